This is an optimization exercise on Yosys and OpenROAD, whose aim is small area, not a production implementation.
The RTL was checked by simulation tests, not by an equivalence proof against the original design.
Order is by start time. A run may have started before the one above it ended, and the first run may already hold edits.
The series may have gaps, and a smaller design here may also do less where the tests do not look.
No activity file was given, so power comes from the tool's default toggle rates.

==> design/flow/design.v <==
`timescale 1 ps/1 ps
module spi_slave_usb
  ( input             spiclk,    
    input             CS,
    input             SI,    
    output            SO,    
    input             rst,   
    output reg [7:0]  status3_pullup,  
    input [7:0]       status_reg3,
    input [7:0]       status3_clr_tog,
    output reg [7:0] vendor_cmd_buf0,  
    output reg [7:0] vendor_cmd_buf1,  
    output reg [7:0] vendor_cmd_buf2,  
    output reg [7:0] vendor_cmd_buf3,  
    output reg [7:0] vendor_cmd_buf4,  
    output reg [7:0] vendor_cmd_buf5,  
    output reg [7:0] vendor_cmd_buf6,  
    output reg [7:0] vendor_cmd_buf7,  
    output reg [7:0] vendor_cmd_buf8,  
    output reg [7:0] vendor_cmd_buf9,  
    output reg [7:0] vendor_cmd_buf10,  
    output reg [7:0] vendor_cmd_buf11,  
    output reg [7:0] vendor_cmd_buf12,  
    output [63:0] wdata, 
    output sram_wr_start,  
    output reg wr_8byte_done,
    input [63:0] rdata,  
    output sram_rd_start,
    output reg rd_8byte_done,  
    input [7:0] reg_status0,
    input [7:0] reg_status1,
    input [7:0] reg_status2
    );
parameter cnt_bit = 16;  
parameter cnt_byte = 13;  
reg [7:0] SI_shift;  
reg [7:0] SI_buf;
reg SO_o1;  
reg [7:0] SO_buf;
reg [cnt_bit :0] Bit; 
reg [cnt_bit :0] SI_bit_cnt; 
reg [cnt_byte:0] SI_byte_cnt; 
reg [2:0]state; 
reg [2:0]state_next; 
localparam IDLE                 =3'b000;    
localparam READ_CMD             =3'b001; 
localparam STATUS_READ          =3'b010; 
localparam VENDOR_CMD_WRITE     =3'b011;
localparam DATA_WRITE           =3'b100;
localparam DATA_READ            =3'b101;
reg byte_done;  
reg [7:0] cmd_bus; 
reg tran_end;
reg err_cmd;
wire status_rd_mode;
reg [63:0] data;  
wire vendor_wr_mode;
reg [15:0] data_len;  
reg [cnt_byte:0]total_data_bytelen; 
reg [2:0]sram_data_8bit_cnt; 
reg [2:0]sram_data_8byte_cnt; 
reg sram_8byte_done;
reg rd_byte_done;
reg [63:0]data_temp;
reg rd_cmd_end;
assign SO =( (CS==0) && (status_rd_mode==1 || sram_rd_start==1) )? SO_o1 : 1'b0;
always @(posedge spiclk or negedge rst)begin
    if (~rst)begin
        SI_shift <= 8'b0;
    end else begin
            if(CS)
                    SI_shift <= 8'b0;
            else 
                    SI_shift <= {SI_shift[6:0],SI};
        end
end
always @(posedge spiclk or negedge rst)begin
    if (~rst)begin
         SI_bit_cnt  <= 0;
         SI_byte_cnt <= 0;
         SI_buf <=0;
    end else if (CS ==0 )begin
        if (SI_bit_cnt==7)begin
            SI_bit_cnt <= 0;
            if (tran_end==1 || err_cmd==1)begin
                SI_byte_cnt <= 0;
            end else begin
                SI_byte_cnt <= SI_byte_cnt+1;
                SI_buf <=  {SI_shift[6:0],SI};  
            end
        end else begin
            SI_bit_cnt <= SI_bit_cnt+1;
        end
    end
end
always @(posedge spiclk or negedge rst)begin
    if (~rst)
        Bit <= 0;
    else if (tran_end==1 || err_cmd==1) 
        Bit <= 0;
    else if (CS==0)
        Bit <= Bit +1;
end
always @(posedge spiclk or negedge rst)begin
    if (~rst)begin
        cmd_bus <= 8'hff; 
    end else if (Bit == 0)begin  
            cmd_bus <= 8'hff;  
    end else if (Bit == 7 )begin  
            cmd_bus <= {SI_shift[6:0],SI};
    end
end
always @(posedge spiclk or negedge rst)begin
    if (~rst)begin
        state <= IDLE;
    end else begin
        state <= state_next;
    end
end
always @(*)begin  
tran_end =0;
err_cmd =0;
    case(state)
        IDLE:begin
                        if (CS==0)begin
                state_next = READ_CMD;
            end
            else begin
                state_next = IDLE;
            end
        end
                READ_CMD:begin
                        if(Bit==7 && ~SI_shift[3:1]==3'b0)begin
                            err_cmd = 1;
                        end
                        if(Bit==8)begin
                            case(cmd_bus)  
                                8'h00:begin 
                                            state_next = STATUS_READ; 
                                            end
                                8'h10:begin 
                                            state_next = VENDOR_CMD_WRITE; 
                                            end
                                8'h20:begin 
                                            state_next = DATA_WRITE; 
                                            end
                                8'h30:begin 
                                            state_next = DATA_READ; 
                                            end
                                default:begin
                                        state_next = IDLE;
                                        end
                            endcase
                        end
                        else begin
                            state_next = READ_CMD;
                        end
        end      
                STATUS_READ:begin
                        if(Bit==15'h27)begin 
                state_next = IDLE;
                tran_end = 1;
            end else begin               
                state_next = STATUS_READ;
            end
        end
                VENDOR_CMD_WRITE:begin
                        if(Bit==15'h6f)begin  
                state_next = IDLE;
                tran_end = 1;
                        end else begin
                state_next = VENDOR_CMD_WRITE;
            end
        end
                DATA_WRITE:begin  
                        if(SI_byte_cnt == total_data_bytelen && SI_bit_cnt ==7)begin 
                state_next = IDLE;
                tran_end = 1;
            end else begin
                state_next = DATA_WRITE;
            end
        end
        DATA_READ:begin  
                        if(SI_byte_cnt == total_data_bytelen && SI_bit_cnt ==7)begin 
                state_next = IDLE;
                tran_end = 1;
            end else begin 
                state_next = DATA_READ;
            end
        end
        default:begin
                state_next = IDLE;
              end
    endcase
end
assign status_rd_mode = (CS==0 && cmd_bus == 8'h00 )? 1'b1 : 1'b0;
assign vendor_wr_mode = (CS==0 && cmd_bus == 8'h10 )? 1'b1 : 1'b0;
assign sram_wr_start = (CS==0 && cmd_bus == 8'h20 )? 1'b1 : 1'b0;
assign sram_rd_start = (CS==0 && cmd_bus == 8'h30 )? 1'b1 : 1'b0;  
always @(negedge spiclk or negedge rst)begin  
   if (~rst)begin
        SO_o1 <= 0;
   end else begin
        if (status_rd_mode==1 || (sram_rd_start==1 && SI_byte_cnt>2) )  
           SO_o1 <= SO_buf[7-SI_bit_cnt]; 
        else
           SO_o1 <= 0;
   end
end
always @(posedge spiclk or negedge rst)begin 
   if (~rst)begin
        status3_pullup <= 1'b0;
   end else if (vendor_wr_mode==1'b1 && SI_byte_cnt<2)begin
        status3_pullup[0] <= 1'b1;
   end else if (sram_wr_start==1'b1 && SI_byte_cnt<2)begin
        status3_pullup[2] <= 1'b1;
   end else if (sram_rd_start==1'b1 && SI_byte_cnt<2)begin
        status3_pullup[1] <= 1'b1;
   end else begin
        status3_pullup <= 1'b0;
   end
end
always @(posedge spiclk or negedge rst)begin
    if (~rst)begin
         byte_done <=0;
    end else begin
            if (SI_bit_cnt ==6)begin
                byte_done <=1;
            end else begin
                byte_done <=0;
            end
    end
end
always @(posedge spiclk or negedge rst)begin
    if (~rst)begin
        vendor_cmd_buf0 <= 8'hf3;
        vendor_cmd_buf1 <= 8'hf4;
        vendor_cmd_buf2 <= 8'hf5;
        vendor_cmd_buf3 <= 8'hf6;
        vendor_cmd_buf4 <= 8'hf7;
        vendor_cmd_buf5 <= 8'hf8;
        vendor_cmd_buf6 <= 8'hf9;
        vendor_cmd_buf7 <= 8'hfa;
        vendor_cmd_buf8 <= 8'hfb;
        vendor_cmd_buf9 <= 8'hfc;
        vendor_cmd_buf10<= 8'hfd;
        vendor_cmd_buf11<= 8'hfe;
        vendor_cmd_buf12<= 8'hff;
    end else if (vendor_wr_mode==1)begin
        case(SI_byte_cnt[3:0])
            4'b0010: begin
                        vendor_cmd_buf0 <= SI_buf; 
                     end
            4'b0011: vendor_cmd_buf1 <= SI_buf;
            4'b0100: vendor_cmd_buf2 <= SI_buf;
            4'b0101: vendor_cmd_buf3 <= SI_buf;
            4'b0110: vendor_cmd_buf4 <= SI_buf;
            4'b0111: vendor_cmd_buf5 <= SI_buf;
            4'b1000: vendor_cmd_buf6 <= SI_buf;
            4'b1001: vendor_cmd_buf7 <= SI_buf;
            4'b1010: vendor_cmd_buf8 <= SI_buf;
            4'b1011: vendor_cmd_buf9 <= SI_buf;
            4'b1100: vendor_cmd_buf10 <= SI_buf;
            4'b1101: begin vendor_cmd_buf11 <= SI_buf; 
                        if (SI_bit_cnt==7)begin
                            vendor_cmd_buf12 <= {SI_shift[6:0],SI}; 
                        end
                     end
        endcase
    end 
end
always @(posedge spiclk or negedge rst)begin
    if (~rst)begin
        data_len <= 16'h0003;  
    end else if (sram_wr_start==1 || sram_rd_start==1)begin    
        if (SI_byte_cnt==2)
            data_len[15:8] <= SI_buf;
        else if (SI_byte_cnt==3)
            data_len[7:0] <= SI_buf;
    end
end
always @(posedge spiclk or negedge rst)begin
    if (~rst)begin
        total_data_bytelen <= 0;  
    end else if (sram_wr_start==1 ||  sram_rd_start==1)begin
        if (SI_byte_cnt < 3)
            total_data_bytelen <= data_len  + 3; 
        else
            total_data_bytelen <= data_len  + 2; 
    end
end
always @(posedge spiclk or negedge rst)begin  
    if (~rst)begin
        sram_data_8bit_cnt <= 0;
        sram_data_8byte_cnt <= 0;
        sram_8byte_done <= 0;
    end 
    else if (sram_wr_start==1 || sram_rd_start==1)begin  
        if (SI_byte_cnt >=3 ) begin
            sram_data_8bit_cnt <= sram_data_8bit_cnt +1;
            sram_8byte_done <= 0;
            if (sram_data_8bit_cnt ==7)begin
                sram_data_8bit_cnt <=0;
                sram_data_8byte_cnt <= sram_data_8byte_cnt+1;
                if(sram_data_8byte_cnt==7)begin
                    sram_data_8byte_cnt <= 0;
                    sram_8byte_done <= 1;
                end
            end
        end    
    end
end
always @(posedge spiclk or negedge rst)begin
    if (~rst)begin
        wr_8byte_done <= 0;
    end 
    else if(sram_wr_start==1 && SI_byte_cnt > 4 && ((sram_data_8byte_cnt==7 && sram_data_8bit_cnt > 6) || (sram_data_8byte_cnt==0 && sram_data_8bit_cnt < 2)) )begin 
        wr_8byte_done <= 1; 
    end 
    else begin
        wr_8byte_done <= 0;
    end
end
always @(posedge spiclk or negedge rst)begin
    if (~rst)begin
        rd_byte_done <= 0;
        rd_8byte_done <= 0;
    end else if (sram_rd_start==1 && SI_byte_cnt >= 2)begin  
            if (SI_bit_cnt ==6)begin
                rd_byte_done <=1;  
            end 
            else if (sram_rd_start==1 && sram_data_8byte_cnt==6 && sram_data_8bit_cnt<2 && SI_byte_cnt < data_len)begin  
                rd_8byte_done <= 1;
            end
            else begin
                rd_byte_done <=0;
                rd_8byte_done <= 0;
            end
    end
end
always @(posedge spiclk or negedge rst)begin
    if (~rst)begin
        data <= 0;
        data_temp <= 0;
        SO_buf <=0;
    end else if (sram_wr_start==1 && SI_byte_cnt >=3 && SI_bit_cnt==7)begin  
            data <= { {SI_shift[6:0]}, SI, {data[63:8]} };
    end else if (Bit==7)begin
            SO_buf <= reg_status0;  
    end else if (status_rd_mode==1 && byte_done)begin
         case(SI_byte_cnt[2:0])  
             3'b001: SO_buf <= reg_status1;
             3'b010: SO_buf <= reg_status2;
             3'b011: SO_buf <= status_reg3;
             default: SO_buf <= 0;
         endcase
    end else if (sram_rd_start==1)begin 
        if ( (SI_byte_cnt == 2 && SI_bit_cnt ==6) || (sram_data_8byte_cnt==7 && sram_data_8bit_cnt==6 ) )begin 
            data_temp <= rdata;
        end
        else if (SI_byte_cnt >= 2 && rd_byte_done==1 )begin
            SO_buf <= data_temp[8:0];
            data_temp <= data_temp >> 8;
        end
    end
end
assign wdata = data;
endmodule
`timescale 1 ps/1 ps
module spi_slave_CPU(
    input cpu_clk,
    input rstb,
    input [7:0] status3_setup_tog,  
    input [7:0] status3_clr_tog,  
    output reg [7:0] CPU_status_reg3  
);
reg [7:0] syc_status3_setup_tog_ff1;  
reg [7:0] syc_status3_setup_tog_ff2; 
reg [7:0] status3_clr_tog_s;
wire [7:0] reg_status3_clear = (status3_clr_tog & ~status3_clr_tog_s) | (~status3_clr_tog & status3_clr_tog_s);
always @(posedge cpu_clk or negedge rstb)begin
    if(rstb==0) syc_status3_setup_tog_ff1 <=0;
    else syc_status3_setup_tog_ff1 <= status3_setup_tog;
end
always @(posedge cpu_clk or negedge rstb)begin
    if(rstb==0) syc_status3_setup_tog_ff2 <=0;
    else syc_status3_setup_tog_ff2 <= syc_status3_setup_tog_ff1;
end
always @(negedge rstb or posedge cpu_clk) begin
   if(~rstb) begin
      status3_clr_tog_s <= 1'b0;
   end
   else begin
      status3_clr_tog_s <= status3_clr_tog;
   end
end
always @(posedge cpu_clk or negedge rstb)begin
    if (rstb==0)begin
        CPU_status_reg3 <= 8'h00;
    end else if (reg_status3_clear[2] == 1'b1)begin
        CPU_status_reg3[2] <= 1'b0;
    end else if (reg_status3_clear[1] == 1'b1)begin
        CPU_status_reg3[1] <= 1'b0;
    end else if (reg_status3_clear[0] == 1'b1)begin
        CPU_status_reg3[0] <= 1'b0;
    end else if ( |syc_status3_setup_tog_ff2[2:0] ==1'b1 )begin  
        if ( syc_status3_setup_tog_ff2[2] ==1'b1 )begin
            CPU_status_reg3[2] <= 1'b1;
        end else if ( syc_status3_setup_tog_ff2[1] ==1'b1 )begin
            CPU_status_reg3[1] <= 1'b1;
        end else if ( syc_status3_setup_tog_ff2[0] ==1'b1 )begin
            CPU_status_reg3[0] <= 1'b1;
        end
    end else begin
             CPU_status_reg3 <=  CPU_status_reg3;
    end
end
endmodule
`timescale 1 ps/1 ps
module sram_ctrl_CPU(
    input CS,
    input sram_wr_start,
    input [63:0]wdata,
    input wr_8byte_done,
    input sram_rd_start,
    input rd_8byte_done,
    input cpu_clk,
    input rstb,
    output CEN,
    output [7:0] WEN,
    output [16:0]A, 
    output [63:0]D, 
    input  [63:0]Q,  
    input ready,  
    input [7:0]wr_start_addr_HS,
    input [7:0]wr_start_addr_H, 
    input [7:0]wr_start_addr_L, 
    input [7:0]rd_start_addr_HS, 
    input [7:0]rd_start_addr_H, 
    input [7:0]rd_start_addr_L,
    output reg[63:0]rdata_cpu_sram 
);
reg sync_sram_wr_start_ff1;
reg sync_sram_wr_start_ff2;
reg sync_sram_wr_start_ff3; 
reg sync_wr_8byte_done_ff1;
reg sync_wr_8byte_done_ff2;
reg sync_wr_8byte_done_ff3; 
reg sync_sram_rd_start_ff1;
reg sync_sram_rd_start_ff2;
reg sync_sram_rd_start_ff3; 
reg sync_rd_8byte_done_ff1;
reg sync_rd_8byte_done_ff2;
reg sync_rd_8byte_done_ff3; 
reg wr_pulse_A;
reg wr_pulse_B;
wire wr_pulse;
reg rd_pulse_A;
reg rd_pulse_B;
reg rd_pulse_C; 
wire rd_pulse;
reg [13:0] wen_cnt; 
reg [16:0] A_temp_wr;
reg [16:0] A_temp_rd;
wire [16:0] A_wr_start;
wire [16:0] A_rd_start;
reg A_wr_keep; 
reg A_rd_keep;
reg [4:0]era_sram_rd_start_cnt;
always @(posedge cpu_clk or negedge rstb)begin
    if(rstb==0)
         era_sram_rd_start_cnt <=0;
    else if (CS==1)
         era_sram_rd_start_cnt <=0;
    else if (CS==0)
         era_sram_rd_start_cnt <= era_sram_rd_start_cnt+1;
end
always @(posedge cpu_clk or negedge rstb)begin
    if(rstb==0)
         sync_sram_wr_start_ff1 <=0;
    else
         sync_sram_wr_start_ff1 <= sram_wr_start;
end
always @(posedge cpu_clk or negedge rstb)begin
    if(rstb==0)
         sync_sram_wr_start_ff2 <=0;
    else
         sync_sram_wr_start_ff2 <= sync_sram_wr_start_ff1;
end
always @(posedge cpu_clk or negedge rstb)begin
    if(rstb==0)
         sync_sram_wr_start_ff3 <=0;
    else
         sync_sram_wr_start_ff3 <= sync_sram_wr_start_ff2;
end
always @(posedge cpu_clk or negedge rstb)begin
    if(rstb==0)
         sync_wr_8byte_done_ff1 <=0;
    else 
         sync_wr_8byte_done_ff1 <= wr_8byte_done;
end
always @(posedge cpu_clk or negedge rstb)begin
    if(rstb==0)
         sync_wr_8byte_done_ff2 <=0;
    else
         sync_wr_8byte_done_ff2 <= sync_wr_8byte_done_ff1;
end
always @(posedge cpu_clk or negedge rstb)begin
    if(rstb==0)
         sync_wr_8byte_done_ff3 <=0;
    else
         sync_wr_8byte_done_ff3 <= sync_wr_8byte_done_ff2;
end
always @(posedge cpu_clk or negedge rstb)begin
    if(rstb==0)
         sync_sram_rd_start_ff1 <=0;
    else if (era_sram_rd_start_cnt>3) 
         sync_sram_rd_start_ff1 <= sram_rd_start;
end
always @(posedge cpu_clk or negedge rstb)begin
    if(rstb==0)
         sync_sram_rd_start_ff2 <=0;
    else
         sync_sram_rd_start_ff2 <= sync_sram_rd_start_ff1;
end
always @(posedge cpu_clk or negedge rstb)begin
    if(rstb==0)
         sync_sram_rd_start_ff3 <=0;
    else
         sync_sram_rd_start_ff3 <= sync_sram_rd_start_ff2;
end
always @(posedge cpu_clk or negedge rstb)begin
    if(rstb==0)
         sync_rd_8byte_done_ff1 <=0;
    else
         sync_rd_8byte_done_ff1 <= rd_8byte_done;
end
always @(posedge cpu_clk or negedge rstb)begin
    if(rstb==0)
         sync_rd_8byte_done_ff2 <=0;
    else
         sync_rd_8byte_done_ff2 <= sync_rd_8byte_done_ff1;
end
always @(posedge cpu_clk or negedge rstb)begin
    if(rstb==0)
         sync_rd_8byte_done_ff3 <=0;
    else
         sync_rd_8byte_done_ff3 <= sync_rd_8byte_done_ff2;
end
always @(*)begin
    if (sync_wr_8byte_done_ff2 ==1 && sync_wr_8byte_done_ff3==0)
        wr_pulse_A =1;
    else
        wr_pulse_A =0;
end
always @(posedge cpu_clk or negedge rstb)begin
    if(rstb==0)
        wr_pulse_B <= 0;
    else if (ready == 0 && wr_pulse ==1) 
        wr_pulse_B <= 1; 
    else if (ready == 1)
        wr_pulse_B <= 0; 
end
assign wr_pulse = wr_pulse_A | wr_pulse_B;
always @(*)begin
    if ((sync_sram_rd_start_ff2 ==1 && sync_sram_rd_start_ff3 ==0) || (sync_rd_8byte_done_ff2 ==0 &&sync_rd_8byte_done_ff3 ==1))
        rd_pulse_A =1;
    else
        rd_pulse_A =0;
end
always @(posedge cpu_clk or negedge rstb)begin
    if(rstb==0)
        rd_pulse_B <= 0;
    else if (ready == 0 && rd_pulse ==1) 
        rd_pulse_B <= 1; 
    else if (ready == 1)
        rd_pulse_B <= 0;
end
assign rd_pulse = rd_pulse_A | rd_pulse_B;
assign CEN = (wr_pulse | rd_pulse) ? 1'b0 : 1'b1;  
assign WEN = wr_pulse==1'b1 ?  8'h00: 
             rd_pulse==1'b1 ?  8'hff: 8'hff;
assign A_wr_start = {{wr_start_addr_HS[0]},{wr_start_addr_H},{wr_start_addr_L}};
assign A_rd_start = {{rd_start_addr_HS[0]},{rd_start_addr_H},{rd_start_addr_L}};
always @(posedge cpu_clk or negedge rstb)begin
    if(rstb==0)begin
            wen_cnt <= 0;
    end else begin
            if(CS==1)begin
                wen_cnt <= 0;
            end else if(CEN==0 && rd_pulse_B==1)begin
                wen_cnt <= wen_cnt +1;
            end
    end
end
always @(posedge cpu_clk or negedge rstb)begin
    if(rstb==0)begin
        A_wr_keep <= 0;
    end else if (sync_sram_wr_start_ff3 ==1) begin
        A_wr_keep <= 1;
    end
end
always @(posedge cpu_clk or negedge rstb)begin
    if(rstb==0)begin
            A_temp_wr <= 0;
    end else begin
        if (A_wr_start!=1'b0 && wen_cnt==14'b0 && wr_pulse==1'b0 && A_wr_keep==1'b0 )begin 
            A_temp_wr <= A_wr_start;
        end else if (wr_pulse && ready==1)begin 
            A_temp_wr <= A_temp_wr + 8;
        end
    end
end
always @(posedge cpu_clk or negedge rstb)begin
    if(rstb==0)begin
        A_rd_keep <= 0;
    end else if (sync_sram_rd_start_ff3 ==1) begin
        A_rd_keep <= 1;
    end
end
always @(posedge cpu_clk or negedge rstb)begin
    if(rstb==0)begin
            A_temp_rd <= 0;
    end else begin
        if (A_rd_start!=1'b0 && wen_cnt==14'b0 && rd_pulse==1'b0 && A_rd_keep==1'b0 )begin 
            A_temp_rd <= A_rd_start;
        end else if (rd_pulse_B==1'b1 && ready==1)begin 
            A_temp_rd <= A_temp_rd + 8;
        end
    end
end
assign A = (wr_pulse) ? A_temp_wr : 
           (rd_pulse) ? A_temp_rd   : 20'h0; 
assign D = wr_pulse ? wdata : 0;
always @(posedge cpu_clk or negedge rstb)begin
    if(rstb==0)
         rd_pulse_C <=0;
    else
         rd_pulse_C <= rd_pulse_B ;
end
always @(posedge cpu_clk or negedge rstb)begin
    if(rstb==0)begin
            rdata_cpu_sram  <= 0;
    end else begin
        if (rd_pulse_C == 1)
            rdata_cpu_sram  <= Q;
    end
end
endmodule
`timescale 1ps/1ps
module cpu2apb
(
  clk,
  resetn,
  xaddress,
  xdatao,
  xdatai,
  xdataz,
  xdatawr,
  xdatard,
  ready,
  pclk,  
  presetn,
  paddr,
  penable,
  pwrite,
  pprot,
  pstrb,
  pwdata
  ,psel1
  ,pready1
  ,prdata1
  ,pslverr1
  ,reg_slverr_clr
  ,slverr      
);
input        clk;
input        resetn;
input[23:0]  xaddress;
input[7:0]   xdatao;
input        xdataz;
input        xdatawr;
input        xdatard;
output[7:0]  xdatai;
output       ready;
input        pclk;
input        presetn;
output[31:0] paddr;
reg   [31:0] paddr;
output       penable;
reg          penable;
output       pwrite;
reg          pwrite;
output[2:0]  pprot;
output       pstrb;
output[7:0]  pwdata;
  output      psel1;
  input       pready1;
  input[7:0] prdata1;
  input       pslverr1;
  input       reg_slverr_clr;
  output      slverr;
  reg         slverr;
wire        valid_cpu_cmd;
wire        pready_muxed;
wire [7:0] prdata_muxed;
reg  [2:0]  apb_state;
wire [2:0]  apb_state_idle;
wire [2:0]  apb_state_setup;
wire [2:0]  apb_state_access;
reg  [15:0] slave_select;
wire [15:0] pready_vector;
wire [15:0] pslverr_vector;
reg  [15:0] psel_vector;
wire        pslverr_muxed;
wire [7:0] prdata0_q;
wire [7:0] prdata1_q;
wire [7:0] prdata2_q;
wire [7:0] prdata3_q;
wire [7:0] prdata4_q;
wire [7:0] prdata5_q;
wire [7:0] prdata6_q;
wire [7:0] prdata7_q;
wire [7:0] prdata8_q;
wire [7:0] prdata9_q;
wire [7:0] prdata10_q;
wire [7:0] prdata11_q;
wire [7:0] prdata12_q;
wire [7:0] prdata13_q;
wire [7:0] prdata14_q;
wire [7:0] prdata15_q;
reg        ready_mask;
assign ready = (((apb_state == apb_state_idle)&(valid_cpu_cmd == 1'b1 ))|
                (apb_state == apb_state_setup)) ? 1'b0 : 1'b1;
assign xdatai = prdata_muxed;
reg [7:0]  pwdata;
assign pprot    = 3'h2;
assign pstrb    = 1'b1;
assign valid_cpu_cmd = xdatawr | xdatard;
always @(posedge clk or negedge resetn) begin
  if (resetn == 1'b0) begin
    ready_mask <= 1'b0;
  end else if (apb_state == apb_state_access && pready_muxed == 1'b1) begin 
    ready_mask <= 1'b1;
  end else begin  
    ready_mask <= 1'b0;
  end  
end
always @(posedge clk or negedge resetn) begin
  if (resetn == 1'b0) begin
    slverr <= 1'b0;
  end else if (reg_slverr_clr) begin 
    slverr <= 1'b0;
  end else if (apb_state == apb_state_access && pready_muxed == 1'b1) begin  
    slverr <= pslverr_muxed;
  end  
end
assign apb_state_idle   = 3'b001;
assign apb_state_setup  = 3'b010;
assign apb_state_access = 3'b100;
always @(posedge pclk or negedge presetn) begin
  if (presetn == 1'b0) begin
    apb_state   <= apb_state_idle;
    psel_vector <= 16'b0;
    penable     <= 1'b0;
    paddr       <= 1'b0;
    pwrite      <= 1'b0;
    pwdata      <= 8'b0;
  end  
  else begin
    if (apb_state == apb_state_idle) begin
      if (valid_cpu_cmd == 1'b1  ) begin
        apb_state   <= apb_state_setup;
        psel_vector <= slave_select;
        paddr       <= xaddress;
        pwrite      <= xdatawr;
        pwdata      <= xdatao;
      end  
    end
    if (apb_state == apb_state_setup) begin
        if (psel1) begin
            apb_state <= apb_state_access;
            penable   <= 1'b1;
        end else begin
            apb_state <= apb_state_idle;
            penable   <= 1'b0;
        end
    end
    if (apb_state == apb_state_access) begin
      if (pready_muxed == 1'b1) begin
        apb_state   <= apb_state_idle;      
        penable     <= 1'b0;
        psel_vector <= 'b0;
      end
    end
  end
end
always @(*) begin
  slave_select = 16'b0;
  case(xaddress[17])  
    1'b1 : slave_select[1]   = 1'b1;
    default : slave_select = 16'b0;
  endcase
end
assign pready_muxed  = |(psel_vector & pready_vector);
assign pslverr_muxed = |(psel_vector & pslverr_vector);
assign prdata_muxed  = prdata0_q  | prdata1_q  | prdata2_q  | prdata3_q  |
                       prdata4_q  | prdata5_q  | prdata6_q  | prdata7_q  |
                       prdata8_q  | prdata9_q  | prdata10_q | prdata11_q |
                       prdata12_q | prdata13_q | prdata14_q | prdata15_q ;
  assign pready_vector[0] = 1'b0;
  assign pslverr_vector[0] = 1'b0;
  assign prdata0_q        = 'b0;
  assign psel1            = psel_vector[1];
  assign pready_vector[1] = pready1;
  assign pslverr_vector[1] = pslverr1;
  assign prdata1_q        = (psel1 == 1'b1) ? prdata1 : 'b0;
  assign pready_vector[2] = 1'b0;
  assign pslverr_vector[2] = 1'b0;
  assign prdata2_q        = 'b0;
  assign pready_vector[3] = 1'b0;
  assign pslverr_vector[3] = 1'b0;
  assign prdata3_q        = 'b0;
  assign pready_vector[4] = 1'b0;
  assign pslverr_vector[4] = 1'b0;
  assign prdata4_q        = 'b0;
  assign pready_vector[5] = 1'b0;
  assign pslverr_vector[5] = 1'b0;
  assign prdata5_q        = 'b0;
  assign pready_vector[6] = 1'b0;
  assign pslverr_vector[6] = 1'b0;
  assign prdata6_q        = 'b0;
  assign pready_vector[7] = 1'b0;
  assign pslverr_vector[7] = 1'b0;
  assign prdata7_q        = 'b0;
  assign pready_vector[8] = 1'b0;
  assign pslverr_vector[8] = 1'b0;
  assign prdata8_q        = 'b0;
  assign pready_vector[9] = 1'b0;
  assign pslverr_vector[9] = 1'b0;
  assign prdata9_q        = 'b0;
  assign pready_vector[10] = 1'b0;
  assign pslverr_vector[10] = 1'b0;
  assign prdata10_q        = 'b0;
  assign pready_vector[11] = 1'b0;
  assign pslverr_vector[11] = 1'b0;
  assign prdata11_q        = 'b0;
  assign pready_vector[12] = 1'b0;
  assign pslverr_vector[12] = 1'b0;
  assign prdata12_q        = 'b0;
  assign pready_vector[13] = 1'b0;
  assign pslverr_vector[13] = 1'b0;
  assign prdata13_q        = 'b0;
  assign pready_vector[14] = 1'b0;
  assign pslverr_vector[14] = 1'b0;
  assign prdata14_q        = 'b0;
  assign pready_vector[15] = 1'b0;
  assign pslverr_vector[15] = 1'b0;
  assign prdata15_q        = 'b0;
endmodule
module reg_spi_slave_reg (
output reg [ 7: 0] reg_rdata_address_H,
output reg [ 7: 0] reg_rdata_address_HS,
output reg [ 7: 0] reg_rdata_address_L,
output reg [ 7: 0] reg_status0,
output reg [ 7: 0] reg_status1,
output reg [ 7: 0] reg_status2,
output reg [ 7: 0] reg_wdata_address_H,
output reg [ 7: 0] reg_wdata_address_HS,
output reg [ 7: 0] reg_wdata_address_L,
output reg [ 7: 0] reg_status3_clr,
input [ 7: 0] reg_status3,
input [ 7: 0] reg_vnedor_cmd0,
input [ 7: 0] reg_vnedor_cmd1,
input [ 7: 0] reg_vnedor_cmd10,
input [ 7: 0] reg_vnedor_cmd11,
input [ 7: 0] reg_vnedor_cmd12,
input [ 7: 0] reg_vnedor_cmd2,
input [ 7: 0] reg_vnedor_cmd3,
input [ 7: 0] reg_vnedor_cmd4,
input [ 7: 0] reg_vnedor_cmd5,
input [ 7: 0] reg_vnedor_cmd6,
input [ 7: 0] reg_vnedor_cmd7,
input [ 7: 0] reg_vnedor_cmd8,
input [ 7: 0] reg_vnedor_cmd9,
input         cpu_clk,
input         presetn,
input  [11:0] paddr,
input         pwrite,
input         psel,
input         penable,
input  [2:0]  pprot,     
input  [0:0]  pstrb,     
input  [7:0] pwdata,    
input         pready_ack,
output reg  [7:0] prdata,
output reg         pready,
output reg         pslverr
);
parameter RD=0;
parameter REG_SPI_SLAVE_REG_SPI_CFG_0 = 12'h0;
parameter REG_SPI_SLAVE_REG_SPI_CFG_1 = 12'h1;
parameter REG_SPI_SLAVE_REG_SPI_CFG_2 = 12'h2;
parameter REG_SPI_SLAVE_REG_SPI_CFG_3 = 12'h3;
parameter REG_SPI_SLAVE_REG_SPI_CFG_4 = 12'h4;
parameter REG_SPI_SLAVE_REG_SPI_CFG_5 = 12'h5;
parameter REG_SPI_SLAVE_REG_SPI_CFG_6 = 12'h6;
parameter REG_SPI_SLAVE_REG_SPI_CFG_7 = 12'h7;
parameter REG_SPI_SLAVE_REG_SPI_CFG_8 = 12'h8;
parameter REG_SPI_SLAVE_REG_SPI_CFG_9 = 12'h9;
parameter REG_SPI_SLAVE_REG_SPI_CFG_10 = 12'ha;
parameter REG_SPI_SLAVE_REG_SPI_CFG_11 = 12'hb;
parameter REG_SPI_SLAVE_REG_SPI_CFG_12 = 12'hc;
parameter REG_SPI_SLAVE_REG_SPI_CFG_13 = 12'hd;
parameter REG_SPI_SLAVE_REG_SPI_CFG_14 = 12'he;
parameter REG_SPI_SLAVE_REG_SPI_CFG_15 = 12'hf;
parameter REG_SPI_SLAVE_REG_SPI_CFG_16 = 12'h10;
parameter REG_SPI_SLAVE_REG_SPI_CFG_17 = 12'h11;
parameter REG_SPI_SLAVE_REG_SPI_CFG_18 = 12'h12;
parameter REG_SPI_SLAVE_REG_SPI_CFG_19 = 12'h13;
parameter REG_SPI_SLAVE_REG_SPI_CFG_20 = 12'h14;
parameter REG_SPI_SLAVE_REG_SPI_CFG_21 = 12'h15;
parameter REG_SPI_SLAVE_REG_SPI_CFG_22 = 12'h16;
parameter REG_STATUS0_INIT = 8'hf0;
parameter REG_STATUS1_INIT = 8'hf1;
parameter REG_STATUS2_INIT = 8'hf2;
parameter REG_STATUS3_INIT = 8'h06;
parameter REG_VNEDOR_CMD0_INIT = 8'hf3;
parameter REG_VNEDOR_CMD1_INIT = 8'hf4;
parameter REG_VNEDOR_CMD2_INIT = 8'hf5;
parameter REG_VNEDOR_CMD3_INIT = 8'hf6;
parameter REG_VNEDOR_CMD4_INIT = 8'hf7;
parameter REG_VNEDOR_CMD5_INIT = 8'hf8;
parameter REG_VNEDOR_CMD6_INIT = 8'hf9;
parameter REG_VNEDOR_CMD7_INIT = 8'hfa;
parameter REG_VNEDOR_CMD8_INIT = 8'hfb;
parameter REG_VNEDOR_CMD9_INIT = 8'hfc;
parameter REG_VNEDOR_CMD10_INIT = 8'hfd;
parameter REG_VNEDOR_CMD11_INIT = 8'hfe;
parameter REG_VNEDOR_CMD12_INIT = 8'hff;
parameter REG_WDATA_ADDRESS_HS_INIT = 8'h1;
parameter REG_WDATA_ADDRESS_H_INIT = 8'h2;
parameter REG_WDATA_ADDRESS_L_INIT = 8'h3;
parameter REG_RDATA_ADDRESS_HS_INIT = 8'h1;
parameter REG_RDATA_ADDRESS_H_INIT = 8'h2;
parameter REG_RDATA_ADDRESS_L_INIT = 8'h3;
reg pready_pre;
wire rdata_en = psel & ~pwrite;
wire rd_en    = penable & psel & ~pwrite & pready_pre;
wire wr_en = psel & pwrite & ~penable;
wire wr_en_mask = wr_en;
wire [7:0] pwstrb_mask = {{8{pstrb[0]}}};
wire [7:0] pwstrb_mask_pwdata = pwstrb_mask[7:0] & pwdata[7:0];
wire en_addr_0000 = (paddr[11:0] == REG_SPI_SLAVE_REG_SPI_CFG_0) & wr_en;
wire en_addr_0001 = (paddr[11:0] == REG_SPI_SLAVE_REG_SPI_CFG_1) & wr_en;
wire en_addr_0002 = (paddr[11:0] == REG_SPI_SLAVE_REG_SPI_CFG_2) & wr_en;
wire en_addr_0003 = (paddr[11:0] == REG_SPI_SLAVE_REG_SPI_CFG_3) & wr_en;
wire en_addr_0004 = (paddr[11:0] == REG_SPI_SLAVE_REG_SPI_CFG_4) & wr_en;
wire en_addr_0005 = (paddr[11:0] == REG_SPI_SLAVE_REG_SPI_CFG_5) & wr_en;
wire en_addr_0006 = (paddr[11:0] == REG_SPI_SLAVE_REG_SPI_CFG_6) & wr_en;
wire en_addr_0007 = (paddr[11:0] == REG_SPI_SLAVE_REG_SPI_CFG_7) & wr_en;
wire en_addr_0008 = (paddr[11:0] == REG_SPI_SLAVE_REG_SPI_CFG_8) & wr_en;
wire en_addr_0009 = (paddr[11:0] == REG_SPI_SLAVE_REG_SPI_CFG_9) & wr_en;
wire en_addr_000a = (paddr[11:0] == REG_SPI_SLAVE_REG_SPI_CFG_10) & wr_en;
wire en_addr_000b = (paddr[11:0] == REG_SPI_SLAVE_REG_SPI_CFG_11) & wr_en;
wire en_addr_000c = (paddr[11:0] == REG_SPI_SLAVE_REG_SPI_CFG_12) & wr_en;
wire en_addr_000d = (paddr[11:0] == REG_SPI_SLAVE_REG_SPI_CFG_13) & wr_en;
wire en_addr_000e = (paddr[11:0] == REG_SPI_SLAVE_REG_SPI_CFG_14) & wr_en;
wire en_addr_000f = (paddr[11:0] == REG_SPI_SLAVE_REG_SPI_CFG_15) & wr_en;
wire en_addr_0010 = (paddr[11:0] == REG_SPI_SLAVE_REG_SPI_CFG_16) & wr_en;
wire en_addr_0011 = (paddr[11:0] == REG_SPI_SLAVE_REG_SPI_CFG_17) & wr_en;
wire en_addr_0012 = (paddr[11:0] == REG_SPI_SLAVE_REG_SPI_CFG_18) & wr_en;
wire en_addr_0013 = (paddr[11:0] == REG_SPI_SLAVE_REG_SPI_CFG_19) & wr_en;
wire en_addr_0014 = (paddr[11:0] == REG_SPI_SLAVE_REG_SPI_CFG_20) & wr_en;
wire en_addr_0015 = (paddr[11:0] == REG_SPI_SLAVE_REG_SPI_CFG_21) & wr_en;
wire en_addr_0016 = (paddr[11:0] == REG_SPI_SLAVE_REG_SPI_CFG_22) & wr_en;
reg [7:0] prdata_p;
reg        pslverr_p;
always@* begin : REG_PRDATA
    pslverr_p = 1'b0;
    case(paddr[11:0])
      REG_SPI_SLAVE_REG_SPI_CFG_0  : prdata_p =  {reg_status0[7:0]} ;
      REG_SPI_SLAVE_REG_SPI_CFG_1  : prdata_p =  {reg_status1[7:0]} ;
      REG_SPI_SLAVE_REG_SPI_CFG_2  : prdata_p =  {reg_status2[7:0]} ;
      REG_SPI_SLAVE_REG_SPI_CFG_3  : prdata_p =  {reg_status3[7:0]} ;
      REG_SPI_SLAVE_REG_SPI_CFG_4  : prdata_p =  {reg_vnedor_cmd0[7:0]} ;
      REG_SPI_SLAVE_REG_SPI_CFG_5  : prdata_p =  {reg_vnedor_cmd1[7:0]} ;
      REG_SPI_SLAVE_REG_SPI_CFG_6  : prdata_p =  {reg_vnedor_cmd2[7:0]} ;
      REG_SPI_SLAVE_REG_SPI_CFG_7  : prdata_p =  {reg_vnedor_cmd3[7:0]} ;
      REG_SPI_SLAVE_REG_SPI_CFG_8  : prdata_p =  {reg_vnedor_cmd4[7:0]} ;
      REG_SPI_SLAVE_REG_SPI_CFG_9  : prdata_p =  {reg_vnedor_cmd5[7:0]} ;
      REG_SPI_SLAVE_REG_SPI_CFG_10 : prdata_p =  {reg_vnedor_cmd6[7:0]} ;
      REG_SPI_SLAVE_REG_SPI_CFG_11 : prdata_p =  {reg_vnedor_cmd7[7:0]} ;
      REG_SPI_SLAVE_REG_SPI_CFG_12 : prdata_p =  {reg_vnedor_cmd8[7:0]} ;
      REG_SPI_SLAVE_REG_SPI_CFG_13 : prdata_p =  {reg_vnedor_cmd9[7:0]} ;
      REG_SPI_SLAVE_REG_SPI_CFG_14 : prdata_p =  {reg_vnedor_cmd10[7:0]} ;
      REG_SPI_SLAVE_REG_SPI_CFG_15 : prdata_p =  {reg_vnedor_cmd11[7:0]} ;
      REG_SPI_SLAVE_REG_SPI_CFG_16 : prdata_p =  {reg_vnedor_cmd12[7:0]} ;
      REG_SPI_SLAVE_REG_SPI_CFG_17 : prdata_p =  {reg_wdata_address_HS[7:0]} ;
      REG_SPI_SLAVE_REG_SPI_CFG_18 : prdata_p =  {reg_wdata_address_H[7:0]} ;
      REG_SPI_SLAVE_REG_SPI_CFG_19 : prdata_p =  {reg_wdata_address_L[7:0]} ;
      REG_SPI_SLAVE_REG_SPI_CFG_20 : prdata_p =  {reg_rdata_address_HS[7:0]} ;
      REG_SPI_SLAVE_REG_SPI_CFG_21 : prdata_p =  {reg_rdata_address_H[7:0]} ;
      REG_SPI_SLAVE_REG_SPI_CFG_22 : prdata_p =  {reg_rdata_address_L[7:0]} ;
      default:begin
          prdata_p = 8'h00;
          pslverr_p = 1'b0;
        end
    endcase
end
always @(posedge cpu_clk or negedge presetn)
begin:blk_prdata_pslverr
  if(~presetn) begin
    prdata <= 8'h0;
  end
  else if(rdata_en) begin
    prdata <= prdata_p;
  end
end
always @(posedge cpu_clk or negedge presetn) 
begin:blk_pready_pre
  if(~presetn)
    pready_pre <= 1'b0;
  else if(psel & !penable)
    pready_pre <= 1'b1;
  else
    pready_pre <= 1'b0;
end
always @(posedge cpu_clk or negedge presetn) 
begin:blk_pready_pslverr
  if(~presetn) begin
    pready  <= 1'b1;
    pslverr <= 1'b1;
  end
  else if(pready) begin
    pready  <= 1'b0;
    pslverr <= 1'b0;
  end
  else if(psel & pready_ack) begin
    pready  <= 1'b1;
    pslverr <= pslverr_p;
  end
end
always @(posedge cpu_clk or negedge presetn)
begin:addr_h0_blk_SPI_CFG_0
  if(~presetn) begin
    reg_status0[7:0] <= REG_STATUS0_INIT[7:0];
  end
  else if(en_addr_0000) begin
    reg_status0[7:0] <= (~pwstrb_mask[7:0] & reg_status0[7:0]) |  pwstrb_mask_pwdata[7:0]; 
  end
end
always @(posedge cpu_clk or negedge presetn)
begin:addr_h1_blk_SPI_CFG_1
  if(~presetn) begin
    reg_status1[7:0] <= REG_STATUS1_INIT[7:0];
  end
  else if(en_addr_0001) begin
    reg_status1[7:0] <= (~pwstrb_mask[7:0] & reg_status1[7:0]) |  pwstrb_mask_pwdata[7:0]; 
  end
end
always @(posedge cpu_clk or negedge presetn)
begin:addr_h2_blk_SPI_CFG_2
  if(~presetn) begin
    reg_status2[7:0] <= REG_STATUS2_INIT[7:0];
  end
  else if(en_addr_0002) begin
    reg_status2[7:0] <= (~pwstrb_mask[7:0] & reg_status2[7:0]) |  pwstrb_mask_pwdata[7:0]; 
  end
end
always @(posedge cpu_clk or negedge presetn)
begin:addr_h3_blk_SPI_CFG_3
  if(~presetn) begin
    reg_status3_clr[7:0] <= 8'h0;
  end
  else if(en_addr_0003) begin
    reg_status3_clr[7:0] <= reg_status3_clr[7:0] ^ pwstrb_mask_pwdata[7:0];
  end
end
always @(posedge cpu_clk or negedge presetn)
begin:addr_h11_blk_SPI_CFG_17
  if(~presetn) begin
    reg_wdata_address_HS[7:0] <= REG_WDATA_ADDRESS_HS_INIT[7:0];
  end
  else if(en_addr_0011) begin
    reg_wdata_address_HS[7:0] <= (~pwstrb_mask[7:0] & reg_wdata_address_HS[7:0]) |  pwstrb_mask_pwdata[7:0]; 
  end
end
always @(posedge cpu_clk or negedge presetn)
begin:addr_h12_blk_SPI_CFG_18
  if(~presetn) begin
    reg_wdata_address_H[7:0] <= REG_WDATA_ADDRESS_H_INIT[7:0];
  end
  else if(en_addr_0012) begin
    reg_wdata_address_H[7:0] <= (~pwstrb_mask[7:0] & reg_wdata_address_H[7:0]) |  pwstrb_mask_pwdata[7:0]; 
  end
end
always @(posedge cpu_clk or negedge presetn)
begin:addr_h13_blk_SPI_CFG_19
  if(~presetn) begin
    reg_wdata_address_L[7:0] <= REG_WDATA_ADDRESS_L_INIT[7:0];
  end
  else if(en_addr_0013) begin
    reg_wdata_address_L[7:0] <= (~pwstrb_mask[7:0] & reg_wdata_address_L[7:0]) |  pwstrb_mask_pwdata[7:0]; 
  end
end
always @(posedge cpu_clk or negedge presetn)
begin:addr_h14_blk_SPI_CFG_20
  if(~presetn) begin
    reg_rdata_address_HS[7:0] <= REG_RDATA_ADDRESS_HS_INIT[7:0];
  end
  else if(en_addr_0014) begin
    reg_rdata_address_HS[7:0] <= (~pwstrb_mask[7:0] & reg_rdata_address_HS[7:0]) |  pwstrb_mask_pwdata[7:0]; 
  end
end
always @(posedge cpu_clk or negedge presetn)
begin:addr_h15_blk_SPI_CFG_21
  if(~presetn) begin
    reg_rdata_address_H[7:0] <= REG_RDATA_ADDRESS_H_INIT[7:0];
  end
  else if(en_addr_0015) begin
    reg_rdata_address_H[7:0] <= (~pwstrb_mask[7:0] & reg_rdata_address_H[7:0]) |  pwstrb_mask_pwdata[7:0]; 
  end
end
always @(posedge cpu_clk or negedge presetn)
begin:addr_h16_blk_SPI_CFG_22
  if(~presetn) begin
    reg_rdata_address_L[7:0] <= REG_RDATA_ADDRESS_L_INIT[7:0];
  end
  else if(en_addr_0016) begin
    reg_rdata_address_L[7:0] <= (~pwstrb_mask[7:0] & reg_rdata_address_L[7:0]) |  pwstrb_mask_pwdata[7:0]; 
  end
end
endmodule  
`timescale 1 ps/1 ps
module spi_slave_top(
input reset_spi, 
input spiclk,
input CS,  
input SI,
output SO,
output [7:0] WEN_o,  
output [16:0]A_o,  
output [63:0]D_o,  
input  [63:0]Q,  
input ready,
output CEN_N,  
output wr,
output rd,
input cpu_clk,
input reset_cpu, 
output [7:0] xdatai_cpu2apb,
output ready_cpu2apb,
input [7:0] xdatao,
input [23:0] xaddress,
input xdatawr,
input xdatard
);
wire CEN;
wire [7:0] WEN;
assign CEN_N = ~CEN;
assign WEN_o = WEN;
assign wr = ( (&WEN[7:0])==0 && CEN ==0)? 1'b1 : 1'b0; 
assign rd = (WEN==8'hff && CEN ==0)? 1'b1 : 1'b0; 
wire [7:0] status3_pullup;
wire [7:0] CPUout_status_reg3;
wire [63:0] wdata_fsm;
wire [63:0] wdata_usb_o;
wire [63:0] rdata_cpu_o;
wire sram_wr_start;
wire wr_8byte_done_fsm;
wire sram_rd_start_fsm;
wire rd_8byte_done_o;
wire [31:0] paddr;
wire [2:0] pprot;
wire [7:0] pwdata;
wire [7:0] prdata1;
wire [7:0] vendor_cmd_buf0;                   
wire [7:0] vendor_cmd_buf1;                   
wire [7:0] vendor_cmd_buf2;                  
wire [7:0] vendor_cmd_buf3;                   
wire [7:0] vendor_cmd_buf4;                   
wire [7:0] vendor_cmd_buf5;                   
wire [7:0] vendor_cmd_buf6;                   
wire [7:0] vendor_cmd_buf7;                   
wire [7:0] vendor_cmd_buf8;                   
wire [7:0] vendor_cmd_buf9;                   
wire [7:0] vendor_cmd_buf10;                   
wire [7:0] vendor_cmd_buf11;                   
wire [7:0] vendor_cmd_buf12; 
wire [7:0] reg_status0;
wire [7:0] reg_status1;
wire [7:0] reg_status2;
wire [7:0] reg_status3_clear;
wire [7:0] status3_clr_tog;
wire [7:0] reg_wdata_address_HS;
wire [7:0] reg_wdata_address_H;
wire [7:0] reg_wdata_address_L;
wire [7:0] reg_rdata_address_HS;
wire [7:0] reg_rdata_address_H;
wire [7:0] reg_rdata_address_L;
spi_slave_usb u_spi_slave_usb(
                          .spiclk               (spiclk), 
                          .CS                   (CS),
                          .SI                   (SI), 
                          .SO                   (SO),       
                          .rst                  (reset_spi),
                          .status3_pullup       (status3_pullup), 
                          .status_reg3          (CPUout_status_reg3),  
                          .status3_clr_tog     (status3_clr_tog), 
                          .vendor_cmd_buf0      (vendor_cmd_buf0),
                          .vendor_cmd_buf1      (vendor_cmd_buf1),
                          .vendor_cmd_buf2      (vendor_cmd_buf2),
                          .vendor_cmd_buf3      (vendor_cmd_buf3),
                          .vendor_cmd_buf4      (vendor_cmd_buf4),
                          .vendor_cmd_buf5      (vendor_cmd_buf5),
                          .vendor_cmd_buf6      (vendor_cmd_buf6),
                          .vendor_cmd_buf7      (vendor_cmd_buf7),
                          .vendor_cmd_buf8      (vendor_cmd_buf8),
                          .vendor_cmd_buf9      (vendor_cmd_buf9),
                          .vendor_cmd_buf10     (vendor_cmd_buf10),
                          .vendor_cmd_buf11     (vendor_cmd_buf11),
                          .vendor_cmd_buf12     (vendor_cmd_buf12),
                          .wdata                (wdata_fsm),  
                          .sram_wr_start        (sram_wr_start), 
                          .wr_8byte_done        (wr_8byte_done_fsm), 
                          .rdata                (rdata_cpu_o),  
                          .sram_rd_start        (sram_rd_start_fsm),
                          .rd_8byte_done        (rd_8byte_done_o),
                          .reg_status0          (reg_status0),
                          .reg_status1          (reg_status1),
                          .reg_status2          (reg_status2)
                         );
spi_slave_CPU u_spi_slave_CPU(
                           .cpu_clk              (cpu_clk),
                           .rstb                 (reset_cpu),
                           .status3_setup_tog    (status3_pullup), 
                           .status3_clr_tog     (status3_clr_tog), 
                           .CPU_status_reg3      (CPUout_status_reg3) 
                          );
sram_ctrl_CPU u_sram_ctrl_CPU(      
                            .CS                  (CS), 
                            .sram_wr_start       (sram_wr_start),
                            .wdata               (wdata_fsm),  
                            .wr_8byte_done        (wr_8byte_done_fsm),  
                            .sram_rd_start       (sram_rd_start_fsm),  
                            .rd_8byte_done        (rd_8byte_done_o), 
                            .cpu_clk            (cpu_clk),  
                            .rstb               (reset_cpu),  
                            .CEN                (CEN),  
                            .WEN                (WEN),  
                            .A                  (A_o),  
                            .D                  (D_o),  
                            .Q                  (Q),  
                            .ready              (ready),  
                            .wr_start_addr_HS   (reg_wdata_address_HS), 
                            .wr_start_addr_H    (reg_wdata_address_H), 
                            .wr_start_addr_L    (reg_wdata_address_L), 
                            .rd_start_addr_HS   (reg_rdata_address_HS ), 
                            .rd_start_addr_H    (reg_rdata_address_H ), 
                            .rd_start_addr_L    (reg_rdata_address_L ),  
                            .rdata_cpu_sram     (rdata_cpu_o)
                    );
cpu2apb u_cpu2apb ( 
                   .xdatai              (xdatai_cpu2apb),         
                   .ready               (ready_cpu2apb),          
                   .paddr               (paddr[31:0]),
                   .penable             (penable),
                   .pwrite              (pwrite),
                   .pprot               (pprot[2:0]),
                   .pstrb               (pstrb),
                   .pwdata              (pwdata[7:0]),
                   .psel1               (psel1),
                   .slverr              (),                       
                   .clk                 (cpu_clk),                        
                   .resetn              (reset_cpu),              
                   .xaddress    (xaddress),
                   .xdatao              (xdatao),
                   .xdatawr             (xdatawr),
                   .xdatard             (xdatard),
                   .pclk                (cpu_clk),
                   .presetn             (reset_cpu),
                   .pready1             (pready1),
                   .prdata1             (prdata1[7:0]),
                   .pslverr1    (pslverr1),
                   .reg_slverr_clr      (1'b0)
);                        
wire [11:0] paddr_sel;
assign paddr_sel =  { {7'b0000000} , {paddr[4:0]} };
reg_spi_slave_reg u_reg_spi_slave_reg(
           .cpu_clk                     (cpu_clk),
               .presetn                 (reset_cpu),
           .paddr                       (paddr_sel[11:0]),
               .pwrite                  (pwrite),
               .psel                    (psel1),
               .penable                 (penable),
               .pprot                   (pprot[2:0]),
               .pstrb                   (pstrb),
               .pwdata                  (pwdata[7:0]),
           .pready_ack      (1'b1),
           .prdata          (prdata1),
           .pready          (pready1),
           .pslverr         (pslverr1),
            .reg_rdata_address_HS    (reg_rdata_address_HS),
            .reg_rdata_address_H     (reg_rdata_address_H),
            .reg_rdata_address_L     (reg_rdata_address_L),
            .reg_status0             (reg_status0),
            .reg_status1             (reg_status1),
            .reg_status2             (reg_status2),
            .reg_wdata_address_HS    (reg_wdata_address_HS),
            .reg_wdata_address_H     (reg_wdata_address_H),
            .reg_wdata_address_L     (reg_wdata_address_L),
            .reg_status3_clr         (status3_clr_tog),
            .reg_status3            (CPUout_status_reg3),
            .reg_vnedor_cmd0        (vendor_cmd_buf0),
            .reg_vnedor_cmd1        (vendor_cmd_buf1),       
            .reg_vnedor_cmd2        (vendor_cmd_buf2),
            .reg_vnedor_cmd3        (vendor_cmd_buf3),
            .reg_vnedor_cmd4        (vendor_cmd_buf4),
            .reg_vnedor_cmd5        (vendor_cmd_buf5),
            .reg_vnedor_cmd6        (vendor_cmd_buf6),
            .reg_vnedor_cmd7        (vendor_cmd_buf7),
            .reg_vnedor_cmd8        (vendor_cmd_buf8),
            .reg_vnedor_cmd9        (vendor_cmd_buf9),
            .reg_vnedor_cmd10       (vendor_cmd_buf10),
            .reg_vnedor_cmd11       (vendor_cmd_buf11),
            .reg_vnedor_cmd12       (vendor_cmd_buf12)
);
endmodule
module spi2usb_sync (
    input         clk,
    input         rst_n,
    input         CS,
    input         SI,
    output        SO,
    output [7:0]  WEN_o,
    output [16:0] A_o,
    output [63:0] D_o,
    input  [63:0] Q,
    input         ready,
    output        CEN_N,
    output        wr,
    output        rd,
    output [7:0]  xdatai_cpu2apb,
    output        ready_cpu2apb,
    input  [7:0]  xdatao,
    input  [23:0] xaddress,
    input         xdatawr,
    input         xdatard
);
spi_slave_top u_top (
    .reset_spi      (rst_n),
    .spiclk         (clk),
    .CS             (CS),
    .SI             (SI),
    .SO             (SO),
    .WEN_o          (WEN_o),
    .A_o            (A_o),
    .D_o            (D_o),
    .Q              (Q),
    .ready          (ready),
    .CEN_N          (CEN_N),
    .wr             (wr),
    .rd             (rd),
    .cpu_clk        (clk),
    .reset_cpu      (rst_n),
    .xdatai_cpu2apb (xdatai_cpu2apb),
    .ready_cpu2apb  (ready_cpu2apb),
    .xdatao         (xdatao),
    .xaddress       (xaddress),
    .xdatawr        (xdatawr),
    .xdatard        (xdatard)
);
endmodule
==> design/flow/run.sh <==
#!/bin/bash
# synth_recipe.tcl (not shown) runs the flow's synth.tcl, then flattens the netlist and writes it again
# the make line also repeats each setting of config.mk as NAME=value (left out here)
make -C /OpenROAD-flow-scripts/flow DESIGN_CONFIG=/design/flow/config.mk WORK_HOME=/design/flow/orfs CLKGATE_MAP_FILE= SYNTH_SCRIPT=/design/flow/synth_recipe.tcl finish
==> design/flow/config.mk <==
export PLATFORM = sky130hd
export DESIGN_NAME = spi2usb_sync
export DESIGN_NICKNAME = spi2usb_sync
export VERILOG_FILES = /design/flow/design.v
export SDC_FILE = /design/flow/constraint.sdc
export NUM_CORES = 4
export LEC_CHECK = 0
export CAP_MARGIN = 20
export CORE_MARGIN = 2
export CORE_UTILIZATION = 40
export SLEW_MARGIN = 20
==> design/flow/constraint.sdc <==
create_clock -name core_clock -period 10.0 [get_ports {clk}]
set_input_delay 2.0000 -clock core_clock [delete_from_list [all_inputs] [get_ports {clk}]]
set_output_delay 2.0000 -clock core_clock [all_outputs]
set_load 0.01 [all_outputs]
==> flow_metrics.env, run 1 <==
export IMPL_status="timing/DRC/antenna clean"
export IMPL_drcViolationCount=0
export IMPL_cp_data_required_time_ps=8000
export IMPL_crit_path_start="u_top.u_spi_slave_usb.SO_o1$_DFF_NN0_"
export IMPL_dieArea_um2=72940
export IMPL_synth_cell_types=79
export IMPL_slew_viol_final=0
export IMPL_place_gp_congestion=0.9250
export IMPL_drt_vias_per_instance=5.517
export IMPL_rrSetupSlack_ps=2680
export IMPL_nets=2791
export IMPL_pre_cts_ws_ps=1681
export IMPL_synth_edf_count=0
export IMPL_dr_pass1_iters=5
export IMPL_leakage_nw=14.87
export IMPL_num_antenna_cells=0
export IMPL_fin_area_um2=33190
export IMPL_worstSetupPathType="flip-flop to output port"
export IMPL_port_buffers=186
export IMPL_coreArea_um2=70030
export IMPL_clock_path_buffers=3
export IMPL_grt_pass1_vias=20260
export IMPL_htreeDepth=3
export IMPL_relSlewSlack_pct=22.77
export IMPL_crit_fanout=1
export IMPL_routed_wl_um=77430
export IMPL_syn_area_um2=28320
export IMPL_hpwlAfterDp_um=53620
export IMPL_cts_sinks=607
export IMPL_cts_setup_buffers=0
export IMPL_clock_root_buffer="clkbuf_16"
export IMPL_final_seq_area_um2=15340
export IMPL_start_util_pct=40.43
export IMPL_wl_per_cell_um=21.26
export IMPL_final_cell_mix="dfrtp_1 (489), mux2_2 (338), nand2_1 (274)"
export IMPL_critical_path_arrival_ps=6890
export IMPL_antenna_found_initial=3
export IMPL_drt_iter0_drc=1621
export IMPL_setup_ws_ps=1105
export IMPL_clock_skew_final_ps=22.44
export IMPL_postSynthAreaPerCell_um2=11.30
export IMPL_setup_violations=0
export IMPL_final_common_cell="dfrtp_1"
export IMPL_ys_ff_latch=607
export IMPL_ctsHoldBuffers=0
export IMPL_start_kind="flip-flop"
export IMPL_grt_usage_pct=21.13
export IMPL_async_flop_share_pct=100.0
export IMPL_cts_resized=0
export IMPL_clk_latency_ps=610
export IMPL_ir_drop_v=0.0001424
export IMPL_path_clk_slew_ps=60
export IMPL_hold_class="flip-flop to flip-flop"
export IMPL_worst_slew_pin_slew_ps=1154
export IMPL_grt_max_degree=172
export IMPL_final_hold_violation_count=0
export IMPL_setup_tns_ps=0
export IMPL_cts_buffers=69
export IMPL_synth_cells=2506
export IMPL_yosysWarnings=11
export IMPL_drive_above_1_share_pct=22.58
export IMPL_min_from="u_top.u_sram_ctrl_CPU.sync_rd_8byte_done_ff1$_DFF_PN0_"
export IMPL_die_width_um=270.1
export IMPL_rsz0062_at_grt="no"
export IMPL_syn2layout_area_growth_pct=17.21
export IMPL_dominantRegCellSynth="dfrtp_1"
export IMPL_seq_area_frac_synth_pct=54.16
export IMPL_crit_path_end_kind="output port"
export IMPL_num_rows=97
export IMPL_power_density_nw_per_um2=194.7
export IMPL_synth_nets=2649
export IMPL_fillerInstances=6362
export IMPL_grt_overflow=0
export IMPL_multi_input_area_um2=12230
export IMPL_die_y_um=270.1
export IMPL_num_vias=20090
export IMPL_r2r_start="u_top.u_spi_slave_usb.SI_byte_cnt[9]$_DFFE_PN0P_"
export IMPL_ant_nets=0
export IMPL_grt_pass1_wl_um=121000
export IMPL_maxCapViolations=0
export IMPL_io_pins=205
export IMPL_dpl_cell_area_um2=30970
export IMPL_cts_tree="built"
flip-flops by register name (all words and copies together), names as in the netlist, 14 cells and up:
signal                                    count
u_top.u_spi_slave_usb.SI_bit_cnt             17
u_top.u_spi_slave_usb.data_temp              64
u_top.u_sram_ctrl_CPU.wen_cnt                14
u_top.u_spi_slave_usb.total_data_bytelen     14
u_top.u_spi_slave_usb.data_len               16
u_top.u_sram_ctrl_CPU.A_temp_rd              17
u_top.u_spi_slave_usb.Bit                    17
u_top.u_sram_ctrl_CPU.rdata_cpu_sram         64
u_top.u_sram_ctrl_CPU.A_temp_wr              17
u_top.u_spi_slave_usb.data                   64
u_top.u_spi_slave_usb.SI_byte_cnt            14
per-stage QoR:
stage	util [%]	hold slack [ps]	total power [W]	cells
2_1_floorplan	-	331.2	0.003652	2506
3_3_place_gp	44.20	338.8	0.004004	3517
3_5_place_dp	44.22	335.8	0.004046	3517
4_1_cts	47.36	349.0	0.006535	3641
5_1_grt	47.39	359.2	0.006768	3641
6_report	47.39	347.6	0.006463	3641
synth_stat cells, drive strengths merged, types with 48 or more instances:
cell | instances | area [µm²]
nor2 | 146 | 548.0
nand2 | 274 | 1028
a21oi | 50 | 250.2
mux2 | 344 | 3874
dfstp | 116 | 3048
xor2 | 49 | 429.2
a22oi | 49 | 367.9
inv | 51 | 191.4
dfrtp | 490 | 12260
clkbuf | 90 | 339.1
o21ai | 165 | 825.8
and2 | 81 | 506.7
buf | 48 | 300.3
nand3 | 69 | 345.3
mux2i | 74 | 740.7
power by group:
group | leakage (nW) | switching (W) | internal (W)
Combinational | 6.10 | 0.000409 | 0.000412
Clock | 1.07 | 0.00103 | 0.00142
Sequential | 7.70 | 0.000385 | 0.00280
path summary, 6_finish.rpt:
kind,end,cells after the start
worst max-delay path,SO,3
worst min-delay path,u_top.u_sram_ctrl_CPU.sync_rd_8byte_done_ff2$_DFF_PN0_,0
worst max register to register,u_top.u_spi_slave_usb.SO_o1$_DFF_NN0_,5
worst min register to register,u_top.u_sram_ctrl_CPU.sync_rd_8byte_done_ff2$_DFF_PN0_,0
max in group asynchronous,u_top.u_spi_slave_usb.SO_o1$_DFF_NN0_,1
min in group asynchronous,u_top.u_spi_slave_usb.data[13]$_DFFE_PN0P_,1
cells by family (layout without fill, tap and decap cells):
family                   Yosys count  count (layout)  synth area share, %
AND/OR/NAND/NOR                  784             784                13.55
flip-flops                       607             607                54.16
multiplexers                     420             420                16.46
AO/OA/AOI/OAI                    375             375                8.325
buffers and inverters            189             384                2.934
XOR/XNOR                          91              91                2.815
adder cells (fa/ha/maj)           40              40                1.767
worst max-delay path: stages, from the launching register on:
cell and delay (ps):
dfrtn_1 380, o21ai_0 70, nor2_1 250, clkdlybuf4s50_1 600
final cells by class:
| type | count | share of cell area, % |
|---|---|---|
| Tap cell | 940 | 3.544 |
| Multi-Input combinational cell | 1710 | 36.84 |
| Inverter | 51 | 0.5768 |
| Clock buffer | 102 | 5.907 |
| Clock inverter | 22 | 0.7087 |
| Timing Repair Buffer | 209 | 6.217 |
| Sequential cell | 607 | 46.21 |
routing by layer:
| layer | vias to the layer above | routed length, µm | part of all wire, % | global-route usage (%) |
|---|---|---|---|---|
| li1 | 9169 | - | - | - |
| met1 | 10210 | 33520 | 43 | 28.14 |
| met2 | 560 | 37070 | 48 | 34.74 |
| met3 | 149 | 4533 | 5.9 | 4.125 |
| met4 | 2 | 2292 | 3.0 | 6.637 |
| met5 | - | 13 | 0.017 | 0 |
==> run 2, diff against run 1 <==
--- a/design/flow/config.mk
+++ b/design/flow/config.mk
@@ -7,5 +7,6 @@
 export LEC_CHECK = 0
 export CAP_MARGIN = 20
 export CORE_MARGIN = 2
-export CORE_UTILIZATION = 40
+export CORE_UTILIZATION = 70
+export CTS_BUF_LIST = sky130_fd_sc_hd__clkbuf_4
 export SLEW_MARGIN = 20
==> flow_metrics.env, run 2 <==
export IMPL_syn_area_um2=28320
export IMPL_grt_use_met3_pct=8.479
export IMPL_r2r_cells=5
export IMPL_drive_above_1_share_pct=26.67
export IMPL_die_width_um=205.1
export IMPL_setup_tns_ps=0
export IMPL_grt_usage_pct=36.10
export IMPL_leakage_nw=15.03
export IMPL_crit_path_start="u_top.u_spi_slave_usb.SO_o1$_DFF_NN0_"
export IMPL_postSynthAreaPerCell_um2=11.30
export IMPL_ant_nets=0
export IMPL_final_common_cell="dfrtp_1"
export IMPL_synth_mux_area_share_pct=16.46
export IMPL_final_cell_mix="dfrtp_1 (489), mux2_2 (338), nand2_1 (273)"
export IMPL_grt_max_degree=129
export IMPL_num_rows=73
export IMPL_dominantRegCellSynth="dfrtp_1"
export IMPL_grt_overflow=0
export IMPL_ys_ff_latch=607
export IMPL_routed_wl_um=74010
export IMPL_drt_vias_per_instance=6.252
export IMPL_cts_buffers=157
export IMPL_syn2layout_area_growth_pct=14.88
export IMPL_nets=2879
export IMPL_start_kind="flip-flop"
export IMPL_wl_per_cell_um=21.84
export IMPL_grt_pass1_wl_um=116600
export IMPL_cts_setup_buffers=0
export IMPL_cts_tree="built"
export IMPL_seq_area_frac_synth_pct=54.16
export IMPL_setup_ws_ps=960.8
export IMPL_synthSimpleGateAreaFrac_pct=13.55
export IMPL_synth_nets=2649
export IMPL_clock_path_buffers=3
export IMPL_critical_path_max_stage_delay_ps=580
export IMPL_hpwlAfterDp_um=50030
export IMPL_cts_resized=0
export IMPL_yosysMostFrequentCell="dfrtp_1"
export IMPL_grt_pass1_vias=21530
export IMPL_cts_sinks=607
export IMPL_num_vias=21190
export IMPL_fillerInstances=2389
export IMPL_timing_rr_end="u_top.u_spi_slave_usb.SO_o1$_DFF_NN0_"
export IMPL_drt_iter0_drc=2103
export IMPL_largestRegisters="u_top.u_spi_slave_usb.data: 64 flops, u_top.u_spi_slave_usb.data_temp: 64 flops, u_top.u_sram_ctrl_CPU.rdata_cpu_sram: 64 flops"
export IMPL_clock_skew_final_ps=116.2
export IMPL_hold_class="flip-flop to flip-flop"
export IMPL_path_clk_slew_ps=70
export IMPL_async_flop_share_pct=100.0
export IMPL_antenna_found_initial=5
export IMPL_relSlewSlack_pct=29.97
export IMPL_synth_cells=2506
export IMPL_dp_cells=3101
export IMPL_clk_latency_ps=920
export IMPL_gr_usage_met2_pct=58.52
export IMPL_rrSetupSlack_ps=2530
export IMPL_dr_pass1_iters=8
export IMPL_port_buffers=186
export IMPL_cp_data_required_time_ps=8000
export IMPL_slew_viol_final=0
export IMPL_path_cells="o21ai_0 -> nor2_1 -> clkdlybuf4s50_1"
export IMPL_ir_drop_v=0.0002001
export IMPL_crit_path_end_kind="output port"
export IMPL_synth_cell_types=79
export IMPL_final_hold_violation_count=0
export IMPL_synth_xor_xnor_area_share_pct=2.815
export IMPL_synthAdderAreaFrac_pct=1.767
export IMPL_place_gp_congestion=0.9859
export IMPL_drcViolationCount=0
export IMPL_synth_common_cells="dfrtp_1 (490), mux2_2 (338), nand2_1 (274)"
export IMPL_synth_edf_count=0
export IMPL_crit_fanout=1
export IMPL_crit_slowest_cell="clkdlybuf4s50_1"
export IMPL_clock_root_buffer="clkbuf_4"
export IMPL_dieArea_um2=42080
export IMPL_die_y_um=205.1
export IMPL_yosysWarnings=11
export IMPL_synth_compound_area_share_pct=8.325
export IMPL_grt_busiest_layer="met2"
export IMPL_start_util_pct=71.10
export IMPL_io_pins=205
export IMPL_status="timing/DRC/antenna clean"
export IMPL_synth_top_area_share_pct=43.30
export IMPL_grtUsageMet1_pct=46.60
export IMPL_worst_slew_pin_slew_ps=1047
export IMPL_htreeDepth=4
export IMPL_ctsHoldBuffers=0
export IMPL_synth_top_family_by_area="multiplexers"
export IMPL_rsz0062_at_grt="no"
export IMPL_worstSetupPathType="flip-flop to output port"
export IMPL_netlist_top_cell_by_area="dfrtp_1"
export IMPL_power_density_nw_per_um2=190.6
export IMPL_hold_depth=0
export IMPL_r2r_start="u_top.u_spi_slave_usb.SI_byte_cnt[9]$_DFFE_PN0P_"
export IMPL_critical_path_arrival_ps=7040
export IMPL_holdWs_ps=347.9
export IMPL_crit_end="SO"
export IMPL_pre_cts_ws_ps=1505
export IMPL_instances_no_fill=3389
export IMPL_setup_violations=0
export IMPL_coreArea_um2=39820
export IMPL_synthTopCellsByArea="dfrtp_1 (43%), mux2_2 (13%), dfstp_2 (11%)"
export IMPL_min_from="u_top.u_sram_ctrl_CPU.sync_sram_wr_start_ff1$_DFF_PN0_"
export IMPL_maxCapViolations=0
==> run 2: cell counts after synthesis <==
No cell type changed its count.
==> run 2: worst min path at each step <==
stage                                                                              end  slack [ps]
after floorplan           u_top.u_spi_slave_CPU.syc_status3_setup_tog_ff2[0]$_DFF_PN0_         330
after global placement    u_top.u_spi_slave_CPU.syc_status3_setup_tog_ff2[1]$_DFF_PN0_         330
after detailed placement        u_top.u_sram_ctrl_CPU.sync_sram_wr_start_ff3$_DFF_PN0_         340
after CTS                       u_top.u_sram_ctrl_CPU.sync_sram_wr_start_ff3$_DFF_PN0_         350
after global routing            u_top.u_sram_ctrl_CPU.sync_sram_wr_start_ff2$_DFF_PN0_         350
final                           u_top.u_sram_ctrl_CPU.sync_sram_wr_start_ff2$_DFF_PN0_         350
==> run 2: cell families (layout without fill, tap and decap cells) <==
group,after synthesis,in the layout
flip-flops,607,607
AO/OA/AOI/OAI,375,375
XOR/XNOR,91,91
other,0,3
buffers and inverters,189,544
adder cells (fa/ha/maj),40,40
AND/OR/NAND/NOR,784,784
multiplexers,420,420
==> run 2: layer usage <==
layer,routed length [µm],vias up
li1,-,9454
met1,29300,10520
met2,35950,973
met3,5830,237
met4,2903,4
met5,31,-
==> run 2: through the flow <==
stage / power, W / instance area (µm²) / util, %
2_1_floorplan: 0.003652 / 28320 / -
3_3_place_gp: 0.003956 / 30410 / 76.37
3_5_place_dp: 0.004027 / 30410 / 76.37
4_1_cts: 0.006205 / 32470 / 81.53
5_1_grt: 0.006490 / 32530 / 81.68
6_report: 0.006200 / 32530 / 81.68
==> run 2: layout make-up <==
cell class	count	area, µm²	share of cell area, %
Timing Repair Buffer	209	2063	6.343
Clock buffer	244	1832	5.631
Tap cell	525	656.9	2.019
Antenna cell	3	7.507	0.02308
Sequential cell	607	15340	47.15
Multi-Input combinational cell	1710	12220	37.56
Inverter	51	191.4	0.5885
Clock inverter	40	222.7	0.6847
==> run 2: report_power, final <==
part	internal [W]	switching (W)
sequential	0.00280	0.000396
clock	0.00116	0.00102
combinational	0.000411	0.000410
==> run 2: worst max-delay path, delay by kind of cell (launching register included) <==
| family | cells | cell delay [ps] |
|---|---|---|
| buf+inv | 1 | 580 |
| flops | 1 | 380 |
| simple gates | 1 | 210 |
| compound gates | 1 | 70 |
==> run 3, diff against run 2 <==
==> design/flow/design.v (replaced) <==
module spi2usb_sync (
    input         clk,
    input         rst_n,
    input         CS,
    input         SI,
    output        SO,
    output [7:0]  WEN_o,
    output [16:0] A_o,
    output [63:0] D_o,
    input  [63:0] Q,
    input         ready,
    output        CEN_N,
    output        wr,
    output        rd,
    output [7:0]  xdatai_cpu2apb,
    output        ready_cpu2apb,
    input  [7:0]  xdatao,
    input  [23:0] xaddress,
    input         xdatawr,
    input         xdatard
);
localparam IDLE             = 3'b000;
localparam READ_CMD         = 3'b001;
localparam STATUS_READ      = 3'b010;
localparam VENDOR_CMD_WRITE = 3'b011;
localparam DATA_WRITE       = 3'b100;
localparam DATA_READ        = 3'b101;
wire csl = ~CS;
reg  [6:0]  si_shift;       
reg  [2:0]  si_bit_cnt;     
reg  [13:0] si_byte_cnt;
reg  [7:0]  si_buf;
reg  [16:0] bit_cnt;        
reg         cmd_ok;         
reg  [1:0]  cmd_hi;         
reg  [2:0]  state, state_next;
reg  [2:0]  st3_set;         
reg         byte_done;
reg  [7:0]  vbuf0, vbuf1, vbuf2, vbuf3, vbuf4, vbuf5, vbuf6,
            vbuf7, vbuf8, vbuf9, vbuf10, vbuf11, vbuf12;
reg  [13:0] data_len;       
reg         data_len_hi;    
reg  [13:0] total_len;
reg  [5:0]  sram_cnt;       
reg         wr_8byte_done;
reg         rd_byte_done;
reg         rd_8byte_done;
reg  [63:0] wdata;
reg  [63:0] data_temp;
reg  [7:0]  so_buf;
reg         so_o1;
wire [7:0] si_byte = {si_shift, SI};
wire       bit7    = (si_bit_cnt == 3'd7);
wire is_st = cmd_ok & (cmd_hi == 2'd0);
wire is_vd = cmd_ok & (cmd_hi == 2'd1);
wire is_wr = cmd_ok & (cmd_hi == 2'd2);
wire is_rd = cmd_ok & (cmd_hi == 2'd3);
wire status_rd_mode = csl & is_st;
wire vendor_wr_mode = csl & is_vd;
wire sram_wr_start  = csl & is_wr;
wire sram_rd_start  = csl & is_rd;
wire sram_mode      = csl & cmd_ok & cmd_hi[1];
reg tran_end, err_cmd;
wire clr_cnt = tran_end | err_cmd;
always @(*) begin
    tran_end = 1'b0;
    err_cmd  = 1'b0;
    case (state)
        IDLE: state_next = csl ? READ_CMD : IDLE;
        READ_CMD: begin
            if (bit_cnt == 17'd7 && si_shift[3:1] == 3'b111)
                err_cmd = 1'b1;
            if (bit_cnt == 17'd8) begin
                if (cmd_ok)
                    state_next = {cmd_hi[1], ~cmd_hi[1], cmd_hi[0]};
                else
                    state_next = IDLE;
            end else
                state_next = READ_CMD;
        end
        STATUS_READ: begin
            if (bit_cnt == 17'h27) begin
                state_next = IDLE;
                tran_end   = 1'b1;
            end else
                state_next = STATUS_READ;
        end
        VENDOR_CMD_WRITE: begin
            if (bit_cnt == 17'h6f) begin
                state_next = IDLE;
                tran_end   = 1'b1;
            end else
                state_next = VENDOR_CMD_WRITE;
        end
        DATA_WRITE, DATA_READ: begin
            if (si_byte_cnt == total_len && bit7) begin
                state_next = IDLE;
                tran_end   = 1'b1;
            end else
                state_next = state;
        end
        default: state_next = IDLE;
    endcase
end
always @(posedge clk or negedge rst_n) begin
    if (~rst_n) state <= IDLE;
    else        state <= state_next;
end
always @(posedge clk or negedge rst_n) begin
    if (~rst_n)  si_shift <= 7'd0;
    else if (CS) si_shift <= 7'd0;
    else         si_shift <= si_byte[6:0];
end
always @(posedge clk or negedge rst_n) begin
    if (~rst_n) begin
        si_bit_cnt  <= 3'd0;
        si_byte_cnt <= 14'd0;
        si_buf      <= 8'd0;
    end else if (csl) begin
        si_bit_cnt <= si_bit_cnt + 3'd1;
        if (bit7) begin
            if (clr_cnt)
                si_byte_cnt <= 14'd0;
            else begin
                si_byte_cnt <= si_byte_cnt + 14'd1;
                si_buf      <= si_byte;
            end
        end
    end
end
always @(posedge clk or negedge rst_n) begin
    if (~rst_n)       bit_cnt <= 17'd0;
    else if (clr_cnt) bit_cnt <= 17'd0;
    else if (csl)     bit_cnt <= bit_cnt + 17'd1;
end
always @(posedge clk or negedge rst_n) begin
    if (~rst_n)
        cmd_ok <= 1'b0;
    else if (bit_cnt == 17'd0)
        cmd_ok <= 1'b0;
    else if (bit_cnt == 17'd7)
        cmd_ok <= (si_byte[7:6] == 2'b00) && (si_byte[3:0] == 4'h0);
end
always @(posedge clk or negedge rst_n) begin
    if (~rst_n)
        cmd_hi <= 2'b11;
    else if (bit_cnt == 17'd7)
        cmd_hi <= si_byte[5:4];
end
wire byte_lt2 = (si_byte_cnt[13:1] == 13'd0);
wire byte_lt3 = byte_lt2 | (si_byte_cnt == 14'd2);
wire byte_gt4 = ~byte_lt3 & (si_byte_cnt != 14'd3) & (si_byte_cnt != 14'd4);
always @(negedge clk or negedge rst_n) begin
    if (~rst_n)
        so_o1 <= 1'b0;
    else if (status_rd_mode | (sram_rd_start & ~byte_lt3))
        so_o1 <= so_buf[~si_bit_cnt];
    else
        so_o1 <= 1'b0;
end
assign SO = csl & cmd_ok & (cmd_hi[1] == cmd_hi[0]) & so_o1;
always @(posedge clk or negedge rst_n) begin
    if (~rst_n)
        st3_set <= 3'd0;
    else if (vendor_wr_mode & byte_lt2)
        st3_set[0] <= 1'b1;
    else if (sram_wr_start & byte_lt2)
        st3_set[2] <= 1'b1;
    else if (sram_rd_start & byte_lt2)
        st3_set[1] <= 1'b1;
    else
        st3_set <= 3'd0;
end
always @(posedge clk or negedge rst_n) begin
    if (~rst_n) byte_done <= 1'b0;
    else        byte_done <= (si_bit_cnt == 3'd6);
end
always @(posedge clk or negedge rst_n) begin
    if (~rst_n) begin
        vbuf0  <= 8'hf3;
        vbuf1  <= 8'hf4;
        vbuf2  <= 8'hf5;
        vbuf3  <= 8'hf6;
        vbuf4  <= 8'hf7;
        vbuf5  <= 8'hf8;
        vbuf6  <= 8'hf9;
        vbuf7  <= 8'hfa;
        vbuf8  <= 8'hfb;
        vbuf9  <= 8'hfc;
        vbuf10 <= 8'hfd;
        vbuf11 <= 8'hfe;
        vbuf12 <= 8'hff;
    end else if (vendor_wr_mode) begin
        case (si_byte_cnt[3:0])
            4'd2:  vbuf0  <= si_buf;
            4'd3:  vbuf1  <= si_buf;
            4'd4:  vbuf2  <= si_buf;
            4'd5:  vbuf3  <= si_buf;
            4'd6:  vbuf4  <= si_buf;
            4'd7:  vbuf5  <= si_buf;
            4'd8:  vbuf6  <= si_buf;
            4'd9:  vbuf7  <= si_buf;
            4'd10: vbuf8  <= si_buf;
            4'd11: vbuf9  <= si_buf;
            4'd12: vbuf10 <= si_buf;
            4'd13: begin
                vbuf11 <= si_buf;
                if (bit7) vbuf12 <= si_byte;
            end
            default: ;
        endcase
    end
end
always @(posedge clk or negedge rst_n) begin
    if (~rst_n) begin
        data_len    <= 14'd3;
        data_len_hi <= 1'b0;
    end else if (sram_mode) begin
        if (si_byte_cnt == 14'd2) begin
            data_len[13:8] <= si_buf[5:0];
            data_len_hi    <= |si_buf[7:6];
        end else if (si_byte_cnt == 14'd3)
            data_len[7:0] <= si_buf;
    end
end
always @(posedge clk or negedge rst_n) begin
    if (~rst_n)
        total_len <= 14'd0;
    else if (sram_mode)
        total_len <= data_len + (byte_lt3 ? 14'd3 : 14'd2);
end
always @(posedge clk or negedge rst_n) begin
    if (~rst_n)
        sram_cnt <= 6'd0;
    else if (sram_mode & ~byte_lt3)
        sram_cnt <= sram_cnt + 6'd1;
end
always @(posedge clk or negedge rst_n) begin
    if (~rst_n)
        wr_8byte_done <= 1'b0;
    else
        wr_8byte_done <= sram_wr_start & byte_gt4 &
                         ((sram_cnt == 6'd63) | (sram_cnt[5:1] == 5'd0));
end
wire byte_lt_len = data_len_hi | (si_byte_cnt < data_len);
always @(posedge clk or negedge rst_n) begin
    if (~rst_n) begin
        rd_byte_done  <= 1'b0;
        rd_8byte_done <= 1'b0;
    end else if (sram_rd_start & ~byte_lt2) begin
        if (si_bit_cnt == 3'd6)
            rd_byte_done <= 1'b1;
        else if (sram_cnt[5:1] == 5'b11000 && byte_lt_len)
            rd_8byte_done <= 1'b1;
        else begin
            rd_byte_done  <= 1'b0;
            rd_8byte_done <= 1'b0;
        end
    end
end
wire [7:0]  status3;
wire [63:0] rdata_cpu_sram;
wire [7:0]  reg_status0, reg_status1, reg_status2;
always @(posedge clk or negedge rst_n) begin
    if (~rst_n) begin
        wdata     <= 64'd0;
        data_temp <= 64'd0;
        so_buf    <= 8'd0;
    end else if (sram_wr_start & ~byte_lt3 & bit7) begin
        wdata <= {si_byte, wdata[63:8]};
    end else if (bit_cnt == 17'd7) begin
        so_buf <= reg_status0;
    end else if (status_rd_mode & byte_done) begin
        case (si_byte_cnt[2:0])
            3'd1:    so_buf <= reg_status1;
            3'd2:    so_buf <= reg_status2;
            3'd3:    so_buf <= status3;
            default: so_buf <= 8'd0;
        endcase
    end else if (sram_rd_start) begin
        if ((si_byte_cnt == 14'd2 && si_bit_cnt == 3'd6) || sram_cnt == 6'd62)
            data_temp <= rdata_cpu_sram;
        else if (~byte_lt2 & rd_byte_done) begin
            so_buf    <= data_temp[7:0];
            data_temp <= {8'd0, data_temp[63:8]};
        end
    end
end
reg  [2:0] st3_ff1, st3_ff2;
reg  [2:0] st3_clr;          
reg  [2:0] st3;
assign status3 = {5'd0, st3};
always @(posedge clk or negedge rst_n) begin
    if (~rst_n) begin
        st3_ff1 <= 3'd0;
        st3_ff2 <= 3'd0;
    end else begin
        st3_ff1 <= st3_set;
        st3_ff2 <= st3_ff1;
    end
end
always @(posedge clk or negedge rst_n) begin
    if (~rst_n)
        st3 <= 3'd0;
    else if (st3_clr[2])
        st3[2] <= 1'b0;
    else if (st3_clr[1])
        st3[1] <= 1'b0;
    else if (st3_clr[0])
        st3[0] <= 1'b0;
    else if (st3_ff2[2])
        st3[2] <= 1'b1;
    else if (st3_ff2[1])
        st3[1] <= 1'b1;
    else if (st3_ff2[0])
        st3[0] <= 1'b1;
end
reg [4:0]  era_cnt;
reg        wst1, wst2, wst3;     
reg        wd1, wd2, wd3;        
reg        rst1, rst2, rst3;     
reg        rd1, rd2, rd3;        
reg        wr_pulse_B, rd_pulse_B, rd_pulse_C;
reg [13:0] wen_cnt;
reg [16:0] a_wr, a_rd;
reg        a_wr_keep, a_rd_keep;
reg [63:0] rdata_q;
assign rdata_cpu_sram = rdata_q;
wire [7:0] wa_hs, wa_h, wa_l, ra_hs, ra_h, ra_l;
always @(posedge clk or negedge rst_n) begin
    if (~rst_n)  era_cnt <= 5'd0;
    else if (CS) era_cnt <= 5'd0;
    else         era_cnt <= era_cnt + 5'd1;
end
always @(posedge clk or negedge rst_n) begin
    if (~rst_n) begin
        wst1 <= 1'b0; wst2 <= 1'b0; wst3 <= 1'b0;
        wd1  <= 1'b0; wd2  <= 1'b0; wd3  <= 1'b0;
        rst1 <= 1'b0; rst2 <= 1'b0; rst3 <= 1'b0;
        rd1  <= 1'b0; rd2  <= 1'b0; rd3  <= 1'b0;
    end else begin
        wst1 <= sram_wr_start; wst2 <= wst1; wst3 <= wst2;
        wd1  <= wr_8byte_done; wd2  <= wd1;  wd3  <= wd2;
        if (era_cnt[4:2] != 3'd0) rst1 <= sram_rd_start;
        rst2 <= rst1; rst3 <= rst2;
        rd1  <= rd_8byte_done; rd2  <= rd1;  rd3  <= rd2;
    end
end
wire wr_pulse = (wd2 & ~wd3) | wr_pulse_B;
wire rd_pulse = (rst2 & ~rst3) | (~rd2 & rd3) | rd_pulse_B;
always @(posedge clk or negedge rst_n) begin
    if (~rst_n) begin
        wr_pulse_B <= 1'b0;
        rd_pulse_B <= 1'b0;
        rd_pulse_C <= 1'b0;
    end else begin
        if (ready)         wr_pulse_B <= 1'b0;
        else if (wr_pulse) wr_pulse_B <= 1'b1;
        if (ready)         rd_pulse_B <= 1'b0;
        else if (rd_pulse) rd_pulse_B <= 1'b1;
        rd_pulse_C <= rd_pulse_B;
    end
end
assign CEN_N = wr_pulse | rd_pulse;
assign WEN_o = {8{~wr_pulse}};
assign wr    = wr_pulse;
assign rd    = ~wr_pulse & rd_pulse;
always @(posedge clk or negedge rst_n) begin
    if (~rst_n)          wen_cnt <= 14'd0;
    else if (CS)         wen_cnt <= 14'd0;
    else if (rd_pulse_B) wen_cnt <= wen_cnt + 14'd1;
end
wire        wen_zero   = (wen_cnt == 14'd0);
wire [16:0] a_wr_start = {wa_hs[0], wa_h, wa_l};
wire [16:0] a_rd_start = {ra_hs[0], ra_h, ra_l};
always @(posedge clk or negedge rst_n) begin
    if (~rst_n) begin
        a_wr_keep <= 1'b0;
        a_rd_keep <= 1'b0;
    end else begin
        if (wst3) a_wr_keep <= 1'b1;
        if (rst3) a_rd_keep <= 1'b1;
    end
end
always @(posedge clk or negedge rst_n) begin
    if (~rst_n)
        a_wr <= 17'd0;
    else if ((a_wr_start != 17'd0) & wen_zero & ~wr_pulse & ~a_wr_keep)
        a_wr <= a_wr_start;
    else if (wr_pulse & ready)
        a_wr[16:3] <= a_wr[16:3] + 14'd1;
end
always @(posedge clk or negedge rst_n) begin
    if (~rst_n)
        a_rd <= 17'd0;
    else if ((a_rd_start != 17'd0) & wen_zero & ~rd_pulse & ~a_rd_keep)
        a_rd <= a_rd_start;
    else if (rd_pulse_B & ready)
        a_rd[16:3] <= a_rd[16:3] + 14'd1;
end
assign A_o = wr_pulse ? a_wr : rd_pulse ? a_rd : 17'd0;
assign D_o = wr_pulse ? wdata : 64'd0;
always @(posedge clk or negedge rst_n) begin
    if (~rst_n)          rdata_q <= 64'd0;
    else if (rd_pulse_C) rdata_q <= Q;
end
reg  [1:0] apb;
reg  [4:0] paddr;
reg        pwrite;
reg  [7:0] pwdata;
reg  [7:0] prdata;
reg        pready;
wire valid_cmd = xdatawr | xdatard;
wire apb_idle  = (apb == 2'b00);
wire psel      = apb[1];
wire penable   = apb[1] & apb[0];
always @(posedge clk or negedge rst_n) begin
    if (~rst_n) begin
        apb    <= 2'b00;
        paddr  <= 5'd0;
        pwrite <= 1'b0;
        pwdata <= 8'd0;
    end else begin
        case (apb)
            2'b00: if (valid_cmd) begin
                apb    <= {xaddress[17], ~xaddress[17]};
                paddr  <= xaddress[4:0];
                pwrite <= xdatawr;
                pwdata <= xdatao;
            end
            2'b01: apb <= 2'b00;
            2'b10: apb <= 2'b11;
            2'b11: if (pready) apb <= 2'b00;
        endcase
    end
end
assign ready_cpu2apb  = ~((apb_idle & valid_cmd) | (apb[1] ^ apb[0]));
assign xdatai_cpu2apb = psel ? prdata : 8'd0;
reg [7:0] r_status0, r_status1, r_status2;
reg [7:0] r_wa_hs, r_wa_h, r_wa_l, r_ra_hs, r_ra_h, r_ra_l;
assign reg_status0 = r_status0;
assign reg_status1 = r_status1;
assign reg_status2 = r_status2;
assign wa_hs = r_wa_hs; assign wa_h = r_wa_h; assign wa_l = r_wa_l;
assign ra_hs = r_ra_hs; assign ra_h = r_ra_h; assign ra_l = r_ra_l;
wire wr_en = psel & pwrite & ~penable;
always @(posedge clk or negedge rst_n) begin
    if (~rst_n)
        st3_clr <= 3'd0;
    else
        st3_clr <= (wr_en && paddr == 5'h03) ? pwdata[2:0] : 3'd0;
end
reg [7:0] prdata_p;
always @(*) begin
    case (paddr)
        5'h00: prdata_p = r_status0;
        5'h01: prdata_p = r_status1;
        5'h02: prdata_p = r_status2;
        5'h03: prdata_p = status3;
        5'h04: prdata_p = vbuf0;
        5'h05: prdata_p = vbuf1;
        5'h06: prdata_p = vbuf2;
        5'h07: prdata_p = vbuf3;
        5'h08: prdata_p = vbuf4;
        5'h09: prdata_p = vbuf5;
        5'h0a: prdata_p = vbuf6;
        5'h0b: prdata_p = vbuf7;
        5'h0c: prdata_p = vbuf8;
        5'h0d: prdata_p = vbuf9;
        5'h0e: prdata_p = vbuf10;
        5'h0f: prdata_p = vbuf11;
        5'h10: prdata_p = vbuf12;
        5'h11: prdata_p = r_wa_hs;
        5'h12: prdata_p = r_wa_h;
        5'h13: prdata_p = r_wa_l;
        5'h14: prdata_p = r_ra_hs;
        5'h15: prdata_p = r_ra_h;
        5'h16: prdata_p = r_ra_l;
        default: prdata_p = 8'h00;
    endcase
end
always @(posedge clk or negedge rst_n) begin
    if (~rst_n)
        prdata <= 8'h0;
    else if (psel & ~pwrite)
        prdata <= prdata_p;
end
always @(posedge clk or negedge rst_n) begin
    if (~rst_n)      pready <= 1'b1;
    else if (pready) pready <= 1'b0;
    else if (psel)   pready <= 1'b1;
end
always @(posedge clk or negedge rst_n) begin
    if (~rst_n) begin
        r_status0 <= 8'hf0;
        r_status1 <= 8'hf1;
        r_status2 <= 8'hf2;
        r_wa_hs   <= 8'h1;
        r_wa_h    <= 8'h2;
        r_wa_l    <= 8'h3;
        r_ra_hs   <= 8'h1;
        r_ra_h    <= 8'h2;
        r_ra_l    <= 8'h3;
    end else if (wr_en) begin
        case (paddr)
            5'h00: r_status0 <= pwdata;
            5'h01: r_status1 <= pwdata;
            5'h02: r_status2 <= pwdata;
            5'h11: r_wa_hs   <= pwdata;
            5'h12: r_wa_h    <= pwdata;
            5'h13: r_wa_l    <= pwdata;
            5'h14: r_ra_hs   <= pwdata;
            5'h15: r_ra_h    <= pwdata;
            5'h16: r_ra_l    <= pwdata;
            default: ;
        endcase
    end
end
endmodule
--- a/design/flow/config.mk
+++ b/design/flow/config.mk
@@ -7,6 +7,8 @@
 export LEC_CHECK = 0
 export CAP_MARGIN = 20
 export CORE_MARGIN = 2
-export CORE_UTILIZATION = 70
-export CTS_BUF_LIST = sky130_fd_sc_hd__clkbuf_4
+export CORE_UTILIZATION = 50
+export CTS_BUF_LIST = sky130_fd_sc_hd__clkbuf_16
+export CTS_CLUSTER_DIAMETER = 80
+export CTS_CLUSTER_SIZE = 30
 export SLEW_MARGIN = 20
==> flow_metrics.env, run 3 <==
export IMPL_yosysMostFrequentCell="dfrtp_1"
export IMPL_start_kind="flip-flop"
export IMPL_coreArea_um2=53600
export IMPL_place_gp_congestion=0.9400
export IMPL_clock_root_buffer="clkbuf_16"
export IMPL_worstSetupPathType="flip-flop to output port"
export IMPL_cp_data_required_time_ps=8000
export IMPL_drt_vias_per_instance=5.925
export IMPL_largestRegisters="data_temp: 64 flops, rdata_q: 64 flops, wdata: 64 flops"
export IMPL_synth_top_area_share_pct=43.63
export IMPL_crit_path_end_kind="output port"
export IMPL_clk_latency_ps=590
export IMPL_worst_slew_pin_slew_ps=1077
export IMPL_cts_setup_buffers=0
export IMPL_drt_iter0_drc=1725
export IMPL_cts_buffers=34
export IMPL_async_flop_share_pct=100.0
export IMPL_io_pins=205
export IMPL_clock_path_buffers=3
export IMPL_start_util_pct=50.40
export IMPL_antenna_found_initial=1
export IMPL_ir_drop_v=0.0001142
export IMPL_synth_cell_types=72
export IMPL_crit_fanout=1
export IMPL_grt_overflow=0
export IMPL_leakage_nw=13.68
export IMPL_yosysWarnings=1
export IMPL_drive_above_1_share_pct=22.12
export IMPL_fillerInstances=4618
export IMPL_synth_nets=2512
export IMPL_ys_ff_latch=581
export IMPL_drcViolationCount=0
export IMPL_relSlewSlack_pct=27.97
export IMPL_die_width_um=236.5
export IMPL_hpwlAfterDp_um=50910
export IMPL_final_common_cell="dfrtp_1"
export IMPL_maxCapViolations=0
export IMPL_cts_tree="built"
export IMPL_final_hold_violation_count=0
export IMPL_routed_wl_um=74370
export IMPL_die_y_um=236.5
export IMPL_nets=2632
export IMPL_grt_pass1_wl_um=116400
export IMPL_seq_area_frac_synth_pct=54.32
export IMPL_final_cell_mix="dfrtp_1 (470), mux2_2 (332), nand2_1 (272)"
export IMPL_postSynthAreaPerCell_um2=11.40
export IMPL_grt_usage_pct=26.82
export IMPL_rsz0062_at_grt="no"
export IMPL_hold_depth=0
export IMPL_rrSetupSlack_ps=2130
export IMPL_cts_sinks=581
export IMPL_ctsHoldBuffers=0
export IMPL_num_rows=85
export IMPL_synth_edf_count=0
export IMPL_path_clk_slew_ps=100
export IMPL_num_vias=19030
export IMPL_wl_per_cell_um=23.16
export IMPL_clock_skew_final_ps=25.50
export IMPL_ant_nets=0
export IMPL_min_to="rd2$_DFF_PN0_"
export IMPL_crit_path_start="so_o1$_DFF_NN0_"
export IMPL_dr_pass1_iters=6
export IMPL_r2r_start="si_byte_cnt[3]$_DFFE_PN0P_"
export IMPL_hold_class="flip-flop to flip-flop"
export IMPL_timing_rr_end="so_o1$_DFF_NN0_"
export IMPL_slew_viol_final=0
export IMPL_cts_resized=0
export IMPL_synth_common_cells="dfrtp_1 (471), mux2_2 (332), nand2_1 (272)"
export IMPL_grt_pass1_vias=19200
export IMPL_dpl_cell_area_um2=29450
export IMPL_r2r_cells=6
export IMPL_synth_cells=2369
export IMPL_port_buffers=186
export IMPL_power_density_nw_per_um2=190.6
export IMPL_dieArea_um2=55910
export IMPL_dominantRegCellSynth="dfrtp_1"
export IMPL_synthTopCellsByArea="dfrtp_1 (44%), mux2_2 (14%), dfstp_2 (11%)"
export IMPL_htreeDepth=2
export IMPL_syn_area_um2=27020
export IMPL_setup_violations=0
export IMPL_fin_area_um2=30640
export IMPL_setup_tns_ps=0
export IMPL_status="timing/DRC/antenna clean"
export IMPL_syn2layout_area_growth_pct=13.40
export IMPL_netlist_top_cell_by_area="dfrtp_1"
export IMPL_min_from="rd1$_DFF_PN0_"
export IMPL_grt_max_degree=129
export IMPL_critical_path_arrival_ps=6940
==> run 3: changes by cell type in the layout (fill, tap and decap cells not counted), moves of 16 or more <==
cell / change
xor2_1: -19
clkbuf_16: +36
nor2_1: -37
clkbuf_4: -244
nor4_1: -16
dfrtp_1: -19
nand3_1: -32
o21ai_0: +19
clkinv_1: -26
==> run 3: worst max-delay path by stage <==
| stage | depth (start not counted) | slack [ps] | endpoint |
|---|---|---|---|
| 2_1_floorplan | 1 | 2330 | SO |
| 3_3_place_gp | 2 | 1650 | SO |
| 3_5_place_dp | 2 | 1730 | SO |
| 4_1_cts | 2 | 1090 | SO |
| 5_1_grt | 2 | 1030 | SO |
| 6_report | 2 | 1060 | SO |
==> run 3: layer usage <==
metal,share of wire [%],track usage [%]
met5,0,0
met4,2.4,7.000
met3,6.0,4.185
met2,47,42.91
met1,45,38.34
==> run 3: per-stage QoR <==
stage                     util [%]  setup slack [ps]  power, W  hold WS, ps  instances
after floorplan                  -              2327  0.003661        331.2       2369
after global placement       54.95              1653  0.004224        339.4       3148
after detailed placement     54.95              1735  0.004259        334.7       3148
after CTS                    57.07              1088  0.005857        353.5       3208
after global routing         57.15              1033  0.006110        366.2       3210
final                        57.16              1060  0.005841        340.6       3211
==> run 3: logic make-up (layout without fill, tap and decap cells) <==
kind of cell,count (synthesis),count (layout),synth area share [%]
XOR/XNOR,69,69,2.237
flip-flops,581,581,54.32
AND/OR/NAND/NOR,701,701,12.66
other,0,2,0
adder cells (fa/ha/maj),40,40,1.852
AO/OA/AOI/OAI,397,397,9.605
buffers and inverters,178,322,2.742
multiplexers,403,403,16.58
==> run 3: area by class of cell <==
| type | count | area (µm²) | area share (%) |
|---|---|---|---|
| multi-input cells | 1610 | 11650 | 38.02 |
| diodes | 2 | 5.005 | 0.01634 |
| repair buffers | 219 | 2138 | 6.979 |
| clock inverters | 24 | 236.5 | 0.7719 |
| inverters | 43 | 161.4 | 0.5268 |
| flip-flops and latches | 581 | 14680 | 47.90 |
| clock buffers | 36 | 900.9 | 2.940 |
| well taps | 696 | 870.8 | 2.842 |
==> run 3: worst max-delay path, cell delays in order (launching register included) <==
cell	delay, ps
dfrtn_1	400
nor3b_1	340
clkdlybuf4s50_1	630
==> run 3: where the power goes <==
part           switching [W]  internal, W
logic               0.000697     0.000480
registers           0.000465      0.00260
clock network       0.000859     0.000735
total                0.00202      0.00382
==> run 4, diff against run 3 <==
==> design/flow/flow/run.sh (new file) <==
#!/bin/bash
# Standard ORFS layout with two changes: ports are buffered with the smallest
# buffer, and the clock tree uses larger sink clusters without dummy loads.
set -euo pipefail
CTS="-sink_clustering_enable -repair_clock_nets -sink_clustering_size 30 -sink_clustering_max_diameter 80 -buf_list sky130_fd_sc_hd__clkbuf_16 -dont_use_dummy_load"
bash standard.sh "BUFFER_PORTS_ARGS=-buffer_cell sky130_fd_sc_hd__buf_1" "CTS_ARGS=$CTS" finish > standard_flow.log 2>&1
==> design/flow/standard.sh (new file) <==
#!/bin/bash
# synth_recipe.tcl (not shown) runs the flow's synth.tcl, then flattens the netlist and writes it again
# the make line also repeats each setting of config.mk as NAME=value (left out here)
make -C /OpenROAD-flow-scripts/flow DESIGN_CONFIG=/design/flow/config.mk WORK_HOME=/design/flow/orfs CLKGATE_MAP_FILE= SYNTH_SCRIPT=/design/flow/synth_recipe.tcl "${@:-finish}"
--- a/design/flow/config.mk
+++ b/design/flow/config.mk
@@ -8,7 +8,4 @@
 export CAP_MARGIN = 20
 export CORE_MARGIN = 2
 export CORE_UTILIZATION = 50
-export CTS_BUF_LIST = sky130_fd_sc_hd__clkbuf_16
-export CTS_CLUSTER_DIAMETER = 80
-export CTS_CLUSTER_SIZE = 30
 export SLEW_MARGIN = 20
removed: design/flow/run.sh
==> flow_metrics.env, run 4 <==
export IMPL_synthAdderAreaFrac_pct=1.852
export IMPL_final_util_pct=54.43
export IMPL_ir_drop_v=0.0001095
export IMPL_path_delay_family="simple AND/OR/NAND/NOR gates"
export IMPL_dr_pass1_iters=7
export IMPL_crit_fanout=1
export IMPL_synthSimpleGateAreaFrac_pct=12.66
export IMPL_cp_num_cells=2
export IMPL_holdWs_ps=358.8
export IMPL_cts_buffers=34
export IMPL_rrSetupSlack_ps=2250
export IMPL_p_seq_share_pct=54.2
export IMPL_grt_usage_pct=26.36
export IMPL_worst_slew_pin_slew_ps=1136
export IMPL_synth_mux_area_share_pct=16.58
export IMPL_instances_no_fill=3181
export IMPL_clock_path_buffers=3
export IMPL_largestRegisters="data_temp: 64 flops, rdata_q: 64 flops, wdata: 64 flops"
export IMPL_leakage_nw=13.05
export IMPL_netlist_top_cell_by_area="dfrtp_1"
export IMPL_grt_pass1_vias=18970
export IMPL_p_int_w=0.003670
export IMPL_fillerInstances=4706
export IMPL_path_clk_slew_ps=90
export IMPL_synthTopCellsByArea="dfrtp_1 (44%), mux2_2 (14%), dfstp_2 (11%)"
export IMPL_power_switching_w=0.001929
export IMPL_place_gp_congestion=0.9327
export IMPL_start_util_pct=50.40
export IMPL_rsz0062_at_grt="no"
export IMPL_final_cell_mix="dfrtp_1 (470), mux2_2 (332), nand2_1 (272)"
export IMPL_r2r_cells=6
export IMPL_drt_vias_per_instance=5.963
export IMPL_async_flop_share_pct=100.0
export IMPL_timing_rr_end="so_o1$_DFF_NN0_"
export IMPL_drcViolationCount=0
export IMPL_synth_compound_area_share_pct=9.605
export IMPL_setup_tns_ps=0
export IMPL_drive_above_1_share_pct=21.73
export IMPL_maxCapViolations=0
export IMPL_num_rows=85
export IMPL_num_vias=18970
export IMPL_wl_per_cell_um=23.06
export IMPL_swShare_pct=34.46
export IMPL_ant_nets=0
export IMPL_power_density_nw_per_um2=191.9
export IMPL_crit_slowest_cell="nor3b_1"
export IMPL_num_antenna_cells=0
export IMPL_die_y_um=236.5
export IMPL_critical_path_arrival_ps=6550
export IMPL_coreArea_um2=53600
export IMPL_synth_cell_types=72
export IMPL_status="timing/DRC/antenna clean"
export IMPL_finalPower_w=0.005600
export IMPL_final_hold_violation_count=0
export IMPL_crit_path_start="so_o1$_DFF_NN0_"
export IMPL_seq_area_frac_synth_pct=54.32
export IMPL_port_buffers=186
export IMPL_yosysMostFrequentCell="dfrtp_1"
export IMPL_synth_common_cells="dfrtp_1 (471), mux2_2 (332), nand2_1 (272)"
export IMPL_grt_pass1_wl_um=114500
export IMPL_clock_root_buffer="clkbuf_16"
export IMPL_synth_top_family_by_area="multiplexers"
export IMPL_dieArea_um2=55910
export IMPL_hold_class="flip-flop to flip-flop"
export IMPL_relSlewSlack_pct=23.69
export IMPL_htreeDepth=2
export IMPL_drt_iter0_drc=1596
export IMPL_synth_xor_xnor_area_share_pct=2.237
export IMPL_cts_tree="built"
export IMPL_cp_data_required_time_ps=8000
export IMPL_clk_latency_ps=590
export IMPL_ctsHoldBuffers=0
export IMPL_final_common_cell="dfrtp_1"
export IMPL_postSynthAreaPerCell_um2=11.40
export IMPL_antenna_found_initial=0
export IMPL_path_cells="nor3b_1 -> buf_1"
export IMPL_slew_viol_final=0
export IMPL_syn_area_um2=27020
export IMPL_cts_resized=0
export IMPL_synth_cells=2369
export IMPL_routed_wl_um=73350
export IMPL_nets=2630
export IMPL_setup_violations=0
export IMPL_pwr_share_clk_pct=24.5
export IMPL_dp_cells=3146
export IMPL_yosysWarnings=1
export IMPL_grt_overflow=0
export IMPL_die_width_um=236.5
export IMPL_crit_end="SO"
export IMPL_synth_nets=2512
export IMPL_worstSetupPathType="flip-flop to output port"
export IMPL_cts_setup_buffers=0
export IMPL_hpwlAfterDp_um=50430
export IMPL_r2r_start="si_byte_cnt[3]$_DFFE_PN0P_"
export IMPL_critical_path_max_stage_delay_ps=400
export IMPL_cts_sinks=581
export IMPL_crit_buf_inv=1
export IMPL_syn2layout_area_growth_pct=7.993
export IMPL_dominantRegCellSynth="dfrtp_1"
export IMPL_crit_path_end_kind="output port"
export IMPL_grt_max_degree=129
export IMPL_start_kind="flip-flop"
export IMPL_io_pins=205
export IMPL_synth_top_area_share_pct=43.63
export IMPL_ys_ff_latch=581
export IMPL_synth_edf_count=0
export IMPL_clock_skew_final_ps=47.11
export IMPL_combPwrFrac_pct=21.3
## run 4: cell counts after synthesis
Identical to the previous run, type by type.
## run 4: worst min-delay path by stage
stage                             from              endpoint  slack, ps  depth (start not counted)
2_1_floorplan            rd1$_DFF_PN0_         rd2$_DFF_PN0_        330                          0
3_3_place_gp   wr_8byte_done$_DFF_PN0_         wd1$_DFF_PN0_        340                          0
3_5_place_dp            wst2$_DFF_PN0_        wst3$_DFF_PN0_        340                          0
4_1_cts                 wst2$_DFF_PN0_        wst3$_DFF_PN0_        360                          0
5_1_grt           st3_ff1[2]$_DFF_PN0_  st3_ff2[2]$_DFF_PN0_        370                          0
6_report                wst2$_DFF_PN0_        wst3$_DFF_PN0_        360                          0
## run 4: final cells by class
type                       instances  area (µm²)  share of cell area, %
tap                              696       870.8                  2.985
sequential                       581       14680                  50.30
inverter                          43       161.4                 0.5532
multi-input combinational       1610       11660                  39.95
timing repair buffer             217       959.7                  3.289
clock buffer                      34       850.8                  2.916
## run 4: power by group through the flow
stage	Clock, W	Combinational, W	Sequential (W)
2_1_floorplan	0	0.000869	0.00279
4_1_cts	0.00141	0.00118	0.00302
3_5_place_dp	0	0.00117	0.00307
3_3_place_gp	0	0.00114	0.00306
5_1_grt	0.00150	0.00130	0.00306
6_report	0.00137	0.00119	0.00304
## run 4: cells by family after synthesis
family / after synthesis
xor gates and xnor gates: 69
muxes: 403
AOI/OAI and AO/OA: 397
adders and majority gates: 40
buffers and inverters: 178
DFF: 581
and+or+nand+nor: 701
## run 4: metal layers
| metal | wire (µm) | share of wire [%] | up-vias | track usage [%] |
|---|---|---|---|---|
| met5 | 0 | 0 | - | 0 |
| met4 | 2026 | 2.8 | 0 | 7.231 |
| met3 | 3915 | 5.3 | 122 | 3.894 |
| met2 | 34580 | 47 | 555 | 42.42 |
| met1 | 32830 | 45 | 9676 | 37.49 |
| li1 | - | - | 8615 | - |
## run 4: stage by stage
| step | cell area [µm²] | setup slack, ps |
|---|---|---|
| after global routing | 29180 | 1385 |
| after global placement | 28270 | 1828 |
| after CTS | 29130 | 1441 |
| after floorplan | 27020 | 2327 |
| final | 29180 | 1455 |
| after detailed placement | 28280 | 1772 |
